From an optimization exercise on the open Yosys and OpenROAD flow, aimed at a short achievable clock period and few clock cycles; shortcuts taken in it are not production practice.
In this exercise RTL edits were held to simulation tests only and were not proved equivalent to the original.
The runs stand in the order in which they began. Some may have run side by side, so a run need not build on the results above it, and the first need not be the original design.
Some runs may be left out. An edit can pass the tests and still lose a function that they never use.

### flow/run.sh
#!/bin/bash
# synth_recipe.tcl (not shown) runs the flow's synth.tcl, then flattens the netlist and writes it again
# the make line also repeats each setting of config.mk as NAME=value (left out here)
make -C /OpenROAD-flow-scripts/flow DESIGN_CONFIG=/design/flow/config.mk WORK_HOME=/design/flow/orfs CLKGATE_MAP_FILE= SYNTH_SCRIPT=/design/flow/synth_recipe.tcl finish
### flow/config.mk
export PLATFORM = sky130hd
export DESIGN_NAME = processor2
export DESIGN_NICKNAME = processor2
export VERILOG_FILES = /design/flow/design.v
export SDC_FILE = /design/flow/constraint.sdc
export NUM_CORES = 4
export LEC_CHECK = 0
export CAP_MARGIN = 20
export CORE_MARGIN = 2
export CORE_UTILIZATION = 40
export SLEW_MARGIN = 20
### flow/constraint.sdc
create_clock -name core_clock -period 100.0 [get_ports {clk}]
set_input_delay 20.0000 -clock core_clock [delete_from_list [all_inputs] [get_ports {clk}]]
set_output_delay 20.0000 -clock core_clock [all_outputs]
set_load 0.01 [all_outputs]
### flow/design.v
module ALU(
	input logic [15:0] a, 
	input logic [15:0] b,
	input logic [4:0] ALUcontrol,
	output logic [15:0] y,
	output logic Cout,
	output logic zeroflag
	);
	wire[15:0] BB;
	wire[15:0] adderout;
	wire[15:0] zeroexout;
	wire[15:0] firstAND = a&BB;
	wire[15:0] firstOR = a|BB;
	wire[15:0] NOTfirstAND = ~firstAND;
	wire[15:0] NOTfirstOR = ~firstOR;
	wire[15:0] ASRout; 
	wire[15:0] LSLVout;
	wire[15:0] LSRVout;
	wire ALUcontrolMSB = ALUcontrol[4];
	wire [3:0] ALUcontrolLSB = ALUcontrol[3:0];
	adder ALU_adder(
	.A(a),.Cout(Cout),.BB(BB),.Cin(ALUcontrolMSB), .S(adderout)
	);
	twoTOone_mux ALU_input_mux(
	.a0(b),
	.a1(~b),
	.sel(ALUcontrolMSB),
	.out(BB)
	);
	zeroextender ALU_zeroextender(
	.nextended(adderout[15]),.extended(zeroexout)
	);
	arithematicshiftright ALU_ASR(
	.in(BB),
	.out(ASRout)
	);
	logicalshiftleftVARIABLE ALU_LSLV(
	.in(BB),.rfread(a),.out(LSLVout)
	);
	logicalshiftrightVARIABLE ALU_LSRV(
	.in(BB),.rfread(a),.out(LSRVout)
	);
	sixteenTOone_mux ALU_mux(
	.a0(NOTfirstOR|firstAND),
	.a1(NOTfirstOR|firstAND),
	.a2(NOTfirstAND&firstOR),
	.a3(NOTfirstAND&firstOR),
	.a4(NOTfirstAND),
	.a5(NOTfirstAND),
	.a6(NOTfirstOR),
	.a7(NOTfirstOR),
	.a8(firstAND),
	.a9(LSRVout),
	.a10(firstOR),
	.a11(firstOR),
	.a12(adderout),
	.a13(LSLVout),
	.a14(zeroexout),
	.a15(ASRout),
	.sel(ALUcontrolLSB),
	.out(y)
	);
	assign zeroflag = y ? 0 : 1;
endmodule
module PC(
	input logic clk,rst,Fstall,
	input logic [15:0] pcnext,
	input logic muxbranch1,
	output logic [15:0] pcout,
	output logic Fmuxbranch1
	);
	reg [15:0] pc;
	reg muxbranch1store;
	always_ff@(posedge clk) begin
		if(rst==1'b1) begin
			pc <= 16'b0000000000000000;
			muxbranch1store <= 1'b0;
		end
		else if(Fstall==1'b1) begin
			pc <= pc;
			muxbranch1store <= muxbranch1store;
		end
		else begin
			pc <= pcnext;
			muxbranch1store <= muxbranch1;
		end
	end
	assign Fmuxbranch1 = muxbranch1store;
	assign pcout = pc;
endmodule
module adder(
	output logic [15:0] S,
	output logic Cout,
 	input logic [15:0] A, BB,
 	input logic Cin 
	);
  always_comb
     {Cout, S} = A + BB + Cin;
endmodule
module adder_pcincrement(
	output logic [15:0] s,
 	input logic [15:0] a
	);
	assign s = a + 16'b0000000000000001;
endmodule
module arithematicshiftright(
	input logic [15:0] in,
	output logic [15:0] out
	);
	wire MSB = in[15];
	assign out = {MSB,in[15:1]};
endmodule
module branch_analyser(
	input logic Dbranchcircuitout,
	input logic Fmuxbranch1,
	input logic [1:0] Dbranch,
	output logic [1:0] muxbranch2,
	output logic brclear
	);
	always_comb begin
		if (Fmuxbranch1==1'b1 && Dbranchcircuitout==1'b0 && (Dbranch==2'b00 || Dbranch==2'b01)) begin
			brclear = 1'b1;
			muxbranch2 = 2'b01;
		end
		else if (Fmuxbranch1==1'b0 && Dbranchcircuitout==1'b1 && (Dbranch==2'b00 || Dbranch==2'b01)) begin
			brclear = 1'b1;
			muxbranch2 = 2'b10;
		end
		else begin
			brclear = 1'b0;
			muxbranch2 = 2'b00;
		end
	end
endmodule
module branchcircuit(
	input logic [1:0] branch,  
	input logic zeroflag,  
	output logic branchcircuitout
	);
	always_comb
	case({branch,zeroflag})
		3'b000 :branchcircuitout = 0;
		3'b001 :branchcircuitout = 1;
		3'b010 :branchcircuitout = 1;
		3'b011 :branchcircuitout = 0;
		3'b100 :branchcircuitout = 0;
		3'b101 :branchcircuitout = 0;
		3'b110 :branchcircuitout = 0;
		3'b111 :branchcircuitout = 0;
	endcase
endmodule
module control_unit(
	input logic [5:0] opcode,
	output logic we3,
	output logic ALUsrc,
	output logic [4:0] ALUcontrol,
	output logic we,
	output logic [1:0] regdata,
	output logic [1:0] regwrite,
	output logic j,
	output logic wehilo,
	output logic jr,
	output logic multdiv,
	output logic [1:0] branch,
	output logic mod
	);
	logic [18:0] signals;
	assign {multdiv,ALUsrc,ALUcontrol,j,jr,regwrite,branch,we,regdata,we3,wehilo,mod} = signals;
	always_comb
	case(opcode)
		6'b000000  :signals = 19'b0001100000110000100;  
		6'b000001  :signals = 19'b0011100000110000100;  
		6'b000010  :signals = 19'b0101100000010001100;  
		6'b000011  :signals = 19'b0101100000010100000;  
		6'b000100  :signals = 19'b0001000000110000100;  
		6'b000101  :signals = 19'b0001010000110000100;  
		6'b000110  :signals = 19'b0000100000110000100;  
		6'b000111  :signals = 19'b0000110000110000100;  
		6'b001000  :signals = 19'b0000010000110000100;  
		6'b001001  :signals = 19'b0000000000110000100;  
		6'b001010  :signals = 19'b0011000000110000100;  
		6'b001011  :signals = 19'b0011010000110000100;  
		6'b001100  :signals = 19'b0010100000110000100;  
		6'b001101  :signals = 19'b0010110000110000100;  
		6'b001110  :signals = 19'b0010000000110000100;  
		6'b001111  :signals = 19'b0010010000110000100;  
		6'b010000  :signals = 19'b0011110000110000100;  
		6'b010001  :signals = 19'b0011100000000000000;  
		6'b010010  :signals = 19'b0011100000001000000;  
		6'b110011  :signals = 19'b0101100000010000100;  
		6'b010100  :signals = 19'b0000000000010000010;  
		6'b010101  :signals = 19'b1000000000010000010;  
		6'b010110  :signals = 19'b0000000000010010100;  
		6'b010111  :signals = 19'b0000000000010011100;  
		6'b011010  :signals = 19'b0001111000110000100;  
		6'b011011  :signals = 19'b0001101000110000100;  
		6'b011100  :signals = 19'b0001001000110000100;  
		6'b011101  :signals = 19'b0000000100010000000;  
		6'b011110  :signals = 19'b0000000010010000000;  
		6'b011111  :signals = 19'b0000000000110000101;  
		default    :signals = 19'b0000000000010000000;  
	endcase
endmodule
module counter(
	input logic clk,
	input logic [1:0] enable,
	output logic [7:0] count
	);
	reg [7:0] counter;
	always_ff@(posedge clk) begin
		if(enable==2'b01 || enable==2'b10) begin	
			counter <= counter+8'b00000001;	
		end
		else begin
			counter <= counter;
		end
	end
	assign count = counter;
endmodule
module datapath(
	input logic clk,
	input logic rst,  
	output logic [15:0] imem_addr,  
	input logic [17:0] imem_data,  
	output logic [15:0] dmem_addr,  
	output logic [15:0] dmem_wdata,  
	output logic dmem_we,  
	input logic [15:0] dmem_rdata,  
	input logic we3,  
	input logic ALUsrc,  
	input logic [4:0] ALUcontrol,  
	output logic ALUcout,  
	input logic we,  
	input logic [1:0] regdata,  
	input logic [1:0] regwrite,  
	input logic j,  
	input logic wehilo,  
	input logic jr,  
	input logic multdiv,  
	input logic mod,
	input logic [1:0] branch,  
	output logic [5:0] opcode  
	);
	wire [15:0] pcinput;
	wire [15:0] Fpcoutput;  
	wire [15:0] Dpcoutput;  
	wire [17:0] Finstructionmemoryoutput;  
	wire [17:0] Dinstructionmemoryoutput;  
	wire [3:0] Erfwriteaddress;  
	wire [15:0] Wrfwritedata;  
	wire zeroflag;
	wire [15:0] Dsignx_immediate;  
	wire [15:0] Ealuoutput;  
	wire [15:0] Maluoutput;  
	wire branchsrc;  
	wire [15:0] F_J_MUX_INPUT;  
	wire [15:0] Ehiregout;  
	wire [15:0] Eloregout;  
	wire [15:0] Ehiregin;  
	wire [15:0] Eloregin;  
	wire [31:0] Emultout;  
	wire [31:0] Edivout;  
	wire [15:0] Fzerox_immediate;  
	wire [1:0] Dpcinputmuxsel;  
	wire [15:0] Dinstruction_increment;  
	wire [3:0] Daddress1;  
	wire [3:0] Daddress2;  
	wire [3:0] Dimmediate;  
	wire [11:0] Djumpaddress;  
	wire [5:0] Dopcode;  
	wire [15:0] Drfreadoutput1;  
	wire [15:0] Drfreadoutput2;  
	wire [15:0] Esignx_immediate;  
	wire [3:0] Eaddress1;  
	wire [3:0] Eaddress2;  
	wire [3:0] Eimmediate;  
	wire [15:0] Erfreadoutput1;  
	wire [15:0] Erfreadoutput2;  
	wire Ewe3;  
	wire [1:0] Eregwrite;  
	wire Ealusrc;  
	wire Emultdiv;  
	wire Ewehilo;  
	wire [4:0] Ealucontrol;  
	wire [15:0] E_forwarding_mux_ALU_1;  
	wire [15:0] E_forwarding_mux_ALU_2;  
	wire [15:0] EaluinputA;  
	wire [15:0] EaluinputB;  
	wire Ewe;  
	wire [1:0] Eregdata;  
	wire [15:0] Mhiregout;  
	wire [15:0] Mloregout;  
	wire [15:0] Mdmwritedata;  
	wire Mwe;  
	wire Mwe3;  
	wire [3:0] Mrfwriteaddress;  
	wire [1:0] Mregdata;  
	wire [15:0] Mdmout;  
	wire [15:0] Wdmout;  
	wire [1:0] Wregdata;  
	wire [15:0] Waluoutput;  
	wire [15:0] Whiregout;  
	wire [15:0] Wloregout;  
	wire [3:0] Wrfwriteaddress;  
	wire Wwe3;  
	wire [15:0] PCinputmux3;  
	wire [15:0] Dequalitycomparitorinput1;  
	wire [15:0] Dequalitycomparitorinput2;  
	wire equalityflag;  
	wire [2:0] Dforward1;  
	wire [2:0] Dforward2;  
	wire [2:0] Dforward3;  
	wire [2:0] Eforward1;  
	wire [2:0] Eforward2;  
	wire Fstall;
	wire Dstall;
	wire Eflush;
	wire fetch_decode_clear;  
	wire branchcircuitout;  
	wire [15:0] Fbranchaddress;  
	wire Fmuxbranch1;  
	wire brclear;  
	wire [1:0] muxbranch2;  
	wire [15:0] muxbranch1OUT;  
	wire [15:0] PCincrement;  
	wire [15:0] Dsignx_immediate_shouldve_branched;  
	wire [15:0] Dsignx_immediate_shouldve_branched_plus_pc;  
	wire [15:0] muxbranch2OUT;  
	wire [7:0] nops;  
	wire [15:0] finalpcmuxout;  
	wire jumpmuxselect;  
	wire muxbranch1;  
	wire [15:0] fetchpcnext;  
	wire [15:0] modout;
	wire [15:0] Mmodout;
	wire [15:0] Wmodout;
	wire [15:0] Wmodmuxout;
	wire Emod;
	wire Mmod;
	wire Wmod;
	assign opcode = Dopcode;
	logic Dj;
	assign Dj = j;	
	logic Djr;
	assign Djr = jr;
	wire [1:0] workout;
	wire [1:0] chaos;
	logic [3:0] Finstruction_branchaddress;  
	assign Finstruction_branchaddress = Finstructionmemoryoutput[3:0];
	logic [11:0] Finstructionjumpaddress;  
	assign Finstructionjumpaddress = Finstructionmemoryoutput[11:0];
	logic [5:0] Fop;  
	assign Fop = Finstructionmemoryoutput[17:12];
	zeroextender_j data_zeroextender_j(
	.nextended(Finstructionjumpaddress),.extended(F_J_MUX_INPUT)
	);
	fourTOone_mux2 PCinputmux(
	.a0(fetchpcnext),.a1(16'b0000000000000000),.a2(16'b0000000000000000),.a3(PCinputmux3),.sel(workout),.out(pcinput)
	);
	adder_pcincrement data_adder_pcincrement(
	.a(Fpcoutput),.s(PCincrement)
	);
	PC data_PC(
	.clk(clk),.rst(rst),.pcnext(finalpcmuxout),.pcout(Fpcoutput),.Fstall(Fstall),
	.muxbranch1(muxbranch1),.Fmuxbranch1(Fmuxbranch1)
	);
	assign imem_addr = Fpcoutput;
	assign Finstructionmemoryoutput = imem_data;
	registerfile data_rf(
	.rd1(Drfreadoutput1),.rd2(Drfreadoutput2),.clk(clk),.we3(Wwe3),.ra1(Daddress1),
	.ra2(Daddress2),.wa3(Wrfwriteaddress),.wd3(Wmodmuxout)
	);
	ALU data_ALU(
	.a(EaluinputA),.b(E_forwarding_mux_ALU_1),.ALUcontrol(Ealucontrol),.y(Ealuoutput),.Cout(ALUcout),.zeroflag(zeroflag)
	);	
	twoTOone_mux ALUinputselectmux(
	.a0(E_forwarding_mux_ALU_2),.a1(Esignx_immediate),.sel(Ealusrc),.out(EaluinputA)
	);
	negadder data_negadder(
	.A(Fzerox_immediate),.B(PCincrement),.S(Fbranchaddress)
	);
	sign_extension data_zeroextender_immediate(
	.imm(Finstruction_branchaddress),.signimm(Fzerox_immediate)
	);
	zeroextender_immediate data_signx_immediate(
	.nextended(Dimmediate),.extended(Dsignx_immediate)
	);
	assign dmem_addr = Maluoutput;
	assign dmem_wdata = Mdmwritedata;
	assign dmem_we = Mwe;
	assign Mdmout = dmem_rdata;
	fourTOone_mux2 data_rfwritedata_mux(
	.a0(Waluoutput),.a1(Wdmout),.a2(Whiregout),.a3(Wloregout),.sel(Wregdata),.out(Wrfwritedata)
	);
	fourTOone_mux data_rfwriteaddress_mux(
	.a0(Eaddress2),.a1(Eimmediate),.a2(4'b0000),.a3(4'b0000),.sel(Eregwrite),.out(Erfwriteaddress)
	);
	twoTOone_mux hiMUX(
	.a0(Emultout[31:16]),.a1(Edivout[31:16]),.sel(Emultdiv),.out(Ehiregin)
	);
	twoTOone_mux loMUX(
	.a0(Emultout[15:0]),.a1(Edivout[15:0]),.sel(Emultdiv),.out(Eloregin)
	);	
	hiloreg data_hi(
	.rd(Ehiregout),.clk(clk),.wehilo(Ewehilo),.wd(Ehiregin)
	);
	hiloreg data_lo(
	.rd(Eloregout),.clk(clk),.wehilo(Ewehilo),.wd(Eloregin)
	);
	branchcircuit data_branchcircuit(
	.branch(branch),.zeroflag(equalityflag),.branchcircuitout(branchcircuitout)	
	);
	multiply data_multiply(
	.a(E_forwarding_mux_ALU_1),.b(E_forwarding_mux_ALU_2),.y(Emultout)
	);
	divide data_divide(
	.a(E_forwarding_mux_ALU_1),.b(E_forwarding_mux_ALU_2),.y(Edivout),.modout(modout)
	);
	pipeline_register_FetchDecode fetch_decode(
	.clk(clk),.rst(rst),.reset(fetch_decode_clear),.Dstall(Dstall),.Finstruction(Finstructionmemoryoutput),.Dinstruction(Dinstructionmemoryoutput),.Finstruction_increment(PCincrement),
	.Dinstruction_increment(Dinstruction_increment),.Daddress1(Daddress1),.Daddress2(Daddress2),.Dimmediate(Dimmediate),.Djumpaddress(Djumpaddress),.Dopcode(Dopcode),
	.Fpc(Fpcoutput),.Dpc(Dpcoutput)  
	);
	or_into_fetch_decode_clear or_into_fetch_decode_clear(
	.jr(Djr),.branchout(brclear),.fetch_decode_clear(fetch_decode_clear)
	);
	pipeline_register_DecodeExecute decode_execute(
	.clk(clk),.reset(Eflush | rst),.Drd1(Drfreadoutput1),.Drd2(Drfreadoutput2),.Da1(Daddress1),.Da2(Daddress2),.Dsignextimm(Dsignx_immediate),.Da3(Dimmediate),.Dhilowrite(wehilo),.Dmultdiv(multdiv),.Dalucontrol(ALUcontrol),.Dalusrc(ALUsrc),.Dregwrite(regwrite),.Dwe3(we3),.Dwe(we),.Dregdata(regdata),
	.Erd1(Erfreadoutput1),.Erd2(Erfreadoutput2),.Ea1(Eaddress1),.Ea2(Eaddress2),.Esignextimm(Esignx_immediate),.Ea3(Eimmediate),.Ehilowrite(Ewehilo),.Emultdiv(Emultdiv),.Ealucontrol(Ealucontrol),.Ealusrc(Ealusrc),.Eregwrite(Eregwrite),.Ewe3(Ewe3),.Ewe(Ewe),.Eregdata(Eregdata),.Dmod(mod),.Emod(Emod)
	);
	pipeline_register_ExecuteMemory execute_memory(
	.clk(clk),.rst(rst),.Ehi(Ehiregout),.Elo(Eloregout),.Ealu(Ealuoutput),.Edmwrite(E_forwarding_mux_ALU_2),.Ewe3(Ewe3),.Ewe(Ewe),.Eregdata(Eregdata),.Ewriteadd(Erfwriteaddress),
	.Mhi(Mhiregout),.Mlo(Mloregout),.Malu(Maluoutput),.Mdmwrite(Mdmwritedata),.Mwe3(Mwe3),.Mwe(Mwe),.Mregdata(Mregdata),.Mwriteadd(Mrfwriteaddress),.Emodout(modout),.Mmodout(Mmodout),.Emod(Emod),.Mmod(Mmod)
	);
	pipeline_register_MemoryWriteback memory_writeback(	
	.clk(clk),.rst(rst),.Mhi(Mhiregout),.Mlo(Mloregout),.Malu(Maluoutput),.Mdmout(Mdmout),.Mwriteadd(Mrfwriteaddress),.Mregdata(Mregdata),.Mwe3(Mwe3),
	.Whi(Whiregout),.Wlo(Wloregout),.Walu(Waluoutput),.Wdmout(Wdmout),.Wwriteadd(Wrfwriteaddress),.Wregdata(Wregdata),.Wwe3(Wwe3),.Mmodout(Mmodout),.Wmodout(Wmodout),.Mmod(Mmod),.Wmod(Wmod)
	);
	eightTOone_mux forwarding_mux_ALU_1(
	.sel(Eforward1),.out(E_forwarding_mux_ALU_1),.a0(Erfreadoutput1),.a1(Wmodmuxout),.a2(Maluoutput),.a3(Mhiregout),.a4(Mloregout),.a5(Mmodout),.a6(16'b0000000000000000),.a7(16'b0000000000000000)
	);
	eightTOone_mux forwarding_mux_ALU_2(
	.sel(Eforward2),.out(E_forwarding_mux_ALU_2),.a0(Erfreadoutput2),.a1(Wmodmuxout),.a2(Maluoutput),.a3(Mhiregout),.a4(Mloregout),.a5(Mmodout),.a6(16'b0000000000000000),.a7(16'b0000000000000000)
	);
	eightTOone_mux forwarding_mux_PC_input_DECODE(
	.a0(Drfreadoutput1),.a1(Maluoutput),.a2(Mhiregout),.a3(Mloregout),.a4(Mmodout),.a5(16'b0000000000000000),.a6(16'b0000000000000000),.a7(16'b0000000000000000),.sel(Dforward3),.out(PCinputmux3)
	);
	eightTOone_mux forwarding_mux_branch1(
	.a0(Drfreadoutput1),.a1(Maluoutput),.a2(Mhiregout),.a3(Mloregout),.a4(Mmodout),.a5(16'b0000000000000000),.a6(16'b0000000000000000),.a7(16'b0000000000000000),.sel(Dforward1),.out(Dequalitycomparitorinput1)
	);
	eightTOone_mux forwarding_mux_branch2(
	.a0(Drfreadoutput2),.a1(Maluoutput),.a2(Mhiregout),.a3(Mloregout),.a4(Mmodout),.a5(16'b0000000000000000),.a6(16'b0000000000000000),.a7(16'b0000000000000000),.sel(Dforward2),.out(Dequalitycomparitorinput2)
	);
	equality equality_comparator(
	.input1(Dequalitycomparitorinput1),.input2(Dequalitycomparitorinput2),.flag(equalityflag)
	);
	hazard_detection_unit hazard_detection_unit(
	.Daddress1(Daddress1),.Daddress2(Daddress2),.Eaddress1(Eaddress1),.Eaddress2(Eaddress2),.Erfwriteaddress(Erfwriteaddress),.Mrfwriteaddress(Mrfwriteaddress),.Wrfwriteaddress(Wrfwriteaddress),.Ewe3(Ewe3),.Mwe3(Mwe3),.Wwe3(Wwe3),.Eregdata(Eregdata),.Mregdata(Mregdata),.Dbranch(branch),
	.Dforward1(Dforward1),.Dforward2(Dforward2),.Dforward3(Dforward3),.Eforward1(Eforward1),.Eforward2(Eforward2),.Fstall(Fstall),.Dstall(Dstall),.Eflush(Eflush), .Dj(j),.Djr(jr),.Mmod(Mmod)
	);
	justwork data_justwork(
	.jr(Djr),.justworkout(workout)
	);
	two_bit_saturating_counter data_two_bit_branch_predictor(
	.Fpc(Fpcoutput),.clk(clk),.rst(rst),.Finstruction(Finstructionmemoryoutput),.Dbranchcircuitout(branchcircuitout),.Dpc(Dpcoutput),.muxbranch1(muxbranch1),.Dbranch(branch),.Dstall(Dstall)
	);
	branch_analyser data_branch_analyser(
	.Dbranchcircuitout(branchcircuitout),.Fmuxbranch1(Fmuxbranch1),.muxbranch2(muxbranch2),.brclear(brclear),.Dbranch(branch)
	);
	twoTOone_mux data_branchmux1(
	.a0(PCincrement),.a1(Fbranchaddress),.sel(muxbranch1),.out(muxbranch1OUT)
	);
	fourTOone_mux2 data_branchmux2(
	.a0(pcinput),.a1(Dinstruction_increment),.a2(Dsignx_immediate_shouldve_branched_plus_pc),.a3(16'b0000000000000000),.sel(muxbranch2),.out(muxbranch2OUT)
	);
	assign finalpcmuxout = muxbranch2OUT;
	sign_extension data_signx_immediate2(
	.imm(Dimmediate),.signimm(Dsignx_immediate_shouldve_branched)
	);
	negadder data_negadder2(
	.A(Dsignx_immediate_shouldve_branched),.B(Dinstruction_increment),.S(Dsignx_immediate_shouldve_branched_plus_pc)
	);
	counter data_counter(
	.clk(clk),.enable(muxbranch2),.count(nops)
	);
	twoTOone_mux jump_2to1mux(
	.a0(muxbranch1OUT),.a1(F_J_MUX_INPUT),.sel(jumpmuxselect),.out(fetchpcnext)
	);
	twoTOone_mux data_modmux(
	.a0(Wrfwritedata),.a1(Wmodout),.sel(Wmod),.out(Wmodmuxout)
	);
	jumpdecider data_jumpdecider(
	.opcode(Fop),.jumpmux(jumpmuxselect)
	);
endmodule
module divide#(parameter N=16)
	(
	input logic [N-1:0] a,b,
	output logic [2*N-1:0] y,
	output logic [N-1:0] modout
	);
	assign y  = (b == 0) ? {{N{1'b0}},{N{1'b1}}} : a/b;
	assign modout = (b == 0) ? a : a%b;
endmodule
module eightTOone_mux
	(
	input logic [15:0] a0,
	input logic [15:0] a1,
	input logic [15:0] a2,
	input logic [15:0] a3,	
	input logic [15:0] a4,
	input logic [15:0] a5,
	input logic [15:0] a6,
	input logic [15:0] a7,
	input logic [2:0] sel,
	output logic [15:0] out
	);
	assign out = sel[2] ? (sel[1] ? (sel[0] ? a7 : a6) : (sel[0] ? a5 : a4)) : (sel[1] ? (sel[0] ? a3 : a2) : (sel[0] ? a1 : a0)); 
endmodule
module equality(
	input logic [15:0] input1,
	input logic [15:0] input2,
	output logic flag
	);
	assign flag = (input1 == input2) ? 1'b1 : 1'b0;
endmodule
module fourTOone_mux
	(
	input logic [3:0] a0,
	input logic [3:0] a1,
	input logic [3:0] a2,
	input logic [3:0] a3,
	input logic [1:0] sel,
	output logic [3:0] out
	);
	assign out = sel[1] ? (sel[0] ? a3 : a2) : (sel[0] ? a1 : a0); 
endmodule
module fourTOone_mux2
	(
	input logic [15:0] a0,
	input logic [15:0] a1,
	input logic [15:0] a2,
	input logic [15:0] a3,
	input logic [1:0] sel,
	output logic [15:0] out
	);
	assign out = sel[1] ? (sel[0] ? a3 : a2) : (sel[0] ? a1 : a0); 
endmodule
module hazard_detection_unit(
	input logic [3:0] Daddress1,  
	input logic [3:0] Daddress2,  
	input logic [3:0] Eaddress1,  
	input logic [3:0] Eaddress2,  
	input logic [3:0] Erfwriteaddress,  
	input logic [3:0] Mrfwriteaddress,  
	input logic [3:0] Wrfwriteaddress,  
	input logic Mmod,
	input logic Ewe3,  
	input logic Mwe3,  
	input logic Wwe3,  
	input logic [1:0] Eregdata,  
	input logic [1:0] Mregdata,  
	input logic [1:0] Dbranch,  
	input logic Djr,  
	input logic Dj,  
	output logic [2:0] Dforward1,  
	output logic [2:0] Dforward2,  
	output logic [2:0] Dforward3,  
	output logic [2:0] Eforward1,  
	output logic [2:0] Eforward2,  
	output logic Fstall,
	output logic Dstall, 
	output logic Eflush
	);
	wire EM1 = (Eaddress1 != 4'b0000)&&(Eaddress1 == Mrfwriteaddress)&&(Mwe3==1'b1);
	wire EM2 = (Eaddress2 != 4'b0000)&&(Eaddress2 == Mrfwriteaddress)&&(Mwe3==1'b1);
	wire EW1 = (Eaddress1 != 4'b0000)&&(Eaddress1 == Wrfwriteaddress)&&(Wwe3==1'b1);
	wire EW2 = (Eaddress2 != 4'b0000)&&(Eaddress2 == Wrfwriteaddress)&&(Wwe3==1'b1);
	assign Eforward1 = EM1 ? ((Mmod==1'b1) ? 3'b101 : (Mregdata == 2'b11) ? 3'b100 : (Mregdata == 2'b10) ? 3'b011 : 3'b010) : (EW1 ? 3'b001 : 3'b000);
	assign Eforward2 = EM2 ? ((Mmod==1'b1) ? 3'b101 : (Mregdata == 2'b11) ? 3'b100 : (Mregdata == 2'b10) ? 3'b011 : 3'b010) : (EW2 ? 3'b001 : 3'b000);
	wire lwstall;
	assign lwstall = (((Erfwriteaddress==Daddress1)||(Erfwriteaddress==Daddress2))&&(Eregdata == 2'b01)) ? 1'b1 : 1'b0;
	assign Dforward1 = ((Daddress1 != 4'b0000)&&(Daddress1 == Mrfwriteaddress)&&(Mwe3 == 1'b1)&&(Mmod==1'b0)&&(Mregdata!=2'b10)&&(Mregdata!=2'b11)) ? (3'b001) : ( ((Daddress1 != 4'b0000)&&(Daddress1==Mrfwriteaddress)&&(Mwe3==1'b1)&&(Mregdata==2'b10)) ? (3'b010) : ( ((Daddress1 != 4'b0000)&&(Daddress1==Mrfwriteaddress)&&(Mwe3==1'b1)&&(Mregdata==2'b11)) ? (3'b011) : ( ((Daddress1 != 4'b0000)&&(Daddress1==Mrfwriteaddress)&&(Mwe3==1'b1)&&(Mmod==1'b1)) ? (3'b100) : (3'b000))));
	assign Dforward2 = ((Daddress2 != 4'b0000)&&(Daddress2 == Mrfwriteaddress)&&(Mwe3 == 1'b1)&&(Mmod==1'b0)&&(Mregdata!=2'b10)&&(Mregdata!=2'b11)) ? (3'b001) : ( ((Daddress2 != 4'b0000)&&(Daddress2==Mrfwriteaddress)&&(Mwe3==1'b1)&&(Mregdata==2'b10)) ? (3'b010) : ( ((Daddress2 != 4'b0000)&&(Daddress2==Mrfwriteaddress)&&(Mwe3==1'b1)&&(Mregdata==2'b11)) ? (3'b011) : ( ((Daddress2 != 4'b0000)&&(Daddress2==Mrfwriteaddress)&&(Mwe3==1'b1)&&(Mmod==1'b1)) ? (3'b100) : (3'b000))));
	wire branchstall;
	assign branchstall = ((Dbranch == 2'b01 || Dbranch == 2'b00)&&(Ewe3==1'b1)&&((Erfwriteaddress==Daddress2)||(Erfwriteaddress==Daddress1))) || ((Dbranch == 2'b01 || Dbranch == 2'b00)&&(Mregdata==2'b01)&&((Mrfwriteaddress==Daddress2)||(Mrfwriteaddress==Daddress1))) ? 1'b1 : 1'b0;
	assign Dforward3 = ((Daddress1 != 4'b0000)&&(Daddress1 == Mrfwriteaddress)&&(Mregdata != 2'b11)&&(Mregdata != 2'b10)&&(Mmod == 1'b0)&&(Mwe3)) ? 3'b001 : ( ((Daddress1 != 4'b0000)&&(Daddress1==Mrfwriteaddress)&&(Mregdata==2'b10)&&(Mwe3==1'b1))? (3'b010) : ( ((Daddress1 != 4'b0000)&&(Daddress1==Mrfwriteaddress)&&(Mregdata==2'b11)&&(Mwe3==1'b1)) ? (3'b011) : ( ((Daddress1 != 4'b0000)&&(Daddress1==Mrfwriteaddress)&&(Mmod==1'b1)&&(Mwe3==1'b1)) ? (3'b100) : (3'b000))));
	wire jumpregstall;
	assign jumpregstall = ((Djr==1'b1)&&(Ewe3==1'b1)&&(Erfwriteaddress==Daddress1)) || ((Djr==1'b1)&&(Mregdata==2'b01)&&(Mrfwriteaddress==Daddress1)) ? 1'b1 : 1'b0 ;
	assign Fstall = lwstall || branchstall || jumpregstall;
	assign Dstall = lwstall || branchstall || jumpregstall;
	assign Eflush = lwstall || branchstall || jumpregstall || Dj;
endmodule
module hiloreg(
	output logic [15:0]rd,  
	input logic clk,wehilo,  
	input logic [15:0]wd  
	);
	reg [15:0] rf;
	always_ff@(posedge clk)begin
		if(wehilo)begin 
			rf <= wd;
		end
	end  
	assign rd = rf;
endmodule
module jumpdecider(
	input logic [5:0] opcode,
	output jumpmux
	);
	assign jumpmux = (opcode==6'b011101) ? 1'b1 : 1'b0;
endmodule
module justwork(
	input logic jr,
	output logic [1:0] justworkout
	);
	always_comb begin
	if (jr == 1'b1) begin
		justworkout = 2'b11;
	end
	else begin
		justworkout = 2'b00;
	end
	end
endmodule
module logicalshiftleftVARIABLE(
	input logic [15:0] in,
	input logic [15:0] rfread,  
	output logic [15:0] out
	);
	assign out = in << rfread[3:0];
endmodule
module logicalshiftrightVARIABLE(
	input logic [15:0] in,
	input logic [15:0] rfread,  
	output logic [15:0] out
	);
	assign out = in >> rfread[3:0];
endmodule
module multiply #(parameter N=16)
	(
	input logic [N-1:0] a,b,
	output logic [2*N-1:0] y
	);
	assign y  = a*b;
endmodule
module negadder(
	output logic [15:0] S,
 	input logic signed [15:0] A, 
	input logic [15:0] B
	);
  always_comb
     S = A + B;
endmodule
module or_into_fetch_decode_clear(
	input logic jr, branchout,
	output logic fetch_decode_clear
	);
	assign fetch_decode_clear = jr ? 1'b1 : branchout ? 1'b1 : 0 ;
endmodule
module pipeline_register_DecodeExecute(
	input logic clk, reset,
	input logic Dmod,
	input logic [15:0] Drd1, Drd2,  
	input logic [3:0] Da1, Da2,  
	input logic [15:0] Dsignextimm,  
	input logic [3:0] Da3,  
	input logic Dhilowrite,  
	input logic Dmultdiv,  
	input logic [4:0] Dalucontrol,  
	input logic Dalusrc,  
	input logic [1:0] Dregwrite,  
	input logic Dwe3,  
	input logic Dwe,  
	input logic [1:0] Dregdata,  
	output logic [15:0] Erd1, Erd2, 
	output logic [3:0] Ea1, Ea2, 
	output logic [15:0] Esignextimm, 
	output logic [3:0] Ea3, 
	output logic Ehilowrite,
	output logic Emultdiv, 
	output logic [4:0] Ealucontrol, 
	output logic Ealusrc, 
	output logic [1:0] Eregwrite, 
	output logic Ewe3, 
	output logic Ewe,
	output logic Emod,
	output logic [1:0] Eregdata
	);
	reg [15:0] plr_DE1[2:0];
	reg [4:0] plr_DE2;
	reg [1:0] plr_DE3[1:0];
	reg plr_DE4[4:0];
	reg [3:0] plr_DE5[2:0];
	reg plr_DE6;
	always_ff@(posedge clk) begin
		if (reset) begin
		plr_DE1[0] <= 16'b0000000000000000;
		plr_DE1[1] <= 16'b0000000000000000;
		plr_DE1[2] <= 16'b0000000000000000;
		plr_DE2 <= 5'b00000;
		plr_DE3[0] <= 2'b00;
		plr_DE3[1] <= 2'b00;
		plr_DE4[0] <= 1'b0;
		plr_DE4[1] <= 1'b0;
		plr_DE4[2] <= 1'b0;
		plr_DE4[3] <= 1'b0;
		plr_DE4[4] <= 1'b0;
		plr_DE5[0] <= 4'b0000;
		plr_DE5[1] <= 4'b0000;
		plr_DE5[2] <= 4'b0000;
		plr_DE6 <=1'b0;
		end
		else begin
		plr_DE1[0] <= Drd1;
		plr_DE1[1] <= Drd2;
		plr_DE1[2] <= Dsignextimm;
		plr_DE2 <= Dalucontrol;
		plr_DE3[0] <= Dregwrite;
		plr_DE3[1] <= Dregdata;
		plr_DE4[0] <= Dhilowrite;
		plr_DE4[1] <= Dmultdiv;
		plr_DE4[2] <= Dalusrc;
		plr_DE4[3] <= Dwe3;
		plr_DE4[4] <= Dwe;
		plr_DE5[0] <= Da1;
		plr_DE5[1] <= Da2;
		plr_DE5[2] <= Da3;
		plr_DE6 <= Dmod;
		end
	end
	assign Erd1 = plr_DE1[0];
	assign Erd2 = plr_DE1[1];
	assign Esignextimm = plr_DE1[2];
	assign Ealucontrol = plr_DE2;
	assign Eregwrite = plr_DE3[0];
	assign Eregdata = plr_DE3[1];
	assign Ehilowrite = plr_DE4[0];
	assign Emultdiv = plr_DE4[1];
	assign Ealusrc = plr_DE4[2];
	assign Ewe3 = plr_DE4[3];
	assign Ewe = plr_DE4[4];
	assign Ea1 = plr_DE5[0];
	assign Ea2 = plr_DE5[1];
	assign Ea3 = plr_DE5[2];
	assign Emod = plr_DE6;
endmodule
module pipeline_register_ExecuteMemory(
	input logic clk, rst,
	input logic [15:0] Emodout,
	input logic Emod,
	input logic [15:0] Ehi, Elo,  
	input logic [15:0] Ealu,  
	input logic [15:0] Edmwrite,  
	input logic Ewe3,  
	input logic Ewe,  
	input logic [1:0] Eregdata,  
	input logic [3:0] Ewriteadd,  
	output logic [15:0] Mhi, Mlo,  
	output logic [15:0] Malu,  
	output logic [15:0] Mdmwrite,  
	output logic Mwe3,  
	output logic Mwe,  
	output logic [1:0] Mregdata,  
	output logic [15:0] Mmodout,
	output logic Mmod,
	output logic [3:0] Mwriteadd  
	);
	reg [15:0] plr_DE1[3:0];
	reg [1:0] plr_DE2 [1:0];
	reg [1:0] plr_DE3;
	reg [3:0] plr_DE4;
	reg [15:0] plr_DE5; 
	reg plr_DE6;
	always_ff@(posedge clk) begin 
		plr_DE1[0] <= Ehi;
		plr_DE1[1] <= Elo;
		plr_DE1[2] <= Ealu;
		plr_DE1[3] <= Edmwrite;
		plr_DE5 <= Emodout;
		if (rst) begin
			plr_DE2[0] <= 1'b0;
			plr_DE2[1] <= 1'b0;
			plr_DE3 <= 2'b00;
			plr_DE4 <= 4'b0000;
			plr_DE6 <= 1'b0;
		end
		else begin
			plr_DE2[0] <= Ewe3;
			plr_DE2[1] <= Ewe;
			plr_DE3 <= Eregdata;
			plr_DE4 <= Ewriteadd;
			plr_DE6 <= Emod;
		end
	end
	assign Mhi = plr_DE1[0];
	assign Mlo = plr_DE1[1];
	assign Malu = plr_DE1[2];
 	assign Mdmwrite = plr_DE1[3];
	assign Mwriteadd = plr_DE4;
	assign Mwe3 = plr_DE2[0]; 
	assign Mwe = plr_DE2[1];
	assign Mregdata = plr_DE3;
	assign Mmodout = plr_DE5;
	assign Mmod = plr_DE6;
endmodule
module pipeline_register_FetchDecode(
	input logic clk, rst, reset, Dstall,
	input logic [17:0] Finstruction,
	input logic [15:0] Finstruction_increment,
	input logic [15:0] Fpc,
	output logic [17:0] Dinstruction,
	output logic [15:0] Dinstruction_increment,
	output logic [3:0] Daddress1,
	output logic [3:0] Daddress2,
	output logic [3:0] Dimmediate,
	output logic [11:0] Djumpaddress,
	output logic [5:0] Dopcode,
	output logic [15:0] Dpc
	);
	reg [17:0] plr_FD1;
	reg [3:0] plr_FD2[1:0];
	reg [3:0] plr_FD3;
	reg [11:0] plr_FD4;
	reg [5:0] plr_FD5;
	reg [15:0] plr_FD6;
	reg [15:0] plr_FD7;
	wire [11:0] jumpaddress = Finstruction[11:0];
	wire [5:0] opcode = Finstruction[17:12];
	wire [3:0] address1 = Finstruction[11:8];
	wire [3:0] address2 = Finstruction[7:4];
	wire [3:0] immediate = Finstruction[3:0];
	always_ff@(posedge clk) begin
		 if (rst==1'b0 && Dstall==1'b1) begin
			plr_FD1 <= plr_FD1;
			plr_FD2[0] <= plr_FD2[0];
			plr_FD2[1] <= plr_FD2[1];
			plr_FD3 <= plr_FD3;
			plr_FD4 <= plr_FD4;
			plr_FD5 <= plr_FD5;
			plr_FD6 <= plr_FD6;
			plr_FD7 <= plr_FD7;
		end
		else if(reset==1'b1 || rst==1'b1) begin
			plr_FD1 <= 18'b000000000000000000;
			plr_FD2[0] <= 4'b0000;
			plr_FD2[1] <= 4'b0000;
			plr_FD3 <= 4'b0000;
			plr_FD4 <= 12'b000000000000;
			plr_FD5 <= 6'b000000;
			plr_FD6 <= 16'b0000000000000000;
			plr_FD7 <= 16'b0000000000000000;
		end
		else begin
			plr_FD1 <= Finstruction;
			plr_FD2[0] <= address1;
			plr_FD2[1] <= address2;
			plr_FD3 <= immediate;
			plr_FD4 <= jumpaddress;
			plr_FD5 <= opcode;
			plr_FD6 <= Finstruction_increment;
			plr_FD7 <= Fpc;
		end
	end
	assign Djumpaddress = plr_FD4;
	assign Dopcode = plr_FD5;
	assign Dinstruction = plr_FD1;
	assign Daddress1 = plr_FD2[0];
	assign Daddress2 = plr_FD2[1];
	assign Dimmediate = plr_FD3;
	assign Dinstruction_increment = plr_FD6;
	assign Dpc = plr_FD7;
endmodule
module pipeline_register_MemoryWriteback(
	input logic clk, rst,
	input logic [15:0] Mhi, Mlo,  
	input logic [15:0] Malu,  
	input logic [15:0] Mdmout,  
	input logic [3:0] Mwriteadd,  
	input logic [1:0] Mregdata,  
	input logic Mwe3,  
	input logic [15:0] Mmodout,
	input logic Mmod,
	output logic Wmod,
 	output logic [15:0] Whi, Wlo,  
	output logic [15:0] Walu,  
	output logic [15:0] Wdmout,  
	output logic [3:0] Wwriteadd,  
	output logic [1:0] Wregdata,  
	output logic [15:0] Wmodout,
	output logic Wwe3  
	);
	reg [15:0] plr_DE1[3:0];
	reg [1:0] plr_DE2;
	reg plr_DE3;
	reg [3:0] plr_DE4;
	reg [15:0] plr_DE5;
	reg plr_DE6;
	always_ff@(posedge clk) begin
		plr_DE1[0] <= Mhi;
		plr_DE1[1] <= Mlo;
		plr_DE1[2] <= Malu;
		plr_DE1[3] <= Mdmout;
		plr_DE5 <= Mmodout;
		if (rst) begin
			plr_DE2 <= 2'b00;
			plr_DE3 <= 1'b0;
			plr_DE4 <= 4'b0000;
			plr_DE6 <= 1'b0;
		end
		else begin
			plr_DE2 <= Mregdata;
			plr_DE3 <= Mwe3;
			plr_DE4 <= Mwriteadd;
			plr_DE6 <= Mmod;
		end
	end
	assign Whi = plr_DE1[0];
	assign Wlo = plr_DE1[1];
	assign Walu = plr_DE1[2];
	assign Wdmout = plr_DE1[3];
	assign Wwriteadd = plr_DE4;
	assign Wregdata = plr_DE2;
	assign Wwe3 = plr_DE3;
	assign Wmodout = plr_DE5;
	assign Wmod = plr_DE6;
endmodule
module registerfile(
	output logic [15:0]rd1,rd2,  
	input logic clk,we3,  
	input logic [3:0]ra1,ra2,wa3,  
	input logic [15:0]wd3  
	);
	reg [15:0] rf[15:0];
	always_ff@(posedge clk)begin
		if(we3)begin 
			rf[wa3] <= wd3;
		end
	end
	assign rd1 = (ra1 == 4'b0000) ? 16'b0000000000000000 : ((we3 && wa3 == ra1) ? wd3 : rf[ra1]);
	assign rd2 = (ra2 == 4'b0000) ? 16'b0000000000000000 : ((we3 && wa3 == ra2) ? wd3 : rf[ra2]);
endmodule
module sign_extension (
		input logic signed [3:0] imm,
		output logic signed [15:0] signimm
		);
	assign signimm = imm;
endmodule
module sixteenTOone_mux
	(
	input logic [15:0] a0,
	input logic [15:0] a1,
	input logic [15:0] a2,
	input logic [15:0] a3,	
	input logic [15:0] a4,
	input logic [15:0] a5,
	input logic [15:0] a6,
	input logic [15:0] a7,
	input logic [15:0] a8,
	input logic [15:0] a9,
	input logic [15:0] a10,
	input logic [15:0] a11,
	input logic [15:0] a12,
	input logic [15:0] a13,
	input logic [15:0] a14,
	input logic [15:0] a15,
	input logic [3:0] sel,
	output logic [15:0] out
	);
	assign out = sel[3] ? (sel[2] ? (sel[1] ? (sel[0] ? a15 : a14) : (sel[0] ? a13 : a12)) : (sel[1] ? (sel[0] ? a11 : a10) : (sel[0] ? a9 : a8))) : (sel[2] ? (sel[1] ? (sel[0] ? a7 : a6) : (sel[0] ? a5 : a4)) : (sel[1] ? (sel[0] ? a3 : a2) : (sel[0] ? a1 : a0)));  
endmodule
module twoTOone_mux
	(
	input logic [15:0] a0,
	input logic [15:0] a1,
	input logic sel,
	output logic [15:0] out
	);
	assign out = sel ? a1 : a0;
endmodule
module two_bit_saturating_counter(
	input logic [15:0] Dpc,
	input logic clk, rst, Dstall,
	input logic Dbranchcircuitout,
	input logic [1:0] Dbranch,
	input logic [15:0] Fpc,
	input logic [17:0] Finstruction,
	output logic muxbranch1
	);
	logic [5:0] branch_or_not; 
	assign branch_or_not = Finstruction[17:12];
	assign muxbranch1 = (branch_or_not==6'b010010) ? 1'b1 : 1'b0;
endmodule
module zeroextender(
	input logic nextended,
	output logic [15:0] extended
	);
	logic [14:0] extend;
	assign extend = 15'b000000000000000;
	assign extended =  {extend,nextended};
endmodule
module zeroextender_immediate(
	input logic [3:0] nextended,
	output logic [15:0] extended
	);
	logic [11:0] extend;
	assign extend = 12'b000000000000;
	assign extended =  {extend,nextended};
endmodule
module zeroextender_j(
	input logic [11:0] nextended,
	output logic [15:0] extended
	);
	logic [3:0] extend;
	assign extend = 4'b0000;
	assign extended =  {extend,nextended};
endmodule
module processor2(
	input logic clk,
	input logic rst,
	output logic [15:0] imem_addr,
	input logic [17:0] imem_data,
	output logic [15:0] dmem_addr,
	output logic [15:0] dmem_wdata,
	output logic dmem_we,
	input logic [15:0] dmem_rdata
	);
	wire we3;
	wire ALUsrc;
	wire [4:0] ALUcontrol;
	wire we;
	wire [1:0] regdata;
	wire [1:0] regwrite;
	wire wehilo;
	wire multdiv;
	wire [1:0] branch;
	wire [5:0] opcode;
	wire ALUcout;
	wire mod;
	wire omg;
	wire plz;
	control_unit processor2_control(
	.we3(we3),.ALUsrc(ALUsrc),.ALUcontrol(ALUcontrol),.we(we),.regdata(regdata),
	.regwrite(regwrite),.wehilo(wehilo),.multdiv(multdiv),.branch(branch),
	.opcode(opcode),.j(omg),.jr(plz),.mod(mod)
	);
	datapath processor2_datapath(
	.we3(we3),.ALUsrc(ALUsrc),.ALUcontrol(ALUcontrol),.we(we),.regdata(regdata),
	.regwrite(regwrite),.wehilo(wehilo),.multdiv(multdiv),.branch(branch),
	.clk(clk),.rst(rst),.imem_addr(imem_addr),.imem_data(imem_data),.dmem_addr(dmem_addr),.dmem_wdata(dmem_wdata),.dmem_we(dmem_we),.dmem_rdata(dmem_rdata),.ALUcout(ALUcout),.opcode(opcode),.jr(plz),.j(omg),.mod(mod)
	);
endmodule
==> impl_metrics.tcl, run 1 <==
set metrics [dict create \
    status "timing/DRC/antenna clean" \
    hold_viol 0 \
    yosysTopAreaCell "edfxtp_1" \
    hold_start "processor2_datapath.data_hi.rf[5]$_DFFE_PP_" \
    cp-start-kind "flip-flop" \
    grt_pass1_wl_um 357000 \
    synth_top_family_by_area "compound AO/OA/AOI/OAI gates" \
    cts_hold_buf 0 \
    cts.sinks 600 \
    fin_skew_ns 0.0519 \
    antenna_found_initial 6 \
    synth_cell_type_count 125 \
    max_cap_violations 0 \
    cts_tree "done" \
    clockBufferDepth 3 \
    setup_viol_count_final 0 \
    nets 8531 \
    port_buffers 84 \
    dieArea_sq_um 170000 \
    synthAdderAreaFrac_pct 19.2 \
    holdPathStages 0 \
    syn_area_per_cell_sq_um 8.81 \
    critPathKind "reg -> reg" \
    synth.top_cell.area_share_pct 14.5 \
    crit_slowest_cell "or4b_4" \
    htree_levels 3 \
    grt_overflow 0 \
    slew_viol_final 0 \
    post-route-period-util_pct 93.6 \
    max_clock_freq_mhz 10.7 \
    routed_wl_um 239000 \
    synth_top_flop_cell "edfxtp_1" \
    synthXorXnorAreaFrac_pct 4.87 \
    viasPerCell 6.14 \
    ys_seq_area_share_pct 22.9 \
    ios 85 \
    drtPass1Iterations 6 \
    holdWs_ns 0.297 \
    r2r_cells 462 \
    synth-simple-area-share_pct 17.4 \
    rows 149 \
    worstPathMaxFanout 34 \
    muxShareOfSynthArea_pct 11.0 \
    yosys_warnings 22 \
    hold_class "reg -> reg" \
    ant_nets 0 \
    wl_per_cell_um 24.3 \
    r2r_slack_ns 6.36 \
    timing.rr.start "processor2_datapath.execute_memory.plr_DE4[1]$_SDFF_PP0_" \
    syn_inst 7551 \
    die_h_um 412 \
    grt_max_degree 81 \
    netlist_top_cells_area "edfxtp_1, ha_1, dfxtp_1" \
    worstSkewPairLatency_ns 0.68 \
    path_clk_slew_ns 0.06 \
    grtUsageTotal_pct 27.3 \
    synthTopCellsByCount "nand2_1, ha_1, nor2_1, a21oi_1, inv_1" \
    die_x_um 412 \
    drt_iter0_drc 5790 \
    synth_area_sq_um 66500 \
    timing.final.ws_setup_ns 6.36 \
    ys_ff_latch 600 \
    async_reset_ff_share_pct 0 \
    end_kind "flip-flop" \
    pre_cts_slack_ns -1.37 \
    crit_top_cell "o21a_1" \
    dp_hpwl_um 176000 \
    cp_data_arrival_time_ns 94.05 \
    via_count 60500 \
    crit_path_max_incr_delay_ns 0.55 \
    coreArea_sq_um 165000 \
    root_buffer "clkbuf_16" \
    relSlewSlack_pct 15.0 \
    post-route-drc-count 0 \
    gp_congestion 0.976 \
    synth_compound_area_share_pct 20.1 \
    yosysMostFrequentCell "nand2_1" \
    start_util_pct 40.3 \
    tightest_slew_ns 1.26 \
    cts_buffers 72 \
    drive_gt1_share_pct 12.6 \
    worstHoldEndpoint "processor2_datapath.execute_memory.plr_DE1[0][5]$_DFF_P_" \
    tns_ns 0 \
    grt_pass1_vias 58200 \
    synth_edf_count 322 \
    cp.required_ns 100.40 \
    area_delta_synth_final_pct 11.1 \
    r2r_end "processor2_datapath.data_lo.rf[0]$_DFFE_PP_" \
    period_minus_slack_ns 93.64 \
]
## metal layers
layer  vias up  wire length, um  global-route usage, %
met4         0            12200                   12.4
met2      2516           108000                   43.9
met3       585            19100                   3.95
li1      28000                -                      -
met1     29400            99700                   36.2
met5         -                0                      0
## logic make-up (layout without fill, tap and decap cells)
kind of cell | count (synthesis) | in the layout
AO/OA/AOI/OAI | 1972 | 1972
XOR/XNOR | 369 | 369
adder cells (fa/ha/maj) | 902 | 902
buffers and inverters | 786 | 869
flip-flops | 600 | 600
multiplexers | 478 | 479
other | 1 | 18
AND/OR/NAND/NOR | 2443 | 2444
## final cells by class
cell class | count | area [sq um]
clock inverter | 42 | 502
multi-input combinational | 6182 | 49200
inverter | 418 | 1570
timing repair buffer | 319 | 2730
sequential | 600 | 15300
tap | 2189 | 2740
clock buffer | 90 | 1970
antenna | 2 | 5.00
fill | 15900 | 91100
## worst max-delay path, delay by kind of cell (launching register included)
| kind | cells | cell delay [ns] |
|---|---|---|
| AO/OA/AOI/OAI | 283 | 55.74 |
| XOR/XNOR | 1 | 0.32 |
| adder cells (fa/ha/maj) | 30 | 9.08 |
| buffers and inverters | 20 | 3.63 |
| flip-flops | 1 | 0.38 |
| multiplexers | 9 | 2.90 |
| AND/OR/NAND/NOR | 119 | 21.10 |
## cell usage in the layout, fill, tap and decap left out, types with 85 or more instances in the layout
cell type / netlist / final
nand2_1: 752 / 741
ha_1: 704 / 704
nor2_1: 614 / 587
inv_1: 402 / 402
a21oi_1: 411 / 385
nor3_1: 343 / 331
edfxtp_1: 322 / 322
o21ai_0: 316 / 297
o21a_1: 289 / 285
dfxtp_1: 278 / 268
xnor2_1: 239 / 239
buf_4: 6 / 220
o31ai_1: 198 / 198
fa_1: 198 / 198
mux4_2: 188 / 188
mux2_2: 146 / 145
a21o_1: 143 / 142
mux2i_1: 139 / 135
xor2_1: 129 / 129
nand3_1: 125 / 123
nor2b_1: 90 / 85
a211oi_1: 90 / 85
## sequential cells by signal, summed over array words and instances, names as in the netlist, 16 cells and up, named ones only
name	count
processor2_datapath.data_rf.rf	256
processor2_datapath.execute_memory.plr_DE1	64
processor2_datapath.memory_writeback.plr_DE1	64
processor2_datapath.decode_execute.plr_DE1	32
processor2_control.signals	18
processor2_datapath.data_PC.pc	16
processor2_datapath.data_hi.rf	16
processor2_datapath.data_lo.rf	16
processor2_datapath.execute_memory.plr_DE5	16
processor2_datapath.fetch_decode.plr_FD6	16
processor2_datapath.memory_writeback.plr_DE5	16
## per-stage QoR
stage	cell area (sq um)	util, %	instances
after floorplan	66600	-	7566
after global placement	70400	42.7	9664
after detailed placement	70400	42.7	9664
after CTS	73000	44.2	9800
after global routing	73900	44.8	9840
final	73900	44.8	9842
## worst max path at each step
stage	start	to	cells past startpoint
2_1_floorplan	processor2_datapath.execute_memory.plr_DE6$_SDFF_PP0_	processor2_datapath.data_lo.rf[0]$_DFFE_PP_	500
3_3_place_gp	processor2_datapath.memory_writeback.plr_DE2[0]$_SDFF_PP0_	processor2_datapath.data_lo.rf[0]$_DFFE_PP_	453
3_5_place_dp	processor2_datapath.memory_writeback.plr_DE2[0]$_SDFF_PP0_	processor2_datapath.data_lo.rf[0]$_DFFE_PP_	455
4_1_cts	processor2_datapath.memory_writeback.plr_DE2[0]$_SDFF_PP0_	processor2_datapath.data_lo.rf[0]$_DFFE_PP_	457
5_1_grt	processor2_datapath.execute_memory.plr_DE3[0]$_SDFF_PP0_	processor2_datapath.data_lo.rf[0]$_DFFE_PP_	467
6_report	processor2_datapath.execute_memory.plr_DE4[1]$_SDFF_PP0_	processor2_datapath.data_lo.rf[0]$_DFFE_PP_	462
## repair_timing
| item | CTS | global route |
|---|---|---|
| hold endpoints to repair | 0 | 0 |
| resized for setup | 8 | 162 |
| gates cloned | 0 | 2 |
| setup endpoints to repair | 1 | 3 |
| setup buffers | 4 | 37 |
| pin swaps | 1 | 26 |
Testbench counts, summed over its fixed seeds: cycles 34,061.
Power of run 1 is not shown: default switching activity piles up to over one toggle a cycle in this logic, so the estimate is an artifact.
==> inputs of run 2 (changes only) <==
==> flow/design.v (replaced) <==
module processor2(
	input  logic        clk,
	input  logic        rst,
	output logic [15:0] imem_addr,
	input  logic [17:0] imem_data,
	output logic [15:0] dmem_addr,
	output logic [15:0] dmem_wdata,
	output logic        dmem_we,
	input  logic [15:0] dmem_rdata
	);
	localparam logic [5:0] OP_ADD = 6'h00, OP_SUB = 6'h01, OP_LW = 6'h02, OP_SW = 6'h03,
		OP_AND = 6'h04, OP_OR = 6'h05, OP_NAND = 6'h06, OP_NOR = 6'h07, OP_XOR = 6'h08,
		OP_XNOR = 6'h09, OP_ANDN = 6'h0A, OP_ORN = 6'h0B, OP_NANDN = 6'h0C, OP_NORN = 6'h0D,
		OP_XNORN = 6'h0E, OP_XORN = 6'h0F, OP_SLT = 6'h10, OP_BEQ = 6'h11, OP_BNE = 6'h12,
		OP_MULT = 6'h14, OP_DIV = 6'h15, OP_MFHI = 6'h16, OP_MFLO = 6'h17, OP_ASR = 6'h1A,
		OP_LSLV = 6'h1B, OP_LSRV = 6'h1C, OP_J = 6'h1D, OP_JR = 6'h1E, OP_MOD = 6'h1F,
		OP_ADDI = 6'h33;
	logic [15:0] pc;             
	logic        iv;             
	logic [17:0] ir;
	logic [15:0] ipc;            
	logic [15:0] rf [1:15];
	logic [15:0] hi, lo;
	logic [15:0] m_addr, m_wdata;
	logic        m_we;
	logic        ld_pend;        
	logic [3:0]  ld_dst;
	logic        dv_pend;        
	logic        dv_mod;
	logic [3:0]  dv_dst;
	logic [15:0] dv_rem;         
	logic [7:0]  dv_qhi;         
	logic [7:0]  dv_xlo;         
	logic [15:0] dv_y;           
	assign imem_addr  = pc;
	assign dmem_addr  = m_addr;
	assign dmem_wdata = m_wdata;
	assign dmem_we    = m_we;
	logic [5:0] op;
	logic [3:0] fa, fb, fc;
	assign op = ir[17:12];
	assign fa = ir[11:8];
	assign fb = ir[7:4];
	assign fc = ir[3:0];
	logic is_alu, is_lw, is_sw, is_beq, is_bne, is_mult, is_div, is_mod, is_mfhi, is_mflo,
	      is_jr, is_addi, is_asr;
	assign is_alu  = (op <= OP_SLT && op != OP_LW && op != OP_SW) ||
	                 op == OP_ASR || op == OP_LSLV || op == OP_LSRV;
	assign is_lw   = op == OP_LW;
	assign is_sw   = op == OP_SW;
	assign is_beq  = op == OP_BEQ;
	assign is_bne  = op == OP_BNE;
	assign is_mult = op == OP_MULT;
	assign is_div  = op == OP_DIV;
	assign is_mod  = op == OP_MOD;
	assign is_mfhi = op == OP_MFHI;
	assign is_mflo = op == OP_MFLO;
	assign is_jr   = op == OP_JR;
	assign is_addi = op == OP_ADDI;
	assign is_asr  = op == OP_ASR;
	logic rd_a, rd_b;
	assign rd_a = is_alu || is_lw || is_sw || is_beq || is_bne || is_mult || is_div ||
	              is_mod || is_jr || is_addi;
	assign rd_b = (is_alu && !is_asr) || is_sw || is_beq || is_bne || is_mult || is_div || is_mod;
	logic [15:0] x, y;
	assign x = (fa == 4'd0) ? 16'd0 : rf[fa];
	assign y = (fb == 4'd0) ? 16'd0 : rf[fb];
	logic late_hit;
	assign late_hit = (ld_pend && ld_dst != 4'd0 &&
	                   ((rd_a && fa == ld_dst) || (rd_b && fb == ld_dst))) ||
	                  (dv_pend && dv_mod && dv_dst != 4'd0 &&
	                   ((rd_a && fa == dv_dst) || (rd_b && fb == dv_dst))) ||
	                  (dv_pend && !dv_mod && (is_mfhi || is_mflo));
	logic stall, go;
	assign stall = iv && late_hit;
	assign go    = iv && !late_hit;
	logic        cin;
	logic [15:0] bb, sum, alu;
	assign cin = op == OP_SUB || op == OP_ANDN || op == OP_ORN || op == OP_NANDN ||
	             op == OP_NORN || op == OP_XNORN || op == OP_XORN || op == OP_SLT;
	assign bb  = cin ? ~x : x;
	assign sum = y + bb + {15'd0, cin};
	always_comb begin
		case (op)
			OP_ADD, OP_SUB:    alu = sum;
			OP_SLT:            alu = {15'd0, sum[15]};
			OP_AND, OP_ANDN:   alu = y & bb;
			OP_OR, OP_ORN:     alu = y | bb;
			OP_NAND, OP_NANDN: alu = ~(y & bb);
			OP_NOR, OP_NORN:   alu = ~(y | bb);
			OP_XOR, OP_XORN:   alu = y ^ bb;
			OP_XNOR, OP_XNORN: alu = ~(y ^ bb);
			OP_ASR:            alu = {x[15], x[15:1]};
			OP_LSLV:           alu = x << y[3:0];
			OP_LSRV:           alu = x >> y[3:0];
			default:           alu = 16'd0;
		endcase
	end
	logic [15:0] addr;           
	assign addr = x + {12'd0, fc};
	logic        xw;
	logic [3:0]  xw_dst;
	logic [15:0] xw_val;
	always_comb begin
		xw     = go && (is_alu || is_addi || is_mfhi || is_mflo);
		xw_dst = (is_addi || is_mfhi || is_mflo) ? fb : fc;
		xw_val = is_addi ? addr : is_mfhi ? hi : is_mflo ? lo : alu;
	end
	logic [15:0] d1_rem;
	logic [7:0]  d1_q;
	always_comb begin
		logic [16:0] r;
		r = 17'd0;
		for (int i = 15; i >= 8; i--) begin
			r = {r[15:0], x[i]};
			if (r >= {1'b0, y}) begin
				r = r - {1'b0, y};
				d1_q[i-8] = 1'b1;
			end else
				d1_q[i-8] = 1'b0;
		end
		d1_rem = r[15:0];
	end
	logic [15:0] d2_rem;
	logic [7:0]  d2_q;
	always_comb begin
		logic [16:0] r;
		r = {1'b0, dv_rem};
		for (int i = 7; i >= 0; i--) begin
			r = {r[15:0], dv_xlo[i]};
			if (r >= {1'b0, dv_y}) begin
				r = r - {1'b0, dv_y};
				d2_q[i] = 1'b1;
			end else
				d2_q[i] = 1'b0;
		end
		d2_rem = r[15:0];
	end
	logic        eq, taken, mispred, redirect;
	logic [15:0] ipc1, btarget, rtarget;
	assign eq       = x == y;
	assign taken    = is_beq ? eq : !eq;
	assign ipc1     = ipc + 16'd1;
	assign btarget  = ipc1 + {{12{fc[3]}}, fc};
	assign mispred  = (is_beq && eq) || (is_bne && eq);
	assign redirect = go && (mispred || is_jr);
	assign rtarget  = is_jr ? x : is_beq ? btarget : ipc1;
	logic [15:0] pc1;
	assign pc1 = pc + 16'd1;
	logic [5:0] fop;
	logic [3:0] fimm;
	assign fop  = imem_data[17:12];
	assign fimm = imem_data[3:0];
	logic f_j, f_bne;
	assign f_j   = fop == OP_J;
	assign f_bne = fop == OP_BNE;
	logic [4:0]  bl;
	logic [11:0] bu_p, bu_m, bu;
	assign bl   = {1'b0, pc1[3:0]} + {1'b0, fimm};
	assign bu_p = pc1[15:4] + 12'd1;
	assign bu_m = pc1[15:4] - 12'd1;
	assign bu   = fimm[3] ? (bl[4] ? pc1[15:4] : bu_m) : (bl[4] ? bu_p : pc1[15:4]);
	logic [15:0] fnext;
	assign fnext = f_j ? {4'd0, imem_data[11:0]} : f_bne ? {bu, bl[3:0]} : pc1;
	always_ff @(posedge clk) begin
		if (rst) begin
			pc      <= 16'd0;
			iv      <= 1'b0;
			m_we    <= 1'b0;
			ld_pend <= 1'b0;
			dv_pend <= 1'b0;
		end else begin
			if (redirect) begin
				pc <= rtarget;
				iv <= 1'b0;
			end else if (!stall) begin
				pc  <= fnext;
				iv  <= 1'b1;
				ir  <= imem_data;
				ipc <= pc;
			end
			m_we    <= go && is_sw;
			ld_pend <= go && is_lw;
			dv_pend <= go && (is_div || is_mod);
		end
		if (go && (is_lw || is_sw)) begin
			m_addr  <= addr;
			m_wdata <= y;
		end
		if (go && is_lw) ld_dst <= fb;
		if (go && (is_div || is_mod)) begin
			dv_mod <= is_mod;
			dv_dst <= fc;
			dv_rem <= d1_rem;
			dv_qhi <= d1_q;
			dv_xlo <= x[7:0];
			dv_y   <= y;
		end
	end
	always_ff @(posedge clk) begin
		for (int r = 1; r < 16; r++) begin
			if (xw && xw_dst == 4'(r))
				rf[r] <= xw_val;
			else if (ld_pend && ld_dst == 4'(r))
				rf[r] <= dmem_rdata;
			else if (dv_pend && dv_mod && dv_dst == 4'(r))
				rf[r] <= d2_rem;
		end
	end
	always_ff @(posedge clk) begin
		if (go && is_mult)
			{hi, lo} <= {16'd0, x} * {16'd0, y};
		else if (dv_pend && !dv_mod) begin
			hi <= 16'd0;
			lo <= {dv_qhi, d2_q};
		end
	end
endmodule
==> run 2 against run 1 <==
Non-clock buffer count down 61. Synthesized cell count down 19%. Setup slack better by 65 ns. Highest routed layer is now met5. Still clean. Maximum frequency rose to 3.2 times the previous value. Synthesized area down 23%. Cell area down 24%. First-iteration DRC count up 28%. Critical path depth down 348. Register-to-register slack better by 65 ns. Global-route usage up 7.4 points. Count of clock-buffer cells in the layout down 32. Utilization down 0.53 points. Critical path type unchanged.
==> impl_metrics.tcl, run 2 <==
set metrics [dict create \
    post_cts_buffers 0 \
    synthTopCellsByCount "nand2_1, a21oi_1, inv_1, ha_1, nor2_1" \
    synth_cell_type_count 126 \
    cts_hold_buf 0 \
    synth_edf_count 395 \
    fin_cells 7787 \
    fillers 12500 \
    relSlewSlack_pct 12.2 \
    ys_ff_latch 415 \
    register_area_sq_um 12300 \
    hold_class "reg -> reg" \
    ant_nets 0 \
    port_buffers 84 \
    drtPass1Iterations 8 \
    max_cap_violations 0 \
    worstSkewPairLatency_ns 0.70 \
    setup_viol_count_final 0 \
    muxShareOfSynthArea_pct 4.56 \
    tightest_slew_ns 1.32 \
    reg_top3 "rf x240, ir x18" \
    timing.rr.start "ir[5]$_DFFE_PP_" \
    rsz0062_at_grt "no" \
    crit_path_max_incr_delay_ns 0.87 \
    nets 6769 \
    grt_pass1_wl_um 335000 \
    yosysMostFrequentCell "nand2_1" \
    synth_top_family_by_area "compound AO/OA/AOI/OAI gates" \
    grt_pass1_vias 47600 \
    routed_wl_um 234000 \
    ios 85 \
    wl_per_cell_um 30.1 \
    cts_buffers 51 \
    holdPathStages 0 \
    r2r_cells 114 \
    dp_hpwl_um 166000 \
    syn_inst 6129 \
    syn_area_per_cell_sq_um 8.39 \
    fin_skew_ns 0.0375 \
    critPathKind "reg -> reg" \
    worstHoldEndpoint "ipc[15]$_DFFE_PP_" \
    htree_levels 2 \
    hold_start "pc[15]$_SDFFE_PP0P_" \
    cp-start-kind "flip-flop" \
    drive_gt1_share_pct 9.34 \
    cts_resized 0 \
    netlist_top_cells_area "edfxtp_1, ha_1, fa_1" \
    synth_compound_area_share_pct 22.8 \
    cts_tree "done" \
    cp.required_ns 100.40 \
    grt_overflow 0 \
    synth_area_sq_um 51500 \
    largest_register_ff_count 240 \
    antenna_found_initial 7 \
    post-route-period-util_pct 29.1 \
    worstPathMaxFanout 51 \
    async_reset_ff_share_pct 0 \
    synthXorXnorAreaFrac_pct 5.16 \
    hold_viol 0 \
    max_clock_freq_mhz 34.4 \
    synthAdderAreaFrac_pct 18.9 \
    yosysTopAreaCell "edfxtp_1" \
    grtUsageTotal_pct 34.7 \
    r2r_end "dv_rem[7]$_DFFE_PP_" \
    r2r_slack_ns 70.95 \
    gp_congestion 1.01 \
    synth_top_flop_cell "edfxtp_1" \
    synth.top_cell.area_share_pct 23.1 \
    coreArea_sq_um 128000 \
    clockBufferDepth 3 \
    status "timing/DRC/antenna clean" \
    cp_data_arrival_time_ns 29.45 \
    path_clk_slew_ns 0.06 \
    die_h_um 363 \
    via_count 50800 \
    met2_length_um 97800 \
    tns_ns 0 \
    grt_max_degree 64 \
    crit_top_cell "o21ai_0" \
    rows 131 \
    yosys_warnings 18 \
    final_cell_mix "nand2_1, a21oi_1, inv_1" \
    area_delta_synth_final_pct 9.88 \
    ys_seq_area_share_pct 23.8 \
    dp.cells 7689 \
    met1_length_um 96800 \
    viasPerCell 6.52 \
    wl_met3_um 27000 \
    largest-register "rf" \
    period_minus_slack_ns 29.05 \
    start_util_pct 40.3 \
    synth-simple-area-share_pct 18.0 \
    multiInputGateArea_sq_um 36400 \
    cts.sinks 415 \
    crit_slowest_cell "nor2b_1" \
    drt_iter0_drc 7438 \
    die_x_um 363 \
    root_buffer "clkbuf_16" \
    top_layer "met5" \
    post-route-drc-count 0 \
    end_kind "flip-flop" \
    dieArea_sq_um 132000 \
    final_common_cell "nand2_1" \
    fin_util_pct 44.3 \
    slew_viol_final 0 \
]
[run 2: per-stage QoR]
stage               setup WS (ns)  area, sq um  hold slack [ns]
detailed placement          71.54        54700            0.548
floorplan                   75.64        51500            0.428
global route                68.58        56500            0.559
global placement            71.95        54700            0.539
finish                      70.95        56500            0.552
CTS                         71.39        56500            0.557
[run 2: logic make-up (layout without fill, tap and decap cells)]
group,Yosys count,in the layout
AO/OA/AOI/OAI,1796,1796
XOR/XNOR,303,303
adder cells (fa/ha/maj),651,651
buffers and inverters,850,842
flip-flops,415,415
multiplexers,210,210
other,0,4
AND/OR/NAND/NOR,1904,1904
[run 2: metal layers]
layer / up-vias / GRT usage [%]
met5: - / 0
met4: 2 / 15.5
met3: 666 / 8.48
met2: 3175 / 51.2
met1: 24700 / 47.9
li1: 22200 / -
[run 2: worst max-delay path by stage]
stage / startpoint / to / slack (ns) / cells after the start
after floorplan: ir[10]$_DFFE_PP_ / dv_rem[6]$_DFFE_PP_ / 75.64 / 125
after global placement: ir[5]$_DFFE_PP_ / dv_rem[7]$_DFFE_PP_ / 71.95 / 114
after detailed placement: ir[5]$_DFFE_PP_ / dv_rem[7]$_DFFE_PP_ / 71.54 / 113
after CTS: ir[5]$_DFFE_PP_ / dv_rem[7]$_DFFE_PP_ / 71.39 / 113
after global routing: ir[5]$_DFFE_PP_ / dv_rem[7]$_DFFE_PP_ / 68.58 / 114
final: ir[5]$_DFFE_PP_ / dv_rem[7]$_DFFE_PP_ / 70.95 / 114
[run 2: critical path: cells and delay by family, from the launching register on]
kind                     cells  cell delay (ns)
AND/OR/NAND/NOR             23             5.71
AO/OA/AOI/OAI               72            15.64
multiplexers                 4             1.89
buffers and inverters        7             2.53
flip-flops                   1             0.32
adder cells (fa/ha/maj)      8             2.51
[run 2: cell type report]
class | instances | area share [%]
clock buffers | 58 | 2.34
well taps | 1662 | 3.68
multi-input cells | 4864 | 64.3
clock inverters | 34 | 0.830
diodes | 4 | 0.0177
flip-flops and latches | 415 | 21.7
repair buffers | 258 | 3.82
inverters | 492 | 3.28
Testbench counts for the RTL of run 2, summed over its fixed seeds: cycles 30,345.
Power of run 2 is left out for the same reason.
==> inputs of run 3 (changes only) <==
==> flow/design.v (replaced) <==
module processor2(
	input  logic        clk,
	input  logic        rst,
	output logic [15:0] imem_addr,
	input  logic [17:0] imem_data,
	output logic [15:0] dmem_addr,
	output logic [15:0] dmem_wdata,
	output logic        dmem_we,
	input  logic [15:0] dmem_rdata
	);
	localparam logic [5:0] OP_ADD = 6'h00, OP_SUB = 6'h01, OP_LW = 6'h02, OP_SW = 6'h03,
		OP_AND = 6'h04, OP_OR = 6'h05, OP_NAND = 6'h06, OP_NOR = 6'h07, OP_XOR = 6'h08,
		OP_XNOR = 6'h09, OP_ANDN = 6'h0A, OP_ORN = 6'h0B, OP_NANDN = 6'h0C, OP_NORN = 6'h0D,
		OP_XNORN = 6'h0E, OP_XORN = 6'h0F, OP_SLT = 6'h10, OP_BEQ = 6'h11, OP_BNE = 6'h12,
		OP_MULT = 6'h14, OP_DIV = 6'h15, OP_MFHI = 6'h16, OP_MFLO = 6'h17, OP_ASR = 6'h1A,
		OP_LSLV = 6'h1B, OP_LSRV = 6'h1C, OP_J = 6'h1D, OP_JR = 6'h1E, OP_MOD = 6'h1F,
		OP_ADDI = 6'h33;
	logic        rst_q;          
	logic [15:0] pc;             
	logic        iv;             
	logic [17:0] ir;
	logic [15:0] ipc;            
	logic        ires;           
	logic [15:0] rf [1:15];
	logic [15:0] hi, lo;
	logic [15:0] m_addr, m_wdata;
	logic        m_we;
	logic        ld_pend;        
	logic [3:0]  ld_dst;
	logic        dv_v   [1:3];   
	logic        dv_mod [1:3];
	logic [3:0]  dv_dst [1:3];
	logic [15:0] dv_rem [1:3];
	logic [15:0] dv_q   [1:3];
	logic [15:0] dv_x   [1:3];
	logic [15:0] dv_y   [1:3];
	assign imem_addr  = pc;
	assign dmem_addr  = m_addr;
	assign dmem_wdata = m_wdata;
	assign dmem_we    = m_we;
	logic [5:0] op;
	logic [3:0] fa, fb, fc;
	assign op = ir[17:12];
	assign fa = ir[11:8];
	assign fb = ir[7:4];
	assign fc = ir[3:0];
	logic is_alu, is_lw, is_sw, is_beq, is_bne, is_mult, is_div, is_mod, is_mfhi, is_mflo,
	      is_jr, is_addi, is_asr;
	assign is_alu  = (op <= OP_SLT && op != OP_LW && op != OP_SW && op != OP_BEQ) ||
	                 op == OP_ASR || op == OP_LSLV || op == OP_LSRV;
	assign is_lw   = op == OP_LW;
	assign is_sw   = op == OP_SW;
	assign is_beq  = op == OP_BEQ;
	assign is_bne  = op == OP_BNE;
	assign is_mult = op == OP_MULT;
	assign is_div  = op == OP_DIV;
	assign is_mod  = op == OP_MOD;
	assign is_mfhi = op == OP_MFHI;
	assign is_mflo = op == OP_MFLO;
	assign is_jr   = op == OP_JR;
	assign is_addi = op == OP_ADDI;
	assign is_asr  = op == OP_ASR;
	logic rd_a, rd_b;
	assign rd_a = is_alu || is_lw || is_sw || is_beq || is_bne || is_mult || is_div ||
	              is_mod || is_jr || is_addi;
	assign rd_b = (is_alu && !is_asr) || is_sw || is_beq || is_bne || is_mult || is_div || is_mod;
	logic [15:0] x, y;
	assign x = (fa == 4'd0) ? 16'd0 : rf[fa];
	assign y = (fb == 4'd0) ? 16'd0 : rf[fb];
	logic late_hit;
	always_comb begin
		late_hit = ld_pend && ld_dst != 4'd0 &&
		           ((rd_a && fa == ld_dst) || (rd_b && fb == ld_dst));
		for (int s = 1; s <= 3; s++) begin
			if (dv_v[s] && dv_mod[s] && dv_dst[s] != 4'd0 &&
			    ((rd_a && fa == dv_dst[s]) || (rd_b && fb == dv_dst[s])))
				late_hit = 1'b1;
			if (dv_v[s] && !dv_mod[s] && (is_mfhi || is_mflo))
				late_hit = 1'b1;
		end
	end
	logic stall, go;
	assign stall = iv && late_hit;
	assign go    = iv && !late_hit;
	logic        cin;
	logic [15:0] bb, sum, alu;
	assign cin = op == OP_SUB || op == OP_ANDN || op == OP_ORN || op == OP_NANDN ||
	             op == OP_NORN || op == OP_XNORN || op == OP_XORN || op == OP_SLT;
	assign bb  = cin ? ~x : x;
	assign sum = y + bb + {15'd0, cin};
	always_comb begin
		case (op)
			OP_ADD, OP_SUB:    alu = sum;
			OP_SLT:            alu = {15'd0, sum[15]};
			OP_AND, OP_ANDN:   alu = y & bb;
			OP_OR, OP_ORN:     alu = y | bb;
			OP_NAND, OP_NANDN: alu = ~(y & bb);
			OP_NOR, OP_NORN:   alu = ~(y | bb);
			OP_XOR, OP_XORN:   alu = y ^ bb;
			OP_XNOR, OP_XNORN: alu = ~(y ^ bb);
			OP_ASR:            alu = {x[15], x[15:1]};
			OP_LSLV:           alu = x << y[3:0];
			OP_LSRV:           alu = x >> y[3:0];
			default:           alu = 16'd0;
		endcase
	end
	logic [15:0] addr;           
	assign addr = x + {12'd0, fc};
	logic        xw;
	logic [3:0]  xw_dst;
	logic [15:0] xw_val;
	always_comb begin
		xw     = go && (is_alu || is_addi || is_mfhi || is_mflo);
		xw_dst = (is_addi || is_mfhi || is_mflo) ? fb : fc;
		xw_val = is_addi ? addr : is_mfhi ? hi : is_mflo ? lo : alu;
	end
	logic       kill_w;
	logic [3:0] kill_dst;
	assign kill_w   = go && (is_alu || is_addi || is_mfhi || is_mflo || is_lw || is_mod);
	assign kill_dst = (is_addi || is_mfhi || is_mflo || is_lw) ? fb : fc;
	function automatic logic [19:0] dstep(input logic [15:0] rem, input logic [3:0] xb,
	                                      input logic [15:0] yv);
		logic [16:0] r;
		logic [3:0]  q;
		r = {1'b0, rem};
		for (int i = 3; i >= 0; i--) begin
			r = {r[15:0], xb[i]};
			if (r >= {1'b0, yv}) begin
				r = r - {1'b0, yv};
				q[i] = 1'b1;
			end else
				q[i] = 1'b0;
		end
		dstep = {r[15:0], q};
	endfunction
	logic [19:0] d0, d1, d2, d3;
	assign d0 = dstep(16'd0, x[15:12], y);
	assign d1 = dstep(dv_rem[1], dv_x[1][11:8], dv_y[1]);
	assign d2 = dstep(dv_rem[2], dv_x[2][7:4], dv_y[2]);
	assign d3 = dstep(dv_rem[3], dv_x[3][3:0], dv_y[3]);
	logic [15:0] mod_res, div_res;
	assign mod_res = d3[19:4];
	assign div_res = {dv_q[3][15:4], d3[3:0]};
	logic        eq, mispred, redirect;
	logic [15:0] ipc1, btarget, rtarget;
	assign eq       = x == y;
	assign ipc1     = ipc + 16'd1;
	assign btarget  = ipc1 + {{12{fc[3]}}, fc};
	assign mispred  = (is_beq || is_bne) && eq;
	assign redirect = go && !ires && (mispred || is_jr);
	assign rtarget  = is_jr ? x : is_beq ? btarget : ipc1;
	logic [15:0] pc1;
	logic [15:0] tgt [0:15];
	assign pc1 = pc + 16'd1;
	always_comb begin
		logic [3:0] kv;
		for (int k = 0; k < 16; k++) begin
			kv = k;
			tgt[k] = pc1 + {{12{kv[3]}}, kv};
		end
	end
	logic [255:0] tgt_flat;
	always_comb
		for (int k = 0; k < 16; k++)
			tgt_flat[16*k +: 16] = tgt[k];
	logic [255:0] rn_flat;
	logic [15:0]  rn_zero, rn_ok;
	always_comb begin
		logic [15:0] v;
		logic        ok;
		rn_flat[15:0] = 16'd0;
		rn_zero[0]    = 1'b1;
		rn_ok[0]      = 1'b1;
		for (int k = 1; k < 16; k++) begin
			v  = (xw && xw_dst == k) ? xw_val : rf[k];
			ok = !(ld_pend && ld_dst == k) && !(kill_w && kill_dst == k && !xw);
			for (int s = 1; s <= 3; s++)
				if (dv_v[s] && dv_mod[s] && dv_dst[s] == k) ok = 1'b0;
			if (xw && xw_dst == k) ok = 1'b1;
			rn_flat[16*k +: 16] = v;
			rn_zero[k] = v == 16'd0;
			rn_ok[k]   = ok;
		end
	end
	logic [15:0] pc_d;
	logic        f_res;
	fetch_next fetch_next_i(
		.d(imem_data), .pc(pc), .pc1(pc1), .tgt(tgt_flat), .rn(rn_flat), .rn_zero(rn_zero),
		.rn_ok(rn_ok), .redirect(redirect), .stall(stall), .rst_q(rst_q), .rtarget(rtarget),
		.next(pc_d), .resolved(f_res)
	);
	always_ff @(posedge clk) begin
		rst_q <= rst;
		pc <= pc_d;
		if (rst_q) begin
			iv      <= 1'b0;
			m_we    <= 1'b0;
			ld_pend <= 1'b0;
		end else begin
			if (redirect)
				iv <= 1'b0;
			else if (!stall)
				iv <= 1'b1;
			m_we    <= go && is_sw;
			ld_pend <= go && is_lw;
		end
		if (!stall) begin
			ir   <= imem_data;
			ipc  <= pc;
			ires <= f_res;
		end
		if (go && (is_lw || is_sw)) begin
			m_addr  <= addr;
			m_wdata <= y;
		end
		if (go && is_lw) ld_dst <= fb;
	end
	always_ff @(posedge clk) begin
		dv_v[1]   <= !rst_q && go && (is_div || is_mod);
		dv_mod[1] <= is_mod;
		dv_dst[1] <= fc;
		dv_rem[1] <= d0[19:4];
		dv_q[1]   <= {d0[3:0], 12'd0};
		dv_x[1]   <= x;
		dv_y[1]   <= y;
		for (int s = 2; s <= 3; s++) begin
			dv_v[s]   <= !rst_q && dv_v[s-1] &&
			             !(dv_mod[s-1] ? (kill_w && kill_dst == dv_dst[s-1]) : (go && is_mult));
			dv_mod[s] <= dv_mod[s-1];
			dv_dst[s] <= dv_dst[s-1];
			dv_x[s]   <= dv_x[s-1];
			dv_y[s]   <= dv_y[s-1];
		end
		dv_rem[2] <= d1[19:4];
		dv_q[2]   <= {dv_q[1][15:12], d1[3:0], 8'd0};
		dv_rem[3] <= d2[19:4];
		dv_q[3]   <= {dv_q[2][15:8], d2[3:0], 4'd0};
	end
	always_ff @(posedge clk) begin
		for (int r = 1; r < 16; r++) begin
			if (xw && xw_dst == r)
				rf[r] <= xw_val;
			else if (ld_pend && ld_dst == r)
				rf[r] <= dmem_rdata;
			else if (dv_v[3] && dv_mod[3] && dv_dst[3] == r)
				rf[r] <= mod_res;
		end
	end
	always_ff @(posedge clk) begin
		if (go && is_mult)
			{hi, lo} <= {16'd0, x} * {16'd0, y};
		else if (dv_v[3] && !dv_mod[3]) begin
			hi <= 16'd0;
			lo <= div_res;
		end
	end
endmodule
module fetch_next(
	input  logic [17:0]  d,          
	input  logic [15:0]  pc,
	input  logic [15:0]  pc1,        
	input  logic [255:0] tgt,        
	input  logic [255:0] rn,         
	input  logic [15:0]  rn_zero,    
	input  logic [15:0]  rn_ok,      
	input  logic         redirect,   
	input  logic         stall,      
	input  logic         rst_q,
	input  logic [15:0]  rtarget,
	output logic [15:0]  next,
	output logic         resolved    
	);
	logic f_j, f_jr, f_beq, f_bne;
	assign f_j   = d[17:12] == 6'h1D;
	assign f_jr  = d[17:12] == 6'h1E;
	assign f_beq = d[17:12] == 6'h11;
	assign f_bne = d[17:12] == 6'h12;
	logic [15:0] ftgt, fjr;
	logic        a_ok, a_zero, b_r0;
	always_comb begin
		ftgt   = 16'd0;
		fjr    = 16'd0;
		a_ok   = 1'b0;
		a_zero = 1'b0;
		for (int k = 0; k < 16; k++) begin
			if (d[3:0] == k) ftgt = tgt[16*k +: 16];
			if (d[11:8] == k) begin
				fjr    = rn[16*k +: 16];
				a_ok   = rn_ok[k];
				a_zero = rn_zero[k];
			end
		end
		b_r0 = d[7:4] == 4'd0;
	end
	logic zres;    
	assign zres     = b_r0 && a_ok;
	assign resolved = ((f_beq || f_bne) && zres) || (f_jr && a_ok);
	always_comb begin
		if (rst_q)                next = 16'd0;
		else if (redirect)        next = rtarget;
		else if (stall)           next = pc;
		else if (f_j)             next = {4'd0, d[11:0]};
		else if (f_jr && a_ok)    next = fjr;
		else if (f_beq && zres)   next = a_zero ? ftgt : pc1;
		else if (f_bne && zres)   next = a_zero ? pc1 : ftgt;
		else if (f_bne)           next = ftgt;
		else                      next = pc1;
	end
endmodule
--- a/flow/config.mk
+++ b/flow/config.mk
@@ -9,3 +9,4 @@
 export CORE_MARGIN = 2
 export CORE_UTILIZATION = 40
 export SLEW_MARGIN = 20
+export SYNTH_HIERARCHICAL = 1
==> run 3 against run 2 <==
Still clean on timing, DRC and antenna. Clock skew increased by 0.032 ns. Synthesized area increased by 31%. Sequential share of layout area decreased by 2.9 points. Critical endpoint is now pc[8]$_DFF_P_.
==> impl_metrics.tcl, run 3 <==
set metrics [dict create \
    status "timing/DRC/antenna clean" \
    syn_area_per_cell_sq_um 7.84 \
    drtPass1Iterations 9 \
    dieArea_sq_um 172000 \
    end_kind "flip-flop" \
    fin_util_pct 44.3 \
    root_buffer "clkbuf_16" \
    crit_chain "buf_4 -> buf_4 -> mux4_2 -> a221oi_2 -> o21ai_4 -> nand3_2 -> a21o_2 -> nand2_1 -> a2111oi_0 -> nor3_1" \
    die_x_um 414 \
    timing.rr.start "ir[6]$_DFFE_PN_" \
    post-route-drc-count 0 \
    port_buffers 84 \
    cp.required_ns 100.57 \
    reg_top3 "rf x240, dv_rem x48, dv_y x48" \
    yosys_warnings 33 \
    muxShareOfSynthArea_pct 6.72 \
    clockBufferDepth 3 \
    synthAdderAreaFrac_pct 14.5 \
    netlist_top_cells_area "edfxtp_1, ha_1, fa_1" \
    ys_seq_area_share_pct 20.7 \
    cts.sinks 525 \
    largest-register "rf" \
    syn_inst 8585 \
    antenna_found_initial 54 \
    final_cell_mix "nand2_1, nor2_1, a21oi_1" \
    routed_wl_um 415000 \
    path_delay_family "compound AO/OA/AOI/OAI gates" \
    rows 150 \
    synth_top_flop_cell "edfxtp_1" \
    die_h_um 414 \
    r2r_slack_ns 84.85 \
    slew_viol_final 0 \
    synthTopCellsByCount "nand2_1, nor2_1, a21oi_1, inv_1, o21ai_0" \
    path_clk_slew_ns 0.06 \
    rsz0062_at_grt "no" \
    grt_max_degree 95 \
    post-route-period-util_pct 23.2 \
    synth_top_family_by_area "compound AO/OA/AOI/OAI gates" \
    async_reset_ff_share_pct 0 \
    ios 85 \
    cp-start-kind "primary input" \
    viasPerCell 6.94 \
    tns_ns 0 \
    drive_gt1_share_pct 10.1 \
    yosysTopAreaCell "edfxtp_1" \
    gp_congestion 1.12 \
    period_minus_slack_ns 23.20 \
    setup.worst_path.start "imem_data[8]" \
    cts_resized 0 \
    coreArea_sq_um 167000 \
    synth_area_sq_um 67300 \
    grt_pass1_wl_um 564000 \
    cp_data_arrival_time_ns 23.77 \
    fin_skew_ns 0.0696 \
    drt_iter0_drc 11300 \
    synth.top_cell.area_share_pct 15.3 \
    worstPathMaxFanout 49 \
    r2r_cells 50 \
    htree_levels 3 \
    worstSkewPairLatency_ns 0.76 \
    grt_overflow 0 \
    start_util_pct 40.3 \
    cp_num_buf_inv 2 \
    synth_cell_type_count 125 \
    crit_top_cell "buf_4" \
    grtUsageTotal_pct 46.5 \
    max_cap_violations 0 \
    yosysMostFrequentCell "nand2_1" \
    synth_compound_area_share_pct 23.4 \
    setup_viol_count_final 0 \
    dp_hpwl_um 310000 \
    critPathKind "in -> reg" \
    hold_class "reg -> reg" \
    cts_tree "done" \
    nets 9174 \
    relSlewSlack_pct 6.43 \
    synth-simple-area-share_pct 21.5 \
    hold_viol 0 \
    via_count 74800 \
    cp.depth 10 \
    crit_slowest_cell "buf_4" \
    wl_per_cell_um 38.5 \
    crit_path_max_incr_delay_ns 0.73 \
    ys_ff_latch 525 \
    r2r_end "dv_rem[1][14]$_DFF_P_" \
    synthXorXnorAreaFrac_pct 6.25 \
    max_clock_freq_mhz 43.1 \
    largest_register_ff_count 240 \
    area_delta_synth_final_pct 10.1 \
    post_cts_buffers 0 \
    cts_buffers 73 \
    ant_nets 0 \
    cts_hold_buf 0 \
    final_common_cell "nand2_1" \
    tightest_slew_ns 1.40 \
    grt_pass1_vias 68200 \
    synth_edf_count 343 \
    crit_path_end "pc[8]$_DFF_P_" \
]
==> run 3: cell count changes in the layout (fill, tap and decap cells not counted), sizes merged, moves of 45 or more <==
cell    delta
nor2     +443
nand2    +243
nor3     +179
xnor2    +166
dfxtp    +162
buf      +151
o21ai    +123
mux2i     +97
a211oi    +96
a31oi     +86
a21o      +67
nor4      +58
edfxtp    -52
inv       +45
==> run 3: area by class of cell <==
type	instances	area (sq um)
diodes	38	95.1
clock buffers	83	1970
clock inverters	48	581
fillers	16900	93000
inverters	542	2040
multi-input cells	6943	49400
flip-flops and latches	525	13900
well taps	2204	2760
repair buffers	399	3240
==> run 3: stage by stage <==
| step | setup WS [ns] | hold WS [ns] | instances | instance area (sq um) |
|---|---|---|---|---|
| CTS | 76.91 | 0.326 | 10700 | 73900 |
| global placement | 76.18 | 0.312 | 10600 | 71300 |
| global route | 76.57 | 0.331 | 10700 | 74000 |
| detailed placement | 76.18 | 0.312 | 10600 | 71300 |
| finish | 76.80 | 0.325 | 10800 | 74100 |
| floorplan | 78.00 | 0.310 | 8601 | 67300 |
==> run 3: metal layers <==
metal / wire length [um] / vias to the layer above / track usage, %
li1: - / 31000 / -
met1: 162000 / 36600 / 60.1
met2: 163000 / 5772 / 64.4
met3: 56500 / 1412 / 17.2
met4: 33900 / 42 / 30.7
met5: 356 / - / 0.0834
==> run 3: worst min-delay path by stage <==
stage                        start                  end  slack (ns)  cells after the start
6_report       dv_q[1][12]$_DFF_P_  dv_q[2][12]$_DFF_P_        0.32                      0
5_1_grt         dv_x[1][7]$_DFF_P_   dv_x[2][7]$_DFF_P_        0.33                      0
4_1_cts        dv_q[1][12]$_DFF_P_  dv_q[2][12]$_DFF_P_        0.33                      0
3_5_place_dp    dv_q[2][9]$_DFF_P_   dv_q[3][9]$_DFF_P_        0.31                      0
3_3_place_gp   dv_q[1][12]$_DFF_P_  dv_q[2][12]$_DFF_P_        0.31                      0
2_1_floorplan  dv_q[1][12]$_DFF_P_  dv_q[2][12]$_DFF_P_        0.31                      0
==> run 3: cells by family after synthesis <==
family,Yosys count
buffers and inverters,1133
other,2
DFF,525
xor gates and xnor gates,480
muxes,382
adders and majority gates,654
AOI/OAI and AO/OA,2375
and+or+nand+nor,3034
==> run 3: per-module statistics from Yosys (local to each module, per instance) <==
module      cells  times used  area, sq um
processor2   7614           1        60500
fetch_next    971           1         6810
Testbench counts for the RTL of run 3, summed over its fixed seeds: cycles 29,162.
Power of run 3 is left out for the same reason.

## what the ideal ports hide
In the flow no input, the clock included, has a driving cell. The finished layouts below were timed again as built, in two steps.
Step 1: set_driving_cell puts a clkbuf_16 on clk and a buf_2 on each other input, an assumption about the parent block.
Step 2, shift: input delay + t, output delay - t, t = (earliest + latest rising clock arrival at the registers) / 2. This alone moves slack from input paths to output paths.
Slacks: ideal / step 1 / step 2; pairs: ideal / step 1.
| run | t (ns) | slack for setup (ns) | latest minus earliest clock arrival (ns) | slew at the worst register clock pin (ns) | pins driven straight from the clock port |
|---|---|---|---|---|---|
| run 1 | 0.737 | 6.357 / 6.357 / 6.357 | 0.052 / 0.052 | 0.08 / 0.08 | 1 |
| run 2 | 0.765 | 70.947 / 70.947 / 70.947 | 0.038 / 0.038 | 0.07 / 0.07 | 1 |
| run 3 | 0.800 | 76.799 / 76.838 / 76.038 | 0.070 / 0.069 | 0.08 / 0.08 | 1 |
After both steps every run listed still meets setup and hold. For run 3, which loses most, drivers alone change the setup slack by +0.039 ns; drivers and shift together by -0.761 ns.
